Source: an optimization exercise on an open RTL-to-GDS flow (aim: small area). Production flows keep margins and buffers that such runs may drop.
Only simulation tests tie the RTL to the original design; equivalence was not proved.
Runs are listed by start time; runs that overlapped did not see each other's results, and the first one shown may already differ from the original design.
The series may have gaps, and a smaller design here may also do less where the tests do not look.
In runs 7 to 14 the design's own scripts or RTL, not TritonCTS, make the clock network.
The clock input has no modelled driver; a real chip could not lean on it and would need a root buffer or a full tree.
Power and IR drop assume default switching activity.

**flow/run.sh**
```bash
#!/bin/bash
# synth_recipe.tcl (not shown) runs the flow's synth.tcl, then flattens the netlist and writes it again
# the make line also repeats each setting of config.mk as NAME=value (left out here)
make -C /OpenROAD-flow-scripts/flow DESIGN_CONFIG=/design/flow/config.mk WORK_HOME=/design/flow/orfs CLKGATE_MAP_FILE= SYNTH_SCRIPT=/design/flow/synth_recipe.tcl finish
```
**flow/config.mk**
```make
export PLATFORM = sky130hd
export DESIGN_NAME = cpu
export DESIGN_NICKNAME = cpu
export VERILOG_FILES = /design/flow/design.v
export SDC_FILE = /design/flow/constraint.sdc
export NUM_CORES = 4
export LEC_CHECK = 0
export CAP_MARGIN = 20
export CORE_MARGIN = 2
export CORE_UTILIZATION = 40
export SLEW_MARGIN = 20
```
**flow/constraint.sdc**
```tcl
create_clock -name core_clock -period 10.0 [get_ports {clk}]
set_input_delay 2.0000 -clock core_clock [delete_from_list [all_inputs] [get_ports {clk}]]
set_output_delay 2.0000 -clock core_clock [all_outputs]
set_load 0.01 [all_outputs]
```
**flow/design.v**
```verilog
`timescale 1ns / 1ps
module full_adder (
    input A,
    input B,
    input Cin,
    output Sum,
    output Cout
);
    wire A_xor_B, A_and_B, A_xor_B_and_Cin;
    xor (A_xor_B, A, B);
    xor (Sum, A_xor_B, Cin);
    and (A_and_B, A, B);
    and (A_xor_B_and_Cin, A_xor_B, Cin);
    or  (Cout, A_and_B, A_xor_B_and_Cin);
endmodule
`timescale 1ns / 1ps
module adder_subtractor_4bit (
    input [3:0] A,      
    input [3:0] B,      
    input Cin,          
    output [3:0] Sum,   
    output Cout         
);
    wire [3:0] B_comp;  
    wire [3:0] carry;   
    assign B_comp = B ^ {4{Cin}};
    full_adder fa0 (.A(A[0]), .B(B_comp[0]), .Cin(Cin),       .Sum(Sum[0]), .Cout(carry[0]));
    full_adder fa1 (.A(A[1]), .B(B_comp[1]), .Cin(carry[0]), .Sum(Sum[1]), .Cout(carry[1]));
    full_adder fa2 (.A(A[2]), .B(B_comp[2]), .Cin(carry[1]), .Sum(Sum[2]), .Cout(carry[2]));
    full_adder fa3 (.A(A[3]), .B(B_comp[3]), .Cin(carry[2]), .Sum(Sum[3]), .Cout(carry[3]));
    assign Cout = carry[3];
endmodule
module seven_seg_decoder (
    input [3:0] binary_in,    
    output reg [6:0] seg_out  
);
    always @(*) begin
        case (binary_in)
            4'h0: seg_out = 7'b100_0000;  
            4'h1: seg_out = 7'b111_1001;  
            4'h2: seg_out = 7'b010_0100;  
            4'h3: seg_out = 7'b011_0000;  
            4'h4: seg_out = 7'b001_1001;  
            4'h5: seg_out = 7'b001_0010;  
            4'h6: seg_out = 7'b000_0010;  
            4'h7: seg_out = 7'b111_1000;  
            4'h8: seg_out = 7'b000_0000;  
            4'h9: seg_out = 7'b001_1000;  
            4'hA: seg_out = 7'b000_1000;  
            4'hB: seg_out = 7'b000_0011;  
            4'hC: seg_out = 7'b100_0110;  
            4'hD: seg_out = 7'b010_0001;  
            4'hE: seg_out = 7'b000_0110;  
            4'hF: seg_out = 7'b000_1110;  
            default: seg_out = 7'b111_1111;  
        endcase
    end
 endmodule
`timescale 1ns / 1ps
module clock_divider_1hz (
    input clk_in,       
    input reset,        
    output reg clk_out,  
    output rise         
);
    parameter DIVIDE_BY = 1000;  
    reg [9:0] counter;  
    assign rise = (counter == (DIVIDE_BY - 1)) && !clk_out;
    always @(posedge clk_in or posedge reset) begin
        if (reset) begin
            counter <= 10'd0;
            clk_out <= 1'b0;
        end else begin
            if (counter == (DIVIDE_BY - 1)) begin
                counter <= 10'd0;
                clk_out <= ~clk_out;
            end else begin
                counter <= counter + 10'd1;
            end
        end
    end
endmodule
`timescale 1ns / 1ps
module clock_divider_1khz (
    input clk_in,       
    input reset,        
    output reg clk_out,  
    output rise         
);
    parameter DIVIDE_BY = 50;  
    reg [5:0] counter;  
    assign rise = (counter == (DIVIDE_BY - 1)) && !clk_out;
    always @(posedge clk_in or posedge reset) begin
        if (reset) begin
            counter <= 6'd0;
            clk_out <= 1'b0;
        end else begin
            if (counter == (DIVIDE_BY - 1)) begin
                counter <= 6'd0;
                clk_out <= ~clk_out;  
            end else begin
                counter <= counter + 6'd1;
            end
        end
    end
endmodule
`timescale 1ns / 1ps
module display_controller (
    input clk,               
    input en,                
    input rst,
    input [3:0] A,
    input [3:0] B,
    output reg [6:0] seg,
    output reg [3:0] an
);
    reg digit_select;         
    wire [6:0] seg_A, seg_B;  
    seven_seg_decoder decoder_A (
        .binary_in(A),
        .seg_out(seg_A)
    );
    seven_seg_decoder decoder_B (
        .binary_in(B),
        .seg_out(seg_B)
    );
    always @(posedge clk or posedge rst) begin
        if (rst)
            digit_select <= 1'b0;
        else if (en)
            digit_select <= ~digit_select;
    end
    always @(*) begin
        if (digit_select == 1'b0) begin
            seg = seg_A;
            an  = 4'b1110;  
        end else begin
            seg = seg_B;
            an  = 4'b1101;  
        end
     end
endmodule
`timescale 1ns / 1ps
module cpu (
    input clk,
    input rst,
    input [7:0] instruction,    
    input [3:0] immediate,
    output [6:0] seg,       
    output [3:0] an,         
    output reg Z_flag,          
    output reg C_flag,          
    output reg N_flag           
);
    reg [3:0] alu_in1, alu_in2;
    wire [3:0] alu_result;
    wire alu_carry_out;
    reg alu_sel;                
    reg [3:0] R1,R2;
    reg [3:0] memory [0:15];    
    wire clk_1hz, clk_display;
    wire tick_1hz, tick_display;
    adder_subtractor_4bit alu_unit (
        .A(alu_in1),
        .B(alu_in2),
        .Cin(alu_sel),
        .Sum(alu_result),
        .Cout(alu_carry_out)
    );
    clock_divider_1hz clk_div_1hz (
        .clk_in(clk),
        .reset(rst),
        .clk_out(clk_1hz),
        .rise(tick_1hz)
    );
        clock_divider_1khz clk_div_display (
            .clk_in(clk),
            .reset(rst),
            .clk_out(clk_display),
            .rise(tick_display)
        );
      display_controller display_inst (
            .clk(clk),
            .en(tick_display),
            .rst(rst),
            .A(R1),
            .B(R2),
            .seg(seg),
            .an(an)
        );
    task update_flags;
        input [3:0] result;
        input cout;
        begin
            Z_flag <= (result == 4'b0000);   
            C_flag <= cout;                  
            N_flag <= result[3];             
        end
    endtask
    always @(*) begin
        alu_sel = instruction[5];   
        case (instruction[1:0])
            2'b00: begin alu_in1 = R1; alu_in2 = immediate; end  
            2'b01: begin alu_in1 = R1; alu_in2 = R2;        end  
            2'b10: begin alu_in1 = R2; alu_in2 = R1;        end  
            default: begin alu_in1 = R2; alu_in2 = immediate; end  
        endcase
    end
    always @(posedge clk) begin
        if (tick_1hz) begin   
            case (instruction[7:0])
                8'b0000_1001: memory[R2] <= R1;  
                8'b0000_1010: memory[R1] <= R2;  
                default: ;
            endcase
        end
    end
    always @(posedge clk or posedge rst) begin
        if (rst) begin
            R1 <= 4'b0000;
            R2 <= 4'b0000;
            Z_flag <= 1'b0;
            C_flag <= 1'b0;
            N_flag <= 1'b0;
        end else if (tick_1hz) begin
            case (instruction[7:0])
                8'b0000_0000: begin  
                    R1 <= immediate;
                    update_flags(immediate, 1'b0);
                end
                8'b0000_0001: begin  
                    R1 <= R2;
                    update_flags(R2, 1'b0);
                end
                8'b0000_0010: begin  
                    R2 <= R1;
                    update_flags(R1, 1'b0);
                end
                8'b0000_0011: begin  
                    R2 <= immediate;
                    update_flags(immediate, 1'b0);
                end
                8'b0000_0101: begin  
                    R1 <= memory[R2];
                    update_flags(memory[R2], 1'b0);
                end
                8'b0000_0110: begin  
                    R2 <= memory[R1];
                    update_flags(memory[R1], 1'b0);
                end
                8'b0001_0000, 8'b0001_0001, 8'b0010_0000, 8'b0010_0001: begin
                    R1 <= alu_result;    
                    update_flags(alu_result, alu_carry_out);
                end
                8'b0001_0010, 8'b0001_0011, 8'b0010_0010, 8'b0010_0011: begin
                    R2 <= alu_result;    
                    update_flags(alu_result, alu_carry_out);
                end
                default: ;  
            endcase
        end
    end
endmodule
```
==> run summary, run 1 <==
Comb pwr share=between 6 and 7%; antenna violations before repair=0; GRT Residual Overflow=0; commonest cells after routing, fill and taps aside=edfxtp_1 (64), nor2_1 (53), nand2_1 (36), mux4_2 (32), dfrtp_1 (30); Clock Power Share=about two fifths; leading area contributor after synthesis=edfxtp_1; number of synthesized flops with an enable pin=64; Seq/Total Area, Yosys=roughly 46%; max_slew headroom=43.1%; DRC violations left=0; nets=552; Area contributors post-synth=edfxtp_1 (33%), dfrtp_1 (13%), mux4_2 (12%); die width=about 120 um; period utilisation layout=a little under three fifths; Max Freq=~0.18 GHz; cts repair resizes=0; chip height=around 120 um; post-synth cell types=66; TritonCTS Buffers=9; via total after detailed routing=between 4k and 5k; Die ar.=between 0.015 and 0.02 mm2; number of global-route vias before repair=~4.3k; P per Cell Area=~120 mW/mm2; min Tclk post-route=approximately 5.6 ns; cts hold-fix bufs=0; drt total wl=about 14,000 um; share of layout cells above drive strength 1=approximately 14%; hpwl dp=about 10,000 um; crit path launch type=primary input; setup ws final=around 4.4 ns; Lkg Pwr=2.03 nW; Initial DRC Count=approximately 450; Finished Core Util=~46%; Setup TNS Final=0 ns; ant diodes=0; status=no timing/DRC/antenna violations; largest family of logic cells by synthesized area=multiplexers; standard-cell rows=43; sequential power share=a little over half; Mean Syn Cell Area=roughly 11 um2; VDD IR max=0.111 mV; CTS tree=done; Sink Count=94; Design Area, Final=0.00645 mm2; Gate Count Post-Synth=about 510; Post-Syn Area=0.00579 mm2; clk slew on worst S/H paths=~0.070 ns; area of placed instances=0.00617 mm2; most common cell after layout, fill and taps aside=edfxtp_1; hold_ws=roughly 0.47 ns; DRT antenna net count=0; vias per inst=between 6 and 7; H-tree levels=3; Final Max Tran Viols=0; total of max-cap violations=0; area occupied by multi-input gates=0.00289 mm2; post-synth top area share=between 30% and 40%; IO Port Bufs=25; Internal=between 600 and 700 uW; mux cell area share after synthesis=about 15%; gp weighted congestion=between 0.9 and 1; worst clock skew=around 0.0077 ns; RSZ-0062 raised after global routing=false; FF/Latch Area=~0.0027 mm2; first-pass detailed-route iteration total=5; Post-Synth Simple-Gate Area=around 14%; maximum fanout along the worst path=14; Clock Latency Late Sink=roughly 0.35 ns; IO Count=28; clk buf depth=2; first-pass GRT wire length=around 24,000 um; CTS root buf=clkbuf_16; Worst-Margin Slew=~0.85 ns; CP required=between 10 and 15 ns; FF+latch count, synth=94; Synth warnings=5; Starting Density=around two fifths; pre-CTS setup slack=4.12 ns; final setup vio count=0; CP Capture Type=flip-flop; Synth Area in XOR/XNOR=around 2.4%; Hold Vio Cnt, Final=0; Crit Path Class=in -> reg; post-CTS setup buffers=0; Synth Area in Compound Gates=13.4%; Sw Share=a little under a quarter; total net switching power=~180 uW; Core Region=~0.014 mm2; Synth Flop Type=edfxtp_1; synth-to-layout area growth=11.5%; largest net degree at the start of global routing=32; DR WL/cell=a little over 20 um; Layout fillers=about 1.3k; Synth Area in Adders=4.88%; Post-synth ARST share=between 30% and 40%; Critical Path AT=between 5 and 6 ns; total track usage=19.3%; Hold Crit Class=reg -> reg
[power groups by stage]
| stage | sequential [mW] | combinational [mW] | clock [mW] |
|---|---|---|---|
| finish | 0.414 | 0.0506 | 0.323 |
| detailed placement | 0.422 | 0.0499 | 0 |
| global placement | 0.422 | 0.0495 | 0 |
| CTS | 0.414 | 0.0501 | 0.332 |
| floorplan | 0.421 | 0.0354 | 0 |
| global route | 0.414 | 0.0559 | 0.345 |
[path summary, 6_finish.rpt]
path	startpoint	end	slack, ns	cells past startpoint
worst max-delay path	instruction[1]	R2[3]	4.43	13
worst min-delay path	clk_div_display.clk_out	clk_div_display.clk_out	0.47	1
worst max register to register	R2[0]	R2[3]	6.25	12
worst min register to register	clk_div_display.clk_out	clk_div_display.clk_out	0.47	1
max in group asynchronous	rst	Z_flag	7.53	2
min in group asynchronous	rst	clk_div_display.counter[2]	2.05	2
[registers in the layout, indices dropped and copies added (netlist names)]
signal                     flops
N_flag                         1
display_inst.digit_select      1
R2                             4
clk_div_display.counter        6
clk_div_1hz.clk_out            1
R1                             4
clk_div_1hz.counter           10
memory                        64
Z_flag                         1
C_flag                         1
clk_div_display.clk_out        1
[metrics by stage]
step           cells  power, mW
3_5_place_dp     687      0.472
3_3_place_gp     687      0.472
4_1_cts          703      0.796
5_1_grt          703      0.815
6_report         703      0.788
2_1_floorplan    508      0.456
[synth_stat cells (all sizes together) (2+ instances only)]
library cell and count:
edfxtp 64, nor2 53, nand2 36, mux4 32, dfrtp 30, o21ai 29, clkbuf 24, a21oi 23
ha 17, inv 16, a22oi 15, nand3 15, buf 11, nor3 11, nor2b 10, xor2 9
mux2i 8, a221oi 7, a31oi 7, mux2 7, xnor2 7, and3 6, nand2b 6, nand4 5
a211oi 4, a22o 4, a311oi 4, a32oi 4, and2 4, nor4 4, a32o 3, fa 3
nor3b 3, a21o 2, and4 2, o2111a 2, o2bb2ai 2, or4 2
[area by class of cell]
class / count / share of cell area [%]
multi-input cells: 362 / 44.8
flip-flops and latches: 94 / 41.4
repair buffers: 34 / 4.93
clock buffers: 9 / 3.49
well taps: 180 / 3.49
inverters: 17 / 0.989
clock inverters: 7 / 0.853
[cells by family after synthesis]
family                     Yosys count
xor gates and xnor gates            16
AOI/OAI and AO/OA                  115
muxes                               47
adders and majority gates           21
other                                1
DFF                                 94
buffers and inverters               52
and+or+nand+nor                    161
[critical path, stage by stage]
cell and delay (ns):
clkdlybuf4s50_1 0.52, inv_1 0.07, ha_1 0.35, nor2_1 0.53
mux2i_1 0.32, o21ai_0 0.14, fa_1 0.41, fa_1 0.37
inv_1 0.09, fa_1 0.45, o2bb2ai_1 0.23, a311oi_1 0.08
o32ai_1 0.26
[metal layers]
metal  up-vias  track usage (%)  routed length [um]
met4         0             7.53                 415
met1      2121             25.7                6280
met5         -                0                   0
met3        38             4.21                 695
met2       149             31.0                6990
li1       1953                -                   -
==> run 2, diff against run 1 <==
==> flow/design.v (replaced) <==
`timescale 1ns / 1ps
module cpu (
    input clk,
    input rst,
    input [7:0] instruction,
    input [3:0] immediate,
    output [6:0] seg,
    output [3:0] an,
    output reg Z_flag,
    output reg C_flag,
    output reg N_flag
);
    reg [5:0] c50;
    reg [1:0] g;
    reg [3:0] k;
    wire w50 = (c50 == 6'd49);
    wire exec = w50 & (g == 2'b10) & (k == 4'd4);
    always @(posedge clk or posedge rst) begin
        if (rst) begin
            c50 <= 6'd0;
            g <= 2'b00;
            k <= 4'd0;
        end else begin
            c50 <= w50 ? 6'd0 : c50 + 6'd1;
            if (w50) begin
                g <= {g[0], ~g[1]};
                if (g == 2'b10) k <= (k == 4'd9) ? 4'd0 : k + 4'd1;
            end
        end
    end
    wire ds = g[0];
    reg [3:0] r1, r2;
    reg v1, v2;
    reg pend, pv;
    wire [3:0] hi = instruction[7:4];
    wire [3:0] lo = instruction[3:0];
    wire hz  = (hi == 4'd0);
    wire xo  = lo[1] ^ lo[0];
    wire aop = (hi == 4'd1 || hi == 4'd2) && lo[3:2] == 2'b00;
    wire cpy = hz && lo[3:2] == 2'b00;
    wire fet = hz && lo[3:2] == 2'b01 && xo;
    wire st  = hz && lo[3:2] == 2'b10 && xo;
    wire rw  = aop | cpy | fet;
    wire d   = lo[1];                  
    reg [3:0] F1, F2;                  
    wire [3:0] X  = d ? r2 : r1;
    wire [3:0] Y  = d ? r1 : r2;
    wire [3:0] rd = d ? F1 : F2;       
    wire [3:0] B  = lo[2] ? rd : (xo ? Y : immediate);
    wire [3:0] A  = hz ? 4'd0 : X;
    wire sub = hi[1];
    wire [4:0] s = {1'b0, A} + {1'b0, B ^ {4{sub}}} + {4'd0, sub};
    wire we1 = exec & rw & ~d;
    wire we2 = exec & rw & d;
    always @(posedge clk) begin
        r1 <= we1 ? s[3:0] : (r1 & {4{v1 | pend}});
        r2 <= we2 ? s[3:0] : (r2 & {4{v2 | pend}});
    end
    always @(posedge clk or posedge rst) begin
        if (rst) begin
            v1 <= 1'b0;
            v2 <= 1'b0;
            Z_flag <= 1'b0;
            C_flag <= 1'b0;
            N_flag <= 1'b0;
        end else begin
            if (we1) v1 <= 1'b1;
            if (we2) v2 <= 1'b1;
            if (exec & rw) begin
                Z_flag <= (s[3:0] == 4'd0);
                C_flag <= s[4];
                N_flag <= s[3];
            end
        end
    end
    reg [3:0] P;
    reg [3:0] ring [0:15];
    wire eq1 = (P == r1);
    wire eq2 = (P == r2);
    wire hit = pend & (pv ? eq1 : eq2);
    wire [3:0] nw = hit ? (pv ? r2 : r1) : ring[0];
    integer i;
    always @(posedge clk) begin
        P <= P + 4'd1;
        for (i = 0; i < 15; i = i + 1)
            ring[i] <= ring[i + 1];
        ring[15] <= nw;
        if (eq1) F1 <= nw;
        if (eq2) F2 <= nw;
        if (exec) begin
            pend <= st;
            pv <= d;
        end else if (hit) begin
            pend <= 1'b0;
        end
    end
    wire [3:0] dv = (ds ? r2 : r1) & {4{ds ? v2 : v1}};
    reg [6:0] pat;
    always @(*) begin
        case (dv)
            4'h0: pat = 7'b100_0000;
            4'h1: pat = 7'b111_1001;
            4'h2: pat = 7'b010_0100;
            4'h3: pat = 7'b011_0000;
            4'h4: pat = 7'b001_1001;
            4'h5: pat = 7'b001_0010;
            4'h6: pat = 7'b000_0010;
            4'h7: pat = 7'b111_1000;
            4'h8: pat = 7'b000_0000;
            4'h9: pat = 7'b001_1000;
            4'hA: pat = 7'b000_1000;
            4'hB: pat = 7'b000_0011;
            4'hC: pat = 7'b100_0110;
            4'hD: pat = 7'b010_0001;
            4'hE: pat = 7'b000_0110;
            default: pat = 7'b000_1110;
        endcase
    end
    assign seg = pat;
    assign an = {2'b11, ~ds, ds};
endmodule
==> run 2 against run 1 <==
Effect of this change: still clean on timing, DRC and antenna; fmax rose by 6.6%; register-to-register slack better by 1.1 ns; non-clock buffer count fell by 9; sequential power about the same; flip-flop and latch count up 9; via count down 47%; synthesized cell count fell by 39%; global-route usage fell by 5.5 points; sequential share of layout area increased by 11 points; hold slack got worse by 0.15 ns; clock power is 19% lower; critical path type is now reg -> out; largest cell class is now flip-flops and latches; largest power group unchanged.
==> run summary, run 2 <==
first-pass GRT wire length=10,700 um; Post-Synth Simple-Gate Area=a little under 10%; Setup TNS Final=0 ns; clk slew on worst S/H paths=0.11 ns; hpwl dp=4580 um; total track usage=roughly 14%; H-tree levels=3; TritonCTS Buffers=9; Die ar.=about 0.010 mm2; antenna violations before repair=0; synth-to-layout area growth=14.5%; Worst-Margin Slew=slightly above 1 ns; slowest CP cell=dfrtp_1; Post-synth ARST share=16.5%; FF+latch count, synth=103; Synth Area in Compound Gates=under 10%; crit path launch type=flip-flop; DRC violations left=0; clk buf depth=2; Lkg Pwr=1.78 nW; largest net degree at the start of global routing=22; Synth Flop Type=dfxtp_1; Largest Register=ring; DRT antenna net count=0; r2r setup slk=7.37 ns; P per Cell Area=around 160 mW/mm2; Sink Count=a little over 100; r2r startpoint=r2[1]; Area contributors post-synth=dfxtp_1 (41%), dfrtp_1 (11%), edfxtp_1 (8.0%); max FFs per register=between 60 and 70; gp weighted congestion=around 0.74; period utilisation layout=roughly 52%; min Tclk post-route=5.23 ns; number of global-route vias before repair=roughly 2.2k; chip height=between 100 and 150 um; ant diodes=0; Seq/Total Area, Yosys=60.2%; largest family of logic cells by synthesized area=multiplexers; nets=about 360; most frequent cells after synthesis=dfxtp_1 (76), nor2_1 (20), dfrtp_1 (17); CP required=approximately 8 ns; hold path start=ring[1][0]; Final Max Tran Viols=0; CP Capture Type=output port; Core Region=a little over 0.009 mm2; maximum fanout along the worst path=13; Crit Path Class=reg -> out; Synth Area in Adders=around 4.2%; Final Power=705 uW; Hold Crit Depth=0; total of max-cap violations=0; cell family with the largest share of critical-path delay=buffers and inverters; Hold Crit Class=reg -> reg; Synth warnings=2; IO Count=28; crit-path max cell delay=approximately 0.67 ns; post-synth top area share=around 41%; cts hold-fix bufs=0; most common cell after layout, fill and taps aside=dfxtp_1; post-synth cell types=47; Synth Area in XOR/XNOR=around 5.4%; Starting Density=between 40% and 50%; Max Freq=approximately 0.19 GHz; VDD IR max=0.158 mV; cts repair resizes=0; Initial DRC Count=54; biggest regs=ring x64, c50 x6; leading area contributor after synthesis=dfxtp_1; via total after detailed routing=~2.3k; die width=101 um; Critical Path AT=approximately 3.2 ns; commonest cells after routing, fill and taps aside=dfxtp_1 (76), clkdlybuf4s50_1 (25), nor2_1 (20), dfrtp_1 (17); most frequent cell after synthesis=dfxtp_1; Clock Latency Late Sink=approximately 0.37 ns; cells on worst reg2reg path=5; post-CTS setup buffers=0; Hold Vio Cnt, Final=0; worst hold endpoint=ring[0][0]; DR WL/cell=between 10 and 15 um; Mean Syn Cell Area=around 12 um2; first-pass detailed-route iteration total=4; drt total wl=6440 um; vias per inst=approximately 5.0; IO Port Bufs=25; mux cell area share after synthesis=10.7%; Layout fillers=837; status=no timing/DRC/antenna violations; Bufs and invs on worst path=2; RSZ-0062 raised after global routing=false; standard-cell rows=35; Finished Core Util=a little under half; CTS root buf=clkbuf_8; share of layout cells above drive strength 1=11.1%; final setup vio count=0; CTS tree=done; worst clock skew=0.0124 ns; Gate Count Post-Synth=approximately 310; Post-Syn Area=0.00373 mm2; critical path cell sequence=mux2i_1 -> nor2_1 -> inv_1 -> ha_1 -> o21ai_0 -> o221ai_1 -> a21oi_1 -> clkdlybuf4s50_1; number of synthesized flops with an enable pin=10; Crit Reg-Reg Endpoint=F1[1]; GRT Residual Overflow=0; max_slew headroom=between 30 and 40%
## run 2: worst max path at each step
stage                        start      to  slack (ns)  cells past startpoint
floorplan           instruction[0]  Z_flag        5.78                      9
global placement    instruction[0]  Z_flag        5.07                      9
detailed placement  instruction[0]  Z_flag        5.02                      9
CTS                           g[0]  seg[3]        4.76                      8
global route                  g[0]  seg[3]        4.40                      9
finish                        g[0]  seg[3]        4.77                      8
## run 2: logic make-up after synthesis
| family | after synthesis |
|---|---|
| mux | 33 |
| buf+inv | 24 |
| fa+ha+maj | 12 |
| compound gates | 44 |
| xor+xnor | 22 |
| other cells | 1 |
| simple gates | 72 |
| flops | 103 |
## run 2: power by group
part           internal, mW  switching [mW]  total [mW]
logic                0.0135          0.0125      0.0260
registers             0.417        0.000273       0.417
clock network         0.101           0.161       0.262
## run 2: per-layer routing
metal  track usage, %  vias up  wire (um)
met4             5.58        0        170
met2             22.2       40       3050
met3             4.44       16        221
li1                 -     1120          -
met1             17.3     1077       3000
met5                0        -          0
## run 2: cell type report
type                            instances  area, um2  area share (%)
Sequential cell                       103       2250            52.5
Multi-Input combinational cell        185       1390            32.4
Timing Repair Buffer                   25        250            5.85
Tap cell                              111        139            3.25
Clock buffer                            9        124            2.90
Clock inverter                          7       81.3            1.90
Inverter                               13       48.8            1.14
## run 2: worst register-to-register path, cell delays in order, from the launching register on
cell and delay, ns:
dfxtp_1 0.50, xor2_1 0.11, nor4_1 0.89, mux2i_1 0.13
nand2b_1 0.33, o21ai_0 0.44
## run 2: stage by stage
step / area, um2 / worst slack, ns / std cells / hold WS (ns)
2_1_floorplan: 3740 / 5.78 / 312 / 0.310
3_3_place_gp: 4070 / 5.07 / 437 / 0.311
3_5_place_dp: 4070 / 5.02 / 437 / 0.312
4_1_cts: 4270 / 4.76 / 453 / 0.330
5_1_grt: 4280 / 4.40 / 453 / 0.336
6_report: 4280 / 4.77 / 453 / 0.323
==> run 3, diff against run 2 <==
--- a/flow/design.v
+++ b/flow/design.v
@@ -10,21 +10,23 @@
     output reg C_flag,
     output reg N_flag
 );
-    reg [5:0] c50;
+    reg [5:0] c;
     reg [1:0] g;
     reg [3:0] k;
-    wire w50 = (c50 == 6'd49);
-    wire exec = w50 & (g == 2'b10) & (k == 4'd4);
+    wire w = c[4] & ~c[3] & ~c[2] & ~c[1] & c[0];
+    wire cfb = ~(c[5] ^ c[4]) ^ w;
+    wire k9 = k[3] & k[0];
+    wire exec = w & g[1] & ~g[0] & k9;
     always @(posedge clk or posedge rst) begin
         if (rst) begin
-            c50 <= 6'd0;
+            c <= 6'b100010;
             g <= 2'b00;
-            k <= 4'd0;
+            k <= 4'd5;
         end else begin
-            c50 <= w50 ? 6'd0 : c50 + 6'd1;
-            if (w50) begin
+            c <= {c[4:0], cfb};
+            if (w) begin
                 g <= {g[0], ~g[1]};
-                if (g == 2'b10) k <= (k == 4'd9) ? 4'd0 : k + 4'd1;
+                if (g == 2'b10) k <= k9 ? 4'd0 : k + 4'd1;
             end
         end
     end
--- a/flow/config.mk
+++ b/flow/config.mk
@@ -7,5 +7,8 @@
 export LEC_CHECK = 0
 export CAP_MARGIN = 20
 export CORE_MARGIN = 2
-export CORE_UTILIZATION = 40
+export CORE_UTILIZATION = 70
+export CTS_BUF_LIST = sky130_fd_sc_hd__clkbuf_16
+export CTS_CLUSTER_DIAMETER = 500
+export CTS_CLUSTER_SIZE = 100
 export SLEW_MARGIN = 20
==> run 3 against run 2 <==
Effect of this change: still clean on timing, DRC and antenna; cell count is 12% lower; clock skew down 0.0043 ns; setup slack better by 0.066 ns; utilization grew 37 points; power increased by 15%; global-route usage up 15 points; first-iteration DRC count grew to 3.8 times the previous value; synthesized area shrank 0.90%; routed wire length grew 24%; flip-flop and latch count unchanged; clock power is about 40% higher; via count up 3.8%; critical endpoint unchanged; largest cell class unchanged.
==> run summary, run 3 <==
synth-to-layout area growth=15.7%; status=no timing/DRC/antenna violations; Clock Latency Late Sink=0.35 ns; Bufs and invs on worst path=1; Die ar.=around 0.006 mm2; biggest regs=ring x64, c x6; clk buf depth=2; vias per inst=5.88; Post-synth ARST share=between 15 and 20%; first-pass GRT wire length=between 10,000 and 15,000 um; number of synthesized flops with an enable pin=10; H-tree levels=3; Max Freq=0.194 GHz; Hold Vio Cnt, Final=0; DRT antenna net count=0; standard-cell rows=26; Core Region=between 0.005 and 0.006 mm2; DR WL/cell=between 20 and 25 um; share of layout cells above drive strength 1=11.6%; gp weighted congestion=roughly 0.83; clk slew on worst S/H paths=around 0.070 ns; Starting Density=between 70 and 80%; Finished Core Util=a little over four fifths; Post-Syn Area=approximately 0.0037 mm2; FF+latch count, synth=103; Synth Flop Type=dfxtp_1; antenna violations before repair=0; IO Port Bufs=25; max_slew headroom=25.7%; Setup TNS Final=0 ns; crit-path max cell delay=0.63 ns; RSZ-0062 raised after global routing=false; post-synth cell types=48; slowest CP cell=dfrtp_1; crit path launch type=flip-flop; most frequent cell after synthesis=dfxtp_1; Crit Path Class=reg -> out; Final Max Tran Viols=0; die width=~77 um; cell family with the largest share of critical-path delay=flip-flops; Area contributors post-synth=dfxtp_1 (41%), dfrtp_1 (8.8%), edfxtp_1 (8.1%); hpwl dp=~4500 um; ant diodes=0; GRT Residual Overflow=0; cts repair resizes=0; CP Capture Type=output port; Mean Syn Cell Area=~12 um2; min Tclk post-route=5.16 ns; most frequent cells after synthesis=dfxtp_1 (76), o21ai_0 (24), mux2i_1 (23), nand2_1 (22); CTS tree=done; post-synth top area share=41.1%; number of global-route vias before repair=between 2k and 2.5k; Layout fillers=about 270; final setup vio count=0; Critical Path AT=around 3.2 ns; Worst-Margin Slew=around 1.1 ns; maximum fanout along the worst path=11; Gate Count Post-Synth=between 200 and 300; nets=between 300 and 400; Initial DRC Count=between 200 and 250; Lkg Pwr=roughly 1.8 nW; Synth warnings=2; DRC violations left=0; period utilisation layout=approximately 52%; total of max-cap violations=0; worst clock skew=0.00808 ns; total track usage=slightly below 30%; VDD IR max=between 0.2 and 0.25 mV; chip height=76.7 um; first-pass detailed-route iteration total=4; IO Count=28; post-CTS setup buffers=0; Largest Register=ring; max FFs per register=64; drt total wl=7990 um; Seq/Total Area, Yosys=60.9%; largest net degree at the start of global routing=20; via total after detailed routing=about 2.3k; CP required=8.00 ns; Sink Count=roughly 100; TritonCTS Buffers=9; most common cell after layout, fill and taps aside=dfxtp_1; commonest cells after routing, fill and taps aside=dfxtp_1 (76), clkdlybuf4s50_1 (25), o21ai_0 (24), mux2i_1 (23), nand2_1 (22); CTS root buf=clkbuf_16; critical path cell sequence=mux2i_1 -> or2_2 -> ha_1 -> o21ai_0 -> o221ai_1 -> a21oi_1 -> clkdlybuf4s50_1; cts hold-fix bufs=0; leading area contributor after synthesis=dfxtp_1; r2r setup slk=~7.0 ns; pre-CTS setup slack=between 5 and 6 ns; Hold Crit Class=reg -> reg; setup ws final=around 4.8 ns; P per Cell Area=about 190 mW/mm2
[run 3: cell count changes after synthesis, moves of 3 or more]
cell,previous run,this run
nand3_1,15,4
nor2_1,20,9
o21ai_0,13,24
nand2_1,13,22
mux2i_1,16,23
a21oi_1,16,11
dfrtp_1,17,13
dfstp_2,0,4
nand2b_1,4,1
xor2_1,16,13
[run 3: power breakdown]
group,internal (mW),leakage (nW),total (mW),switching (mW)
logic,0.0143,0.727,0.0289,0.0145
clock network,0.200,0.156,0.367,0.167
registers,0.417,0.943,0.418,0.000594
total,0.632,1.83,0.814,0.182
[run 3: area by class of cell]
class / instances / area (um2) / share of cell area [%]
Inverter: 11 / 41.3 / 0.964
Tap cell: 70 / 87.6 / 2.05
Clock buffer: 9 / 225 / 5.26
Multi-Input combinational cell: 173 / 1340 / 31.3
Sequential cell: 103 / 2250 / 52.6
Clock inverter: 7 / 86.3 / 2.02
Timing Repair Buffer: 25 / 250 / 5.84
[run 3: worst paths after layout]
kind                                  from    endpoint  cells past startpoint
worst min register to register  ring[2][3]  ring[1][3]                      0
worst max register to register       r2[1]       F1[0]                      5
max in group asynchronous              rst        k[3]                      2
worst min-delay path            ring[2][3]  ring[1][3]                      0
min in group asynchronous              rst      Z_flag                      2
worst max-delay path                  g[0]      seg[3]                      7
[run 3: routing by layer]
layer	vias up	GRT usage, %	wire length [um]
met5	-	0	0
met4	0	10.2	125
met3	12	9.41	526
met2	94	46.8	4010
met1	1147	36.7	3330
li1	1086	-	-
[run 3: logic make-up after synthesis]
kind of cell	Yosys count	synth area share, %
adder cells (fa/ha/maj)	11	3.92
flip-flops	103	60.9
other	1	0.101
buffers and inverters	23	3.04
XOR/XNOR	18	4.26
AO/OA/AOI/OAI	48	7.61
AND/OR/NAND/NOR	54	7.27
multiplexers	40	12.9
[run 3: stage by stage]
stage / instance area [um2] / hold slack, ns / std cells / total power, mW
after floorplan: 3700 / 0.310 / 299 / 0.445
after global placement: 3970 / 0.311 / 382 / 0.454
after global routing: 4280 / 0.332 / 398 / 0.831
after CTS: 4280 / 0.325 / 398 / 0.815
after detailed placement: 3970 / 0.312 / 382 / 0.455
final: 4280 / 0.325 / 398 / 0.814
==> run 4, diff against run 3 <==
--- a/flow/config.mk
+++ b/flow/config.mk
@@ -7,8 +7,7 @@
 export LEC_CHECK = 0
 export CAP_MARGIN = 20
 export CORE_MARGIN = 2
-export CORE_UTILIZATION = 70
-export CTS_BUF_LIST = sky130_fd_sc_hd__clkbuf_16
+export CORE_UTILIZATION = 40
 export CTS_CLUSTER_DIAMETER = 500
 export CTS_CLUSTER_SIZE = 100
 export SLEW_MARGIN = 20
==> run 4 against run 3 <==
Effect of this change: still clean on timing, DRC and antenna; non-clock buffer count unchanged; critical path depth unchanged; flip-flop and latch count unchanged; clock-buffer cell count unchanged; register-to-register slack improved by 0.12 ns; clock power decreased by 25%; critical endpoint unchanged.
==> run summary, run 4 <==
Final Power=around 700 uW; total track usage=13.6%; area of placed instances=just over 0.004 mm2; Final Max Tran Viols=0; maximum fanout along the worst path=11; share of layout cells above drive strength 1=11.6%; DR WL/cell=between 10 and 15 um; Max Freq=0.193 GHz; Mean Syn Cell Area=12.4 um2; pre-CTS setup slack=5.08 ns; number of synthesized flops with an enable pin=10; Setup TNS Final=0 ns; post-CTS setup buffers=0; period utilisation layout=between 50 and 60%; Hold Crit Class=reg -> reg; status=no timing/DRC/antenna violations; largest net degree at the start of global routing=21; Largest Register=ring; DRC violations left=0; clk buf depth=2; CTS tree=done; max_slew headroom=between 30% and 40%; Worst-Margin Slew=~1.0 ns; min Tclk post-route=around 5.2 ns; Area contributors post-synth=dfxtp_1 (41%), dfrtp_1 (8.8%), edfxtp_1 (8.1%); first-pass GRT wire length=roughly 10,000 um; Layout Cells excl Fill=about 440; Die ar.=0.0100 mm2; Post-synth ARST share=between 15 and 20%; post-synth cell types=48; Gate Count Post-Synth=around 300; largest family of logic cells by synthesized area=multiplexers; max FFs per register=64; standard-cell rows=35; antenna violations before repair=0; drt total wl=just over 6000 um; Synth warnings=2; Sink Count=103; highest routed layer=met4; gp weighted congestion=~0.8; clk slew on worst S/H paths=0.10 ns; first-pass detailed-route iteration total=4; nets=approximately 350; IO Count=28; Lkg Pwr=~1.8 nW; CP Capture Type=output port; met3 wire len=about 240 um; setup ws final=about 4.8 ns; Seq/Total Area, Yosys=between 60% and 70%; ant diodes=0; Crit Path Class=reg -> out; cts repair resizes=0; FF+latch count, synth=103; commonest cells after routing, fill and taps aside=dfxtp_1 (76), clkdlybuf4s50_1 (25), o21ai_0 (24), mux2i_1 (23), nand2_1 (22); Clock Latency Late Sink=between 0.3 and 0.4 ns; post-synth top area share=41.1%; Initial DRC Count=75; Synth Area in Compound Gates=under 10%; most common cell after layout, fill and taps aside=dfxtp_1; Synth Flop Type=dfxtp_1; RSZ-0062 raised after global routing=false; synth-to-layout area growth=14.7%; DRT antenna net count=0; Routed met1 length=2920 um; die width=100 um; GRT Residual Overflow=0; total of max-cap violations=0; Critical Path AT=approximately 3.2 ns; worst clock skew=between 0.008 and 0.009 ns; chip height=roughly 100 um; number of global-route vias before repair=approximately 2.1k; most frequent cells after synthesis=dfxtp_1 (76), o21ai_0 (24), mux2i_1 (23), nand2_1 (22); CTS root buf=clkbuf_8; final setup vio count=0; leading area contributor after synthesis=dfxtp_1; crit path launch type=flip-flop; mux cell area share after synthesis=roughly 13%; P per Cell Area=approximately 170 mW/mm2; WL met2=just under 3000 um; hpwl dp=between 4000 and 5000 um; Starting Density=40.6%; via total after detailed routing=between 2k and 2.5k; biggest regs=ring x64, c x6; Design Area, Final=~0.0042 mm2; placed cells=roughly 420; Post-Synth Simple-Gate Area=7.27%; H-tree levels=3; Synth Area in XOR/XNOR=under 10%; Hold Vio Cnt, Final=0; CP required=~8.0 ns; vias per inst=about 4.9; Finished Core Util=46.6%; VDD IR max=0.132 mV; most frequent cell after synthesis=dfxtp_1; Post-Syn Area=approximately 0.0037 mm2; hold_ws=~0.33 ns; Core Region=0.00911 mm2; Synth Area in Adders=3.92%; cts hold-fix bufs=0; TritonCTS Buffers=9; IO Port Bufs=25
==> run 4: cell types whose count changed in the layout (fill, tap and decap cells not counted), moves of 2 or more <==
cell / previous run / this run
clkbuf_16: 9 / 0
clkbuf_8: 0 / 9
inv_6: 1 / 4
inv_8: 3 / 0
clkinv_8: 0 / 2
==> run 4: routing by layer <==
metal	vias up	track usage [%]
met5	-	0
met4	0	6.01
met3	10	5.43
met2	33	20.4
met1	1047	17.2
li1	1081	-
==> run 4: worst max-delay path, stage by stage, from the launching register on <==
cell             delay, ns
dfrtp_1               0.64
mux2i_1               0.58
or2_2                 0.26
ha_1                  0.29
o21ai_0               0.20
o221ai_1              0.14
a21oi_1               0.17
clkdlybuf4s50_1       0.55
==> run 4: worst paths after layout <==
kind / startpoint / end / slack, ns / cells past startpoint
setup / recovery: g[0] / seg[3] / 4.82 / 7
hold / removal: ring[7][0] / ring[6][0] / 0.33 / 0
setup reg to reg: c[3] / r1[2] / 7.14 / 5
hold reg to reg: ring[7][0] / ring[6][0] / 0.33 / 0
max in group asynchronous: rst / v1 / 7.59 / 2
min in group asynchronous: rst / k[1] / 2.00 / 2
==> run 4: kinds of logic after synthesis <==
| kind of cell | after synthesis |
|---|---|
| mux | 40 |
| buf+inv | 23 |
| compound gates | 48 |
| other cells | 1 |
| fa+ha+maj | 11 |
| flops | 103 |
| xor+xnor | 18 |
| simple gates | 54 |
==> run 4: layout make-up <==
type                            count  area, um2
Multi-Input combinational cell    173       1340
Sequential cell                   103       2250
Fill cell                         821       4870
Tap cell                          111        139
Clock inverter                      7       97.6
Clock buffer                        9        124
Inverter                           11       41.3
Timing Repair Buffer               25        250
==> run 4: report_power, final <==
part	switching (mW)	internal [mW]
registers	0.000475	0.417
clock network	0.151	0.123
logic	0.0134	0.0143
==> run 5, diff against run 4 <==
==> flow/flow/run.sh (new file) <==
#!/bin/bash
# Own layout flow: the standard flow (standard.sh), with three changes:
#  1. after the standard synthesis, its combinational cells are re-mapped for
#     area with Yosys/ABC (flow/remap.ys, flow/area.abc); every flip-flop keeps
#     its cell and name;
#  2. the port buffers are sky130_fd_sc_hd__buf_1;
#  3. clock tree synthesis without dummy loads.
# Each tool's output goes to a log file of its own in the work folder.
set -euo pipefail
W=$(pwd)
R=$W/orfs/results/$FLOW_PLATFORM/cpu/base
LIB=$FLOW_HOME/platforms/$FLOW_PLATFORM/lib/sky130_fd_sc_hd__tt_025C_1v80.lib
YOSYS=$FLOW_HOME/../tools/install/yosys/bin/yosys
[[ -x $YOSYS ]] || YOSYS=yosys

# 1. standard synthesis
bash standard.sh "$R/1_2_yosys.v" > "$W/log_1_synth.log" 2>&1
cp "$R/1_2_yosys.v" "$W/std_1_2_yosys.v"

# 2. area re-map of the combinational logic
DU=$(sed -n '/DONT_USE_CELLS += /,/^$/p' "$FLOW_HOME/platforms/$FLOW_PLATFORM/config.mk" \
     | grep -oE "sky130_fd_sc_hd__[a-z0-9_]+" | sed 's/^/-dont_use /' | tr '\n' ' ')
sed -e "s#@LIB@#$LIB#g" -e "s#@IN@#$W/std_1_2_yosys.v#" -e "s#@TOP@#$FLOW_TOP#" \
    -e "s#@DONTUSE@#$DU#" -e "s#@ABC@#$W/flow/area.abc#" -e "s#@OUT@#$W/remap_1_2_yosys.v#" \
    -e "s#@STAT0@#$W/remap_stat_before.txt#" -e "s#@STAT1@#$W/remap_stat_after.txt#" \
    "$W/flow/remap.ys" > "$W/remap.ys"
"$YOSYS" -s "$W/remap.ys" > "$W/log_2_remap.log" 2>&1
cp "$W/remap_1_2_yosys.v" "$R/1_2_yosys.v"

# 3. the rest of the standard flow
bash standard.sh finish \
    "BUFFER_PORTS_ARGS=-buffer_cell sky130_fd_sc_hd__buf_1" \
    "CTS_ARGS=-sink_clustering_enable -repair_clock_nets -dont_use_dummy_load" \
    > "$W/log_3_layout.log" 2>&1
==> flow/flow/area.abc (new file) <==
strash
&get -n
&st
&if -K 4
&mfs
&st
&syn2
&if -K 6
&mfs
&st
&dch
&nf -R 1000 -a
&put
topo
==> flow/flow/remap.ys (new file) <==
# Re-map the combinational cells of the standard synthesis for area.
# The flip-flop cells are kept as they are (blackboxes), with their names.
read_liberty -ignore_miss_func @LIB@
blackbox sky130_fd_sc_hd__df* sky130_fd_sc_hd__edf* sky130_fd_sc_hd__sdf* sky130_fd_sc_hd__sedf* sky130_fd_sc_hd__dl*
read_verilog @IN@
hierarchy -top @TOP@
flatten
rename -hide w:*.*
opt_clean -purge
tee -o @STAT0@ stat -liberty @LIB@
abc -liberty @LIB@ @DONTUSE@ -script @ABC@
read_liberty -lib -ignore_redef @LIB@
hierarchy -top @TOP@
opt_clean -purge
hilomap -singleton -hicell sky130_fd_sc_hd__conb_1 HI -locell sky130_fd_sc_hd__conb_1 LO
insbuf -buf sky130_fd_sc_hd__buf_1 A X
splitnets
opt_clean -purge
check -assert -mapped
tee -o @STAT1@ stat -liberty @LIB@
write_verilog -noattr -noexpr -nohex -nodec @OUT@
==> flow/standard.sh (new file) <==
#!/bin/bash
# synth_recipe.tcl (not shown) runs the flow's synth.tcl, then flattens the netlist and writes it again
# the make line also repeats each setting of config.mk as NAME=value (left out here)
make -C /OpenROAD-flow-scripts/flow DESIGN_CONFIG=/design/flow/config.mk WORK_HOME=/design/flow/orfs CLKGATE_MAP_FILE= SYNTH_SCRIPT=/design/flow/synth_recipe.tcl "${@:-finish}"
--- a/flow/config.mk
+++ b/flow/config.mk
@@ -8,6 +8,4 @@
 export CAP_MARGIN = 20
 export CORE_MARGIN = 2
 export CORE_UTILIZATION = 40
-export CTS_CLUSTER_DIAMETER = 500
-export CTS_CLUSTER_SIZE = 100
 export SLEW_MARGIN = 20
removed: flow/run.sh
==> run 5 against run 4 <==
Effect of this change: synthesized cell count down 0.67%; synthesized area down 7.2%; design area down 11%; register-to-register slack worse by 0.03 ns; power down 11%; largest power group unchanged.
==> run summary, run 5 <==
Initial DRC Count=79; Final Max Tran Viols=0; final setup vio count=0; GRT Residual Overflow=0; post-CTS setup buffers=0; setup ws final=~5.5 ns; ant diodes=0; antenna violations before repair=0; TritonCTS Buffers=9; P per Cell Area=roughly 170 mW/mm2; CP Capture Point=seg[0]; Sink Count=~100; CTS root buf=clkbuf_8; Layout fillers=between 700 and 800; DRC violations left=0; H-tree levels=3; area of placed instances=approximately 0.0036 mm2; area occupied by multi-input gates=between 0.001 and 0.0015 mm2; cells on worst reg2reg path=11; Mean Syn Cell Area=11.6 um2; CP required=8.00 ns; chip height=96.6 um; Hold Vio Cnt, Final=0; period utilisation layout=between 40% and 50%; total track usage=between 10% and 20%; nets=between 300 and 400; Die ar.=0.00934 mm2; IO Count=28; Lkg Pwr=about 1.5 nW; FF/Latch Area=approximately 0.0023 mm2; biggest regs=ring x64, c x6; drt total wl=5900 um; vias per inst=slightly below 5; Setup TNS Final=0 ns; pre-CTS setup slack=approximately 5.2 ns; share of layout cells above drive strength 1=4.57%; max FFs per register=64; maximum fanout along the worst path=11; Worst-Margin Slew=approximately 0.83 ns; die width=96.6 um; Crit Reg-Reg Endpoint=r2[0]; Clock Latency Late Sink=0.36 ns; status=no timing/DRC/antenna violations; cts hold-fix bufs=0; r2r setup slk=about 7.1 ns; r2r startpoint=c[2]; synth-to-layout area growth=10.3%; IO Port Bufs=25; cts repair resizes=0; RSZ-0062 raised after global routing=false; VDD IR max=0.105 mV; CP Capture Type=output port; Hold Crit Class=reg -> reg; standard-cell rows=33; DRT antenna net count=0; total of max-cap violations=0; Crit Path Class=reg -> out; Core Region=a little over 0.008 mm2; Critical Path AT=around 2.5 ns; commonest cells after routing, fill and taps aside=dfxtp_1 (76), nor2_1 (29), buf_1 (25), o21ai_0 (23), nand2_1 (20); first-pass GRT wire length=10,000 um; crit path from=g[0]; Post-Syn Area=around 0.0034 mm2; Gate Count Post-Synth=approximately 300; via total after detailed routing=2,092; Largest Register=ring; DR WL/cell=approximately 14 um; largest net degree at the start of global routing=20; clk buf depth=2; clk slew on worst S/H paths=between 0.1 and 0.15 ns; crit path launch type=flip-flop; worst clock skew=between 0.03 and 0.04 ns; Design Area, Final=~0.0038 mm2; CTS tree=done; most common cell after layout, fill and taps aside=dfxtp_1; Starting Density=41.6%; number of global-route vias before repair=about 2.1k; first-pass detailed-route iteration total=4; gp weighted congestion=0.794; Synth warnings=2; hpwl dp=between 4000 and 5000 um; max_slew headroom=about 44%; Max Freq=approximately 0.22 GHz; min Tclk post-route=4.47 ns
==> run 5: metrics by stage <==
stage / utilization, % / hold slack [ns] / power [mW] / instances
2_1_floorplan: - / 0.310 / 0.443 / 297
3_3_place_gp: 44.2 / 0.310 / 0.450 / 424
3_5_place_dp: 44.2 / 0.312 / 0.451 / 424
4_1_cts: 45.7 / 0.303 / 0.648 / 433
5_1_grt: 45.8 / 0.309 / 0.664 / 433
6_report: 45.8 / 0.302 / 0.637 / 433
==> run 5: routing by layer <==
metal | track usage (%) | wire [um]
met1 | 18.6 | 3020
met2 | 20.1 | 2540
met3 | 3.97 | 247
met4 | 5.63 | 90
met5 | 0 | 0
==> run 5: worst max-delay path, cell delays in order, from the launching register on <==
cell	delay (ns)
dfrtp_1	0.64
mux2i_1	0.51
or2_0	0.39
o21ai_0	0.19
a211oi_1	0.24
buf_1	0.17
==> run 5: layout make-up <==
class | count | share of cell area (%)
flip-flops and latches | 103 | 59.5
multi-input cells | 183 | 30.5
well taps | 105 | 3.47
clock buffers | 9 | 3.27
repair buffers | 25 | 2.48
inverters | 8 | 0.793
==> run 5: worst min-delay path by stage <==
stage / cells past startpoint / start / slack, ns / to
3_3_place_gp: 0 / ring[3][0] / 0.31 / ring[2][0]
4_1_cts: 0 / ring[10][1] / 0.30 / ring[9][1]
5_1_grt: 0 / ring[15][3] / 0.31 / ring[14][3]
2_1_floorplan: 0 / ring[1][0] / 0.31 / ring[0][0]
6_report: 0 / ring[10][1] / 0.30 / ring[9][1]
3_5_place_dp: 0 / ring[11][2] / 0.31 / ring[10][2]
==> run 5: where the power goes <==
part / total, mW / internal [mW] / switching, mW
combinational: 0.0243 / 0.00903 / 0.0152
sequential: 0.417 / 0.417 / 0.000173
clock: 0.196 / 0.0809 / 0.115
total: 0.637 / 0.507 / 0.131
==> run 6, diff against run 5 <==
--- a/flow/design.v
+++ b/flow/design.v
@@ -46,10 +46,8 @@
     wire d   = lo[1];                  
     reg [3:0] F1, F2;                  
     wire [3:0] X  = d ? r2 : r1;
-    wire [3:0] Y  = d ? r1 : r2;
-    wire [3:0] rd = d ? F1 : F2;       
-    wire [3:0] B  = lo[2] ? rd : (xo ? Y : immediate);
-    wire [3:0] A  = hz ? 4'd0 : X;
+    wire [3:0] B  = xo ? (d ? (lo[2] ? F1 : r1) : (lo[2] ? F2 : r2)) : immediate;
+    wire [3:0] A  = (hi[1] | hi[0]) ? X : 4'd0;    
     wire sub = hi[1];
     wire [4:0] s = {1'b0, A} + {1'b0, B ^ {4{sub}}} + {4'd0, sub};
     wire we1 = exec & rw & ~d;
@@ -79,11 +77,13 @@
     reg [3:0] ring [0:15];
     wire eq1 = (P == r1);
     wire eq2 = (P == r2);
-    wire hit = pend & (pv ? eq1 : eq2);
-    wire [3:0] nw = hit ? (pv ? r2 : r1) : ring[0];
+    wire hit1 = pend & pv & eq1;       
+    wire hit2 = pend & ~pv & eq2;      
+    wire hit = hit1 | hit2;
+    wire [3:0] nw = hit1 ? r2 : (hit2 ? r1 : ring[0]);
     integer i;
     always @(posedge clk) begin
-        P <= P + 4'd1;
+        P <= {P[2:0], P[3] ^ P[2] ^ ~(P[2] | P[1] | P[0])};    
         for (i = 0; i < 15; i = i + 1)
             ring[i] <= ring[i + 1];
         ring[15] <= nw;
@@ -96,7 +96,7 @@
             pend <= 1'b0;
         end
     end
-    wire [3:0] dv = (ds ? r2 : r1) & {4{ds ? v2 : v1}};
+    wire [3:0] dv = ds ? (r2 & {4{v2}}) : (r1 & {4{v1}});
     reg [6:0] pat;
     always @(*) begin
         case (dv)
==> run 6 against run 5 <==
Effect of this change: hold slack better by 0.018 ns; combinational power down 12%; sequential power about the same; clock power about the same; synthesized area down 2.6%; register-to-register slack better by 0.08 ns; design area down 2.5%; clock skew down 0.0075 ns; first-iteration DRC count up 27%; routed wire length up 1.1%; synthesized cell count up 0.68%.
==> run summary, run 6 <==
status=no timing/DRC/antenna violations; Die ar.=a little over 0.009 mm2; DRC violations left=0; maximum fanout along the worst path=9; CP required=roughly 10 ns; Starting Density=between 40% and 50%; Max Freq=between 0.2 and 0.25 GHz; VDD IR max=around 0.11 mV; cts repair resizes=0; clk buf depth=2; biggest regs=ring x64, c x6; DRT antenna net count=0; Post-Syn Area=0.00334 mm2; nets=346; Lkg Pwr=about 1.5 nW; gp weighted congestion=between 0.8 and 0.9; cts hold-fix bufs=0; Mean Syn Cell Area=approximately 11 um2; Final Max Tran Viols=0; chip height=around 95 um; ant diodes=0; GRT Residual Overflow=0; Critical Path AT=4.76 ns; RSZ-0062 raised after global routing=false; CTS root buf=clkbuf_8; area occupied by multi-input gates=~0.0011 mm2; Core Region=0.00818 mm2; via total after detailed routing=2,192; IO Port Bufs=25; worst clock skew=~0.03 ns; share of layout cells above drive strength 1=about 4.2%; placed cells=roughly 430; clk slew on worst S/H paths=about 0.090 ns; largest net degree at the start of global routing=20; FF/Latch Area=about 0.0023 mm2; max FFs per register=64; period utilisation layout=around 45%; standard-cell rows=33; Setup TNS Final=0 ns; Crit Path Class=in -> reg; first-pass GRT wire length=between 10,000 and 15,000 um; min Tclk post-route=between 4 and 5 ns; H-tree levels=3; Initial DRC Count=100; max_slew headroom=between 20 and 30%; Synth warnings=2; post-CTS setup buffers=0; die width=between 90 and 100 um; Largest Register=ring; synth-to-layout area growth=10.4%; DR WL/cell=about 14 um; r2r setup slk=between 7 and 8 ns; hpwl dp=4110 um; Hold Crit Class=reg -> reg; Layout Cells excl Fill=between 400 and 500; Hold Vio Cnt, Final=0; total of max-cap violations=0; antenna violations before repair=0; final setup vio count=0; most common cell after layout, fill and taps aside=dfxtp_1; Worst-Margin Slew=approximately 1.1 ns; Layout fillers=between 700 and 800; Sink Count=around 100; TritonCTS Buffers=9; P per Cell Area=roughly 170 mW/mm2; CP Capture Type=flip-flop; CTS tree=done; crit path launch type=primary input; first-pass detailed-route iteration total=4; Gate Count Post-Synth=between 200 and 300; vias per inst=between 5 and 6; Clock Latency Late Sink=roughly 0.36 ns; number of global-route vias before repair=between 2k and 2.5k; drt total wl=about 6000 um; Finished Core Util=between 40% and 50%; total track usage=between 10% and 20%; IO Count=28; commonest cells after routing, fill and taps aside=dfxtp_1 (76), nand2_1 (35), nor2_1 (32), o21ai_0 (27), buf_1 (25)
## run 6: cell types whose count changed in the layout (fill, tap and decap cells not counted), moves of 4 or more
| cell | delta |
|---|---|
| mux2i_1 | -12 |
| a22oi_1 | +5 |
| o21a_1 | +5 |
| o21ai_0 | +4 |
| nand2_1 | +15 |
| o211ai_1 | +9 |
| o22ai_1 | -6 |
## run 6: per-layer routing
| layer | global-route usage (%) | up-vias | part of all wire [%] |
|---|---|---|---|
| met5 | 0 | - | 0 |
| met4 | 5.48 | 0 | 0.84 |
| met3 | 5.61 | 4 | 4.9 |
| met2 | 22.3 | 43 | 47 |
| met1 | 19.7 | 1058 | 47 |
| li1 | - | 1087 | - |
## run 6: stage by stage
stage / hold WS, ns / setup WS (ns) / cell area (um2) / total power, mW
after detailed placement: 0.312 / 5.22 / 3560 / 0.447
after CTS: 0.318 / 5.57 / 3680 / 0.640
after global placement: 0.310 / 5.37 / 3560 / 0.447
final: 0.320 / 5.50 / 3690 / 0.632
after global routing: 0.318 / 5.24 / 3690 / 0.662
after floorplan: 0.310 / 5.98 / 3350 / 0.440
## run 6: area by class of cell
type	instances	area share (%)
clock buffer	9	3.36
inverter	6	0.610
multi-input combinational	187	28.9
sequential	103	61.0
tap	105	3.56
timing repair buffer	25	2.54
## run 6: worst paths after layout
path	startpoint	endpoint	cells after the start
worst max-delay path	instruction[1]	Z_flag	12
worst min-delay path	ring[4][2]	ring[3][2]	0
worst max register to register	c[2]	r1[0]	9
worst min register to register	ring[4][2]	ring[3][2]	0
max in group asynchronous	rst	c[5]	2
min in group asynchronous	rst	k[3]	2
## run 6: worst max-delay path: stages
cell	delay, ns
buf_1	0.40
nor2b_1	0.43
or2_0	0.27
o21ai_0	0.10
a21oi_1	0.24
mux2_1	0.25
nor2_1	0.08
or3_1	0.38
and3_1	0.19
nor2_1	0.16
nand2_1	0.09
o21ai_0	0.16
## run 6: where the power goes
group	internal, mW	switching, mW
Combinational	0.00753	0.0140
Clock	0.0809	0.113
Sequential	0.417	0
Total	0.505	0.127
==> run 7, diff against run 6 <==
==> flow/flow/run.sh (replaced) <==
#!/bin/bash
# Own layout flow: the standard flow (standard.sh), with three changes:
#  1. after the standard synthesis, its combinational cells are re-mapped for
#     area with Yosys/ABC (flow/remap.ys, flow/area.abc); every flip-flop keeps
#     its cell and name;
#  2. the port buffers are sky130_fd_sc_hd__buf_1;
#  3. a two-level clock tree built by flow/cts.tcl in place of the standard
#     CTS step (one root buffer fed by the clock port, six leaf buffers).
# Each tool's output goes to a log file of its own in the work folder.
set -euo pipefail
W=$(pwd)
R=$W/orfs/results/$FLOW_PLATFORM/cpu/base
LIB=$FLOW_HOME/platforms/$FLOW_PLATFORM/lib/sky130_fd_sc_hd__tt_025C_1v80.lib
YOSYS=$FLOW_HOME/../tools/install/yosys/bin/yosys
[[ -x $YOSYS ]] || YOSYS=yosys

# 1. standard synthesis
bash standard.sh "$R/1_2_yosys.v" > "$W/log_1_synth.log" 2>&1
cp "$R/1_2_yosys.v" "$W/std_1_2_yosys.v"

# 2. area re-map of the combinational logic: each ABC script in turn, the
#    smallest result is kept
DU=$(sed -n '/DONT_USE_CELLS += /,/^$/p' "$FLOW_HOME/platforms/$FLOW_PLATFORM/config.mk" \
     | grep -oE "sky130_fd_sc_hd__[a-z0-9_]+" | sed 's/^/-dont_use /' | tr '\n' ' ')
best=""; bestarea=""
for s in area area2; do
  sed -e "s#@LIB@#$LIB#g" -e "s#@IN@#$W/std_1_2_yosys.v#" -e "s#@TOP@#$FLOW_TOP#" \
      -e "s#@DONTUSE@#$DU#" -e "s#@ABC@#$W/flow/$s.abc#" -e "s#@OUT@#$W/remap_$s.v#" \
      -e "s#@STAT0@#$W/remap_stat_before.txt#" -e "s#@STAT1@#$W/remap_stat_$s.txt#" \
      "$W/flow/remap.ys" > "$W/remap_$s.ys"
  "$YOSYS" -s "$W/remap_$s.ys" > "$W/log_2_remap_$s.log" 2>&1 || continue
  a=$(awk '/Chip area for module/ {print $NF}' "$W/remap_stat_$s.txt")
  echo "remap $s: $a"
  if [[ -z $best ]] || python3 -c "import sys; sys.exit(0 if float('$a') < float('$bestarea') else 1)"; then
    best=$s; bestarea=$a
  fi
done
[[ -n $best ]]
echo "remap kept: $best ($bestarea)"
cp "$W/remap_$best.v" "$R/1_2_yosys.v"

# 3. placement with the standard flow, small port buffers
KNOBS=("BUFFER_PORTS_ARGS=-buffer_cell sky130_fd_sc_hd__buf_1")
bash standard.sh place "${KNOBS[@]}" > "$W/log_3_place.log" 2>&1

# 4. clock tree
RESULTS=$R LIB=$LIB FLOWDIR=$W/flow CTS_ROOT=sky130_fd_sc_hd__clkbuf_2 \
  CTS_LEAF=sky130_fd_sc_hd__clkbuf_8 CTS_NX=3 CTS_NY=2 \
  openroad -no_init -exit "$W/flow/cts.tcl" > "$W/log_4_cts.log" 2>&1

# 5. the rest of the standard flow
bash standard.sh finish "${KNOBS[@]}" > "$W/log_5_route.log" 2>&1
==> flow/flow/area2.abc (new file) <==
strash
&get -n
&st
&if -K 3
&mfs
&st
&syn2
&if -K 4
&mfs
&st
&syn2
&if -K 6
&mfs
&st
&dch
&nf -R 1000 -a -p
&put
topo
==> flow/flow/cts.tcl (new file) <==
# Clock tree: the sinks are split into NX x NY groups of equal size by
# position; each group gets a leaf buffer at its centre, and one root buffer,
# driven by the clock port, drives the leaves.  Then hold repair as the
# standard CTS step does, and the results it writes.
set R $::env(RESULTS)
read_liberty $::env(LIB)
read_db $R/3_place.odb
read_sdc $R/3_place.sdc
source $::env(FLOW_HOME)/platforms/$::env(FLOW_PLATFORM)/setRC.tcl
source $::env(FLOWDIR)/tree.tcl
build_clock_tree clk $::env(CTS_LEAF) $::env(CTS_NX) $::env(CTS_NY) $::env(CTS_ROOT)
detailed_placement
set_propagated_clock [all_clocks]
estimate_parasitics -placement
report_clock_skew
repair_timing -setup -hold -setup_margin 0 -hold_margin 0 -verbose
detailed_placement
check_placement -verbose
estimate_parasitics -placement
report_worst_slack -min
report_worst_slack -max
set worst 0
foreach pin [get_pins -hierarchical */CLK] {
  set s [get_property $pin slew_max]
  if {$s > $worst} { set worst $s }
}
puts "worst flip-flop clock pin slew (placement estimate): $worst"
write_db $R/4_1_cts.odb
write_sdc -no_timestamp $R/4_cts.sdc
==> flow/flow/tree.tcl (new file) <==
# build_clock_tree NET MASTER NX NY: split the clock sinks into NX columns by x
# (equal counts), each into NY groups by y, and drive each group from its own
# buffer placed at the group's centre; the clock port drives the buffers.
proc build_clock_tree {netname mastername nx ny {rootname ""}} {
  set block [ord::get_db_block]
  set clknet [$block findNet $netname]
  set master [[ord::get_db] findMaster $mastername]
  set srcnet $clknet
  set pts {}
  foreach it [$clknet getITerms] {
    set bb [[$it getInst] getBBox]
    lappend pts [list [expr {([$bb xMin]+[$bb xMax])/2}] [expr {([$bb yMin]+[$bb yMax])/2}] $it]
  }
  set pts [lsort -integer -index 0 $pts]
  set n [llength $pts]
  if {$rootname ne ""} {
    # a root buffer at the centre of all sinks drives the group buffers
    set sx 0; set sy 0
    foreach p $pts { set sx [expr {$sx + [lindex $p 0]}]; set sy [expr {$sy + [lindex $p 1]}] }
    set root [odb::dbInst_create $block [[ord::get_db] findMaster $rootname] clkbuf_root]
    set srcnet [odb::dbNet_create $block clknet_root]
    $srcnet setSigType CLOCK
    $root setLocation [expr {$sx/$n}] [expr {$sy/$n}]
    $root setPlacementStatus PLACED
    [$root findITerm A] connect $clknet
    [$root findITerm X] connect $srcnet
  }
  set k 0
  for {set i 0} {$i < $nx} {incr i} {
    set col [lrange $pts [expr {$i*$n/$nx}] [expr {($i+1)*$n/$nx - 1}]]
    set col [lsort -integer -index 1 $col]
    set m [llength $col]
    for {set j 0} {$j < $ny} {incr j} {
      set grp [lrange $col [expr {$j*$m/$ny}] [expr {($j+1)*$m/$ny - 1}]]
      set buf [odb::dbInst_create $block $master clkbuf_leaf_$k]
      set net [odb::dbNet_create $block clknet_leaf_$k]
      $net setSigType CLOCK
      set sx 0; set sy 0
      foreach p $grp {
        set sx [expr {$sx + [lindex $p 0]}]; set sy [expr {$sy + [lindex $p 1]}]
        set it [lindex $p 2]
        $it disconnect
        $it connect $net
      }
      set g [llength $grp]
      $buf setLocation [expr {$sx/$g}] [expr {$sy/$g}]
      $buf setPlacementStatus PLACED
      [$buf findITerm A] connect $srcnet
      [$buf findITerm X] connect $net
      incr k
    }
  }
}
==> run 7 against run 6 <==
Effect of this change: still clean on timing, DRC and antenna; sequential share of layout area rose by 0.61 points; flip-flop and latch count unchanged; via count is 0.68% lower; utilization is 0.44 points lower; clock skew is 0.016 ns lower; first-iteration DRC count is 2.0% lower; synthesized cell count stayed put; critical path depth decreased by 6; cell count shrank 0.46%; power down 4.6%.
==> run summary, run 7 <==
Synth warnings=2; total track usage=between 10% and 20%; Design Area, Final=0.00365 mm2; Post-Syn Area=0.00334 mm2; Mean Syn Cell Area=~11 um2; P per Cell Area=165 mW/mm2; share of layout cells above drive strength 1=3.66%; met1 Resource Use GR=19.9%; status=no timing/DRC/antenna violations; Hold Vio Cnt, Final=0; min Tclk post-route=between 4 and 5 ns; die width=roughly 95 um; Starting Density=roughly 41%; GRT Residual Overflow=0; IO Port Bufs=25; CP required=approximately 8 ns; drt total wl=5900 um; Hold Crit Class=reg -> reg; Lkg Pwr=between 1 and 1.5 nW; area of placed instances=0.00356 mm2; standard-cell rows=33; IO Count=28; DRT antenna net count=0; Largest Register=ring; total of max-cap violations=0; via total after detailed routing=between 2k and 2.5k; Initial DRC Count=98; Max Freq=roughly 0.23 GHz; maximum fanout along the worst path=6; clk slew on worst S/H paths=approximately 0.11 ns; DR WL/cell=13.6 um; Worst-Margin Slew=about 1.0 ns; first-pass GRT wire length=~9900 um; largest net degree at the start of global routing=19; met3 usage=about 1.7%; max FFs per register=64; vias per inst=about 5; Final Max Tran Viols=0; ant diodes=0; Core Region=0.00818 mm2; commonest cells after routing, fill and taps aside=dfxtp_1 (76), nand2_1 (35), nor2_1 (32), o21ai_0 (27), buf_1 (25); crit path launch type=flip-flop; Final Power=roughly 600 uW; period utilisation layout=a little over two fifths; Setup TNS Final=0 ns; final setup vio count=0; CP Capture Type=output port; Die ar.=0.00910 mm2; Clock Latency Late Sink=0.51 ns; nets=around 340; Gate Count Post-Synth=298; grt met2 use=21.4%; gp weighted congestion=0.831; antenna violations before repair=0; chip height=approximately 95 um; VDD IR max=0.128 mV; max_slew headroom=slightly below 30%; hpwl dp=approximately 4100 um; synth-to-layout area growth=9.32%; gr busiest metal=met2; number of global-route vias before repair=~2k; biggest regs=ring x64, c x6; Critical Path AT=2.35 ns; Crit Path Class=reg -> out; most common cell after layout, fill and taps aside=dfxtp_1; DRC violations left=0; RSZ-0062 raised after global routing=false; worst clock skew=approximately 0.013 ns; first-pass detailed-route iteration total=4
## run 7: worst max-delay path, stage by stage, from the launching register on
cell,delay [ns]
dfxtp_1,0.54
nand2_1,0.11
o21ai_0,0.50
nand2_1,0.14
a211o_1,0.31
o21ai_0,0.07
buf_1,0.18
## run 7: final timing paths
check / from / endpoint / slack (ns) / depth (start not counted)
max reg2reg: c[2] / r1[3] / 7.25 / 9
min: ring[8][0] / ring[7][0] / 0.32 / 0
max: r1[3] / seg[3] / 5.65 / 6
min in group asynchronous: rst / c[4] / 1.44 / 2
max in group asynchronous: rst / c[5] / 8.22 / 2
min reg2reg: ring[8][0] / ring[7][0] / 0.32 / 0
## run 7: metal layers
| metal | wire length, um | vias to the layer above |
|---|---|---|
| met1 | 2820 | 1034 |
| met2 | 2620 | 44 |
| li1 | - | 1088 |
| met5 | 0 | - |
| met4 | 127 | 0 |
| met3 | 322 | 11 |
## run 7: cell type report
| class | count | area (um2) |
|---|---|---|
| fillers | 774 | 4520 |
| flip-flops and latches | 103 | 2250 |
| multi-input cells | 187 | 1070 |
| well taps | 105 | 131 |
| repair buffers | 25 | 93.8 |
| plain buffers | 7 | 87.6 |
| inverters | 6 | 22.5 |
## run 7: metrics by stage
stage	worst slack [ns]	hold WS [ns]	utilization, %	instances
6_report	5.65	0.319	44.7	433
3_3_place_gp	5.37	0.310	43.6	426
2_1_floorplan	5.98	0.310	-	299
3_5_place_dp	5.22	0.312	43.6	426
5_1_grt	5.43	0.330	44.7	433
## run 7: report_power, final
group / internal, mW / switching (mW)
logic: 0.00753 / 0.0139
registers: 0.417 / 0
clock network: 0.0557 / 0.110
total: 0.480 / 0.124
==> run 8, diff against run 7 <==
--- a/flow/design.v
+++ b/flow/design.v
@@ -32,7 +32,7 @@
     end
     wire ds = g[0];
     reg [3:0] r1, r2;
-    reg v1, v2;
+    reg v;                             
     reg pend, pv;
     wire [3:0] hi = instruction[7:4];
     wire [3:0] lo = instruction[3:0];
@@ -53,19 +53,17 @@
     wire we1 = exec & rw & ~d;
     wire we2 = exec & rw & d;
     always @(posedge clk) begin
-        r1 <= we1 ? s[3:0] : (r1 & {4{v1 | pend}});
-        r2 <= we2 ? s[3:0] : (r2 & {4{v2 | pend}});
+        r1 <= we1 ? s[3:0] : (r1 & {4{v | pend}});
+        r2 <= we2 ? s[3:0] : (r2 & {4{v | pend}});
     end
     always @(posedge clk or posedge rst) begin
         if (rst) begin
-            v1 <= 1'b0;
-            v2 <= 1'b0;
+            v <= 1'b0;
             Z_flag <= 1'b0;
             C_flag <= 1'b0;
             N_flag <= 1'b0;
         end else begin
-            if (we1) v1 <= 1'b1;
-            if (we2) v2 <= 1'b1;
+            if (exec & rw) v <= 1'b1;
             if (exec & rw) begin
                 Z_flag <= (s[3:0] == 4'd0);
                 C_flag <= s[4];
@@ -96,7 +94,7 @@
             pend <= 1'b0;
         end
     end
-    wire [3:0] dv = ds ? (r2 & {4{v2}}) : (r1 & {4{v1}});
+    wire [3:0] dv = (ds ? r2 : r1) & {4{v}};
     reg [6:0] pat;
     always @(*) begin
         case (dv)
--- a/flow/flow/run.sh
+++ b/flow/flow/run.sh
@@ -23,7 +23,7 @@
 DU=$(sed -n '/DONT_USE_CELLS += /,/^$/p' "$FLOW_HOME/platforms/$FLOW_PLATFORM/config.mk" \
      | grep -oE "sky130_fd_sc_hd__[a-z0-9_]+" | sed 's/^/-dont_use /' | tr '\n' ' ')
 best=""; bestarea=""
-for s in area area2; do
+for s in area area2 area3; do
   sed -e "s#@LIB@#$LIB#g" -e "s#@IN@#$W/std_1_2_yosys.v#" -e "s#@TOP@#$FLOW_TOP#" \
       -e "s#@DONTUSE@#$DU#" -e "s#@ABC@#$W/flow/$s.abc#" -e "s#@OUT@#$W/remap_$s.v#" \
       -e "s#@STAT0@#$W/remap_stat_before.txt#" -e "s#@STAT1@#$W/remap_stat_$s.txt#" \
==> flow/flow/area3.abc (new file) <==
strash
&get -n
&st
&deepsyn -T 60
&if -K 3
&mfs
&st
&syn2
&if -K 4
&mfs
&st
&syn2
&if -K 6
&mfs
&st
&dch
&nf -R 1000 -a -p
&put
topo
--- a/flow/flow/remap.ys
+++ b/flow/flow/remap.ys
@@ -12,7 +12,8 @@
 read_liberty -lib -ignore_redef @LIB@
 hierarchy -top @TOP@
 opt_clean -purge
-hilomap -singleton -hicell sky130_fd_sc_hd__conb_1 HI -locell sky130_fd_sc_hd__conb_1 LO
+hilomap -hicell sky130_fd_sc_hd__conb_1 HI -locell sky130_fd_sc_hd__conb_1 LO
+opt_clean -purge
 insbuf -buf sky130_fd_sc_hd__buf_1 A X
 splitnets
 opt_clean -purge
==> run 8 against run 7 <==
Effect of this change: flip-flop and latch count is 1 lower; sequential power fell by 1%; clock power about the same; critical path type unchanged; highest routed layer unchanged.
==> run summary, run 8 <==
status=no timing/DRC/antenna violations; gp weighted congestion=0.852; Sw Share=21.0%; vias per inst=slightly below 5; number of global-route vias before repair=between 1.5k and 2k; hpwl dp=~4000 um; GRT Residual Overflow=0; sequential power share=around two thirds; worst clock skew=0.0149 ns; synth-to-layout area growth=9.96%; clk slew on worst S/H paths=roughly 0.11 ns; Worst-Margin Slew=0.937 ns; Setup TNS Final=0 ns; P per Cell Area=166 mW/mm2; Critical Path AT=2.72 ns; min Tclk post-route=roughly 4.7 ns; Hold Crit Depth=0; max FFs per register=between 60 and 70; first-pass detailed-route iteration total=4; DRC violations left=0; Mean Syn Cell Area=11.3 um2; CP required=8.00 ns; VDD IR max=0.123 mV; Initial DRC Count=93; area occupied by multi-input gates=0.00104 mm2; Internal=479 uW; max_slew headroom=between 30% and 40%; CP Capture Type=output port; die width=approximately 95 um; most common cell after layout, fill and taps aside=dfxtp_1; total track usage=between 10% and 20%; first-pass GRT wire length=roughly 9500 um; Gate Count Post-Synth=just under 300; Comb pwr share=under 10%; final setup vio count=0; largest net degree at the start of global routing=23; chip height=~95 um; IO Count=28; Hold Vio Cnt, Final=0; nets=between 300 and 400; Layout fillers=between 700 and 800; Lkg Pwr=about 1.5 nW; via total after detailed routing=2,115; IO Port Bufs=25; Max Freq=approximately 0.21 GHz; biggest regs=ring x64, c x6; Clock Latency Late Sink=roughly 0.51 ns; standard-cell rows=33; Finished Core Util=between 40 and 50%; RSZ-0062 raised after global routing=false; total net switching power=127 uW; Die ar.=around 0.0090 mm2; Core Region=0.00813 mm2; DR WL/cell=between 10 and 15 um; Final Max Tran Viols=0; Synth warnings=2; period utilisation layout=about 47%; Post-Syn Area=around 0.0033 mm2; drt total wl=~5700 um; ant diodes=0; antenna violations before repair=0; share of layout cells above drive strength 1=4.59%; crit path launch type=flip-flop; Largest Register=ring; Crit Path Class=reg -> out; Hold Crit Class=reg -> reg; Starting Density=between 40% and 50%; FF/Latch Area=roughly 0.0022 mm2; total of max-cap violations=0; cells on worst reg2reg path=9; commonest cells after routing, fill and taps aside=dfxtp_1 (76), nand2_1 (27), buf_1 (25), nor2_1 (22); maximum fanout along the worst path=11; DRT antenna net count=0; Clock Power Share=a little over a quarter
run 8: cell type report:
type	count	area share, %
multi-input combinational	178	28.6
sequential	102	61.1
timing repair buffer	27	2.98
tap	105	3.60
buffer	7	2.40
inverter	13	1.34
run 8: final timing paths:
kind	from	end	slack, ns
max reg2reg	c[2]	r2[1]	6.87
max in group asynchronous	rst	k[2]	8.22
min	ring[6][1]	ring[5][1]	0.33
min in group asynchronous	rst	k[3]	1.44
max	g[0]	seg[3]	5.28
min reg2reg	ring[6][1]	ring[5][1]	0.33
run 8: per-stage QoR:
stage | cells | hold slack, ns | setup WS, ns | instance area [um2] | total power, mW
2_1_floorplan | 294 | 0.310 | 6.04 | 3320 | 0.441
3_3_place_gp | 425 | 0.311 | 5.11 | 3550 | 0.449
3_5_place_dp | 425 | 0.312 | 5.04 | 3550 | 0.450
5_1_grt | 432 | 0.339 | 4.96 | 3650 | 0.631
6_report | 432 | 0.331 | 5.28 | 3650 | 0.606
run 8: routing by layer:
metal,track usage (%),share of wire (%),up-vias
met3,1.82,4.4,7
met1,17.9,48,995
li1,-,-,1076
met2,21.8,45,37
met4,2.66,2.0,0
met5,0,0,-
run 8: power by group through the flow:
stage	sequential [mW]	combinational (mW)	clock (mW)
global placement	0.423	0.0268	0
finish	0.413	0.0269	0.166
floorplan	0.423	0.0178	0
global route	0.414	0.0304	0.187
detailed placement	0.423	0.0270	0
run 8: worst max-delay path, stage by stage (launching register included):
cell and delay, ns:
dfrtp_1 0.57, clkinv_1 0.23, o21ai_0 0.56, nor2b_1 0.36
nand2_1 0.08, nand2_1 0.06, nand2_1 0.04, o21ai_0 0.12
buf_1 0.18
==> run 9, diff against run 8 <==
--- a/flow/flow/run.sh
+++ b/flow/flow/run.sh
@@ -23,7 +23,7 @@
 DU=$(sed -n '/DONT_USE_CELLS += /,/^$/p' "$FLOW_HOME/platforms/$FLOW_PLATFORM/config.mk" \
      | grep -oE "sky130_fd_sc_hd__[a-z0-9_]+" | sed 's/^/-dont_use /' | tr '\n' ' ')
 best=""; bestarea=""
-for s in area area2 area3; do
+for s in area area2 area3 b1 b2 b4 b5 b6 b7; do
   sed -e "s#@LIB@#$LIB#g" -e "s#@IN@#$W/std_1_2_yosys.v#" -e "s#@TOP@#$FLOW_TOP#" \
       -e "s#@DONTUSE@#$DU#" -e "s#@ABC@#$W/flow/$s.abc#" -e "s#@OUT@#$W/remap_$s.v#" \
       -e "s#@STAT0@#$W/remap_stat_before.txt#" -e "s#@STAT1@#$W/remap_stat_$s.txt#" \
==> flow/flow/b1.abc (new file) <==
strash
&get -n
&st
&dch
&nf -R 1000 -a
&put
topo
==> flow/flow/b2.abc (new file) <==
strash
&get -n
&st
&syn2
&dch
&nf -R 1000 -a -p
&put
topo
==> flow/flow/b4.abc (new file) <==
strash
dc2
&get -n
&st
&if -K 6 -a
&mfs
&st
&syn2
&dch
&nf -R 1000 -a
&put
topo
==> flow/flow/b5.abc (new file) <==
strash
&get -n
&st
&synch2
&if -K 4
&mfs
&st
&dch -f
&nf -R 1000 -a -p
&put
topo
==> flow/flow/b6.abc (new file) <==
strash
&get -n
&st
&if -K 5
&mfs
&st
&syn2
&if -K 3
&mfs
&st
&dch
&nf -R 1000 -a -p
&put
topo
==> flow/flow/b7.abc (new file) <==
strash
dch -f
map -a
strash
&get -n
&st
&if -K 4
&mfs
&st
&dch
&nf -R 1000 -a -p
&put
topo
==> run 9 against run 8 <==
Effect of this change: still clean on timing, DRC and antenna; global-route usage shrank 0.084 points; hold slack lost 0.0097 ns; die area shrank 0.76%; sequential share of layout area grew 0.55 points; sequential power is essentially flat; synthesized cell count shrank 3.7%; clock skew grew 0.0014 ns; cell count shrank 2.5%; largest power group unchanged.
==> run summary, run 9 <==
Post-Syn Area=0.00329 mm2; Bufs and invs on worst path=2; DRT antenna net count=0; biggest regs=ring x64, c x6; IO Count=28; Clock Latency Late Sink=roughly 0.50 ns; setup ws final=5.24 ns; chip height=~95 um; RSZ-0062 raised after global routing=false; cell family with the largest share of critical-path delay=compound AO/OA/AOI/OAI gates; IO Port Bufs=25; Clock Power Share=between 20 and 30%; pre-CTS setup slack=5.09 ns; hold_ws=roughly 0.32 ns; Core Region=a little over 0.008 mm2; DRC violations left=0; hpwl dp=about 4000 um; Internal=478 uW; Mean Syn Cell Area=about 12 um2; Hold Crit Class=reg -> reg; slowest CP cell=o21ai_0; Finished Core Util=around 45%; first-pass GRT wire length=roughly 9400 um; sequential power share=around two thirds; Final Power=between 600 and 700 uW; crit-path max cell delay=approximately 0.6 ns; critical path cell sequence=clkinv_1 -> o21ai_0 -> nand2b_1 -> nand2_1 -> o31ai_1 -> buf_1; period utilisation layout=between 40 and 50%; maximum fanout along the worst path=12; status=no timing/DRC/antenna violations; met1 Resource Use GR=20.8%; share of layout cells above drive strength 1=between 4 and 5%; met3 usage=around 1.6%; Starting Density=40.7%; most common cell after layout, fill and taps aside=dfxtp_1; vias per inst=5.01; Synth warnings=2; standard-cell rows=33; Sw Share=roughly a fifth; max_slew headroom=32.5%; die width=around 95 um; Layout Cells excl Fill=~420; Critical Path AT=around 2.8 ns; Largest Register=ring; Lkg Pwr=roughly 1.5 nW; crit path launch type=flip-flop; final setup vio count=0; total net switching power=around 130 uW; min Tclk post-route=about 4.8 ns; Gate Count Post-Synth=about 280; area of placed instances=around 0.0035 mm2; gr busiest metal=met1; CP Capture Type=output port; number of global-route vias before repair=between 1.5k and 2k; VDD IR max=0.118 mV; gp weighted congestion=around 0.79; drt total wl=5840 um; nets=approximately 330; DR WL/cell=~14 um; CP required=8.00 ns; antenna violations before repair=0; clk slew on worst S/H paths=0.11 ns; commonest cells after routing, fill and taps aside=dfxtp_1 (76), buf_1 (25), nand2_1 (23), nor2_1 (20), o21ai_0 (20); grt met2 use=18.9%; Initial DRC Count=~150; GRT Residual Overflow=0; Hold Vio Cnt, Final=0; placed cells=a little over 400; max FFs per register=64; largest net degree at the start of global routing=25; P per Cell Area=about 170 mW/mm2; total of max-cap violations=0; via total after detailed routing=around 2.1k; first-pass detailed-route iteration total=5; worst clock skew=approximately 0.016 ns; synth-to-layout area growth=9.85%; Comb pwr share=roughly 4.2%; Final Max Tran Viols=0; ant diodes=0; Die ar.=approximately 0.009 mm2; total track usage=between 10 and 15%; Worst-Margin Slew=1.01 ns; Crit Path Class=reg -> out; Setup TNS Final=0 ns; Design Area, Final=approximately 0.0036 mm2; Max Freq=between 0.2 and 0.25 GHz
-- run 9: metal layers --
layer	share of wire [%]	vias up
met1	53	1010
met2	42	46
met5	0	-
li1	-	1047
met3	4.2	7
met4	1.3	0
-- run 9: power groups by stage --
| stage | Combinational (mW) | Clock, mW | Sequential, mW |
|---|---|---|---|
| 2_1_floorplan | 0.0168 | 0 | 0.422 |
| 3_3_place_gp | 0.0250 | 0 | 0.422 |
| 3_5_place_dp | 0.0252 | 0 | 0.422 |
| 5_1_grt | 0.0286 | 0.188 | 0.413 |
| 6_report | 0.0256 | 0.166 | 0.413 |
-- run 9: path summary, 6_finish.rpt --
check                           slack [ns]  startpoint    endpoint  cells past startpoint
worst max-delay path                  5.24        g[0]      seg[6]                      6
worst min-delay path                  0.32  ring[1][3]  ring[0][3]                      0
worst max register to register        7.53       r1[0]      N_flag                     10
worst min register to register        0.32  ring[1][3]  ring[0][3]                      0
max in group asynchronous             8.22         rst        k[2]                      2
min in group asynchronous             1.45         rst        c[4]                      2
-- run 9: layout make-up --
type,count,area [um2]
Sequential cell,102,2230
Multi-Input combinational cell,171,1030
Buffer,7,87.6
Fill cell,786,4480
Timing Repair Buffer,27,109
Tap cell,105,131
Inverter,9,33.8
==> run 10, diff against run 9 <==
--- a/flow/flow/run.sh
+++ b/flow/flow/run.sh
@@ -1,11 +1,15 @@
 #!/bin/bash
-# Own layout flow: the standard flow (standard.sh), with three changes:
+# Own layout flow: the standard flow (standard.sh), with these changes:
 #  1. after the standard synthesis, its combinational cells are re-mapped for
-#     area with Yosys/ABC (flow/remap.ys, flow/area.abc); every flip-flop keeps
-#     its cell and name;
+#     area with Yosys/ABC (flow/remap.ys), once with each ABC script in the
+#     list below (flow/*.abc), and the smallest netlist is kept; every
+#     flip-flop keeps its cell and name;
 #  2. the port buffers are sky130_fd_sc_hd__buf_1;
-#  3. a two-level clock tree built by flow/cts.tcl in place of the standard
-#     CTS step (one root buffer fed by the clock port, six leaf buffers).
+#  3. a two-level clock tree built by flow/cts.tcl (with flow/tree.tcl) in
+#     place of the standard CTS step: one root buffer fed by the clock port,
+#     six leaf buffers, each driving the flip-flops of one region;
+#  4. everything else (floorplan, power grid, placement, routing) is the
+#     standard flow's.
 # Each tool's output goes to a log file of its own in the work folder.
 set -euo pipefail
 W=$(pwd)
@@ -23,7 +27,7 @@
 DU=$(sed -n '/DONT_USE_CELLS += /,/^$/p' "$FLOW_HOME/platforms/$FLOW_PLATFORM/config.mk" \
      | grep -oE "sky130_fd_sc_hd__[a-z0-9_]+" | sed 's/^/-dont_use /' | tr '\n' ' ')
 best=""; bestarea=""
-for s in area area2 area3 b1 b2 b4 b5 b6 b7; do
+for s in area area2 b1 b2 b4 b5 b6 b7 c2 c3 c4; do
   sed -e "s#@LIB@#$LIB#g" -e "s#@IN@#$W/std_1_2_yosys.v#" -e "s#@TOP@#$FLOW_TOP#" \
       -e "s#@DONTUSE@#$DU#" -e "s#@ABC@#$W/flow/$s.abc#" -e "s#@OUT@#$W/remap_$s.v#" \
       -e "s#@STAT0@#$W/remap_stat_before.txt#" -e "s#@STAT1@#$W/remap_stat_$s.txt#" \
==> flow/flow/c2.abc (new file) <==
strash
&get -n
&st
&syn2
&syn2
&dch
&nf -R 1000 -a -p
&put
topo
==> flow/flow/c3.abc (new file) <==
strash
&get -n
&st
&syn3
&dch
&nf -R 1000 -a -p
&put
topo
==> flow/flow/c4.abc (new file) <==
strash
&get -n
&st
&syn2
&dch
&nf -R 1000 -a -p -F 8 -A 8 -C 32
&put
topo
removed: flow/flow/area3.abc
==> run 10 against run 9 <==
Effect of this change: critical path type unchanged; largest cell class unchanged; flip-flop and latch count is the same; critical path depth stayed put; first-iteration DRC count rose by 5.4%; highest routed layer unchanged; die area decreased by 0.33%; still clean on timing, DRC and antenna; sequential power about the same.
==> run summary, run 10 <==
Die ar.=0.00894 mm2; IO Count=28; grt met2 use=approximately 21%; Post-Syn Area=0.00328 mm2; Hold Vio Cnt, Final=0; total of max-cap violations=0; biggest regs=ring x64, c x6; met3 usage=under 10%; critical path cell sequence=clkinv_1 -> o21ai_0 -> or2_0 -> nand2_1 -> o32ai_1 -> buf_1; gp weighted congestion=a little under 0.8; crit path from=g[0]; total track usage=a little over an eighth; nets=about 330; most common cell after layout, fill and taps aside=dfxtp_1; first-pass detailed-route iteration total=4; area of placed instances=0.00351 mm2; min Tclk post-route=about 4.7 ns; max_slew headroom=between 30% and 40%; Worst-Margin Slew=1.01 ns; IO Port Bufs=25; Clock Latency Late Sink=~0.5 ns; CP Capture Type=output port; period utilisation layout=47.0%; r2r startpoint=r2[3]; crit path launch type=flip-flop; placed cells=roughly 420; Crit Path Class=reg -> out; Largest Register=ring; commonest cells after routing, fill and taps aside=dfxtp_1 (76), nand2_1 (26), buf_1 (25), o21ai_0 (24), nor2_1 (18); DRT antenna net count=0; via total after detailed routing=approximately 2.1k; status=no timing/DRC/antenna violations; RSZ-0062 raised after global routing=false; Initial DRC Count=156; die width=about 95 um; CP required=around 8.0 ns; Gate Count Post-Synth=~290; chip height=94.5 um; Starting Density=just over 40%; maximum fanout along the worst path=11; largest net degree at the start of global routing=26; first-pass GRT wire length=~9600 um; Critical Path AT=between 2 and 3 ns; VDD IR max=between 0.08 and 0.09 mV; Design Area, Final=between 0.003 and 0.004 mm2; max FFs per register=64; Setup TNS Final=0 ns; Lkg Pwr=roughly 1.4 nW; clk slew on worst S/H paths=about 0.11 ns; hold path start=ring[1][0]; Synth warnings=2; vias per inst=~4.9; P per Cell Area=roughly 170 mW/mm2; number of global-route vias before repair=1,925; final setup vio count=0; antenna violations before repair=0; ant diodes=0; gr busiest metal=met1; GRT Residual Overflow=0; Max Freq=approximately 0.21 GHz; Final Max Tran Viols=0; hpwl dp=between 4000 and 5000 um; met1 Resource Use GR=between 20 and 25%; Core Region=~0.0081 mm2; worst clock skew=between 0.015 and 0.02 ns; DR WL/cell=13.8 um; Hold Crit Class=reg -> reg; synth-to-layout area growth=9.65%; Mean Syn Cell Area=about 11 um2; slowest CP cell=dfrtp_1; Layout Cells excl Fill=~420; share of layout cells above drive strength 1=just over 4%; standard-cell rows=33; drt total wl=5820 um; crit-path max cell delay=0.55 ns; DRC violations left=0
-- run 10: area by class of cell --
cell class                 count  area (um2)
fill                         778        4500
buffer                         7        87.6
tap                          105         131
multi-input combinational    170        1000
sequential                   102        2230
inverter                      13        48.8
timing repair buffer          26         101
-- run 10: final timing paths --
check                                  end  slack (ns)  cells past startpoint
worst max-delay path                seg[6]        5.30                      6
worst min-delay path            ring[0][0]        0.32                      0
worst max register to register       F1[3]        7.53                      7
worst min register to register  ring[0][0]        0.32                      0
max in group asynchronous             c[5]        8.22                      2
min in group asynchronous                v        1.44                      2
-- run 10: where the power goes --
group | switching [mW] | internal, mW | total [mW] | leakage (nW)
clock | 0.108 | 0.0558 | 0.164 | 0.0473
combinational | 0.0172 | 0.0104 | 0.0277 | 0.434
sequential | 0 | 0.412 | 0.412 | 0.929
total | 0.125 | 0.479 | 0.604 | 1.41
-- run 10: critical path, delay by kind of cell (launching register included) --
kind | cells | cell delay (ns)
compound gates | 2 | 0.81
buf+inv | 2 | 0.40
simple gates | 2 | 0.45
flops | 1 | 0.55
-- run 10: metal layers --
metal  vias to the layer above  wire length, um
li1                       1048                -
met1                       983             2880
met2                        51             2570
met3                         6              304
met4                         0               56
met5                         -                0
-- run 10: metrics by stage --
stage,hold slack [ns],total power [mW],utilization [%],setup slack [ns]
after global routing,0.321,0.633,44.4,4.95
final,0.320,0.604,44.4,5.30
after detailed placement,0.312,0.449,43.4,5.52
after floorplan,0.310,0.440,-,6.20
after global placement,0.311,0.449,43.4,5.59
==> run 11, diff against run 10 <==
--- a/flow/design.v
+++ b/flow/design.v
@@ -87,12 +87,8 @@
         ring[15] <= nw;
         if (eq1) F1 <= nw;
         if (eq2) F2 <= nw;
-        if (exec) begin
-            pend <= st;
-            pv <= d;
-        end else if (hit) begin
-            pend <= 1'b0;
-        end
+        pend <= (exec & st) | (pend & ~hit);    
+        if (!pend) pv <= d;                     
     end
     wire [3:0] dv = (ds ? r2 : r1) & {4{v}};
     reg [6:0] pat;
==> run 11 against run 10 <==
Effect of this change: highest routed layer unchanged; setup slack gained 0.20 ns; critical path depth shrank 1; cell count fell by 1.2%; clock power hardly changed; synthesized cell count down 1.0%; via count shrank 1.0%; first-iteration DRC count shrank 38%; global-route usage down 0.23 points.
==> run summary, run 11 <==
slowest CP cell=o21ai_1; crit-path max cell delay=about 0.58 ns; Final Max Tran Viols=0; GRT Residual Overflow=0; status=no timing/DRC/antenna violations; number of global-route vias before repair=~1.9k; IO Port Bufs=25; Die ar.=approximately 0.0089 mm2; Clock Latency Late Sink=just over 0.5 ns; most common cell after layout, fill and taps aside=dfxtp_1; period utilisation layout=45.0%; Setup TNS Final=0 ns; Core Region=between 0.007 and 0.008 mm2; critical path cell sequence=clkinv_1 -> o21ai_1 -> a22oi_1 -> nor3_1 -> buf_1; hpwl dp=around 4100 um; gp weighted congestion=between 0.8 and 0.9; VDD IR max=0.145 mV; IO Count=28; Hold Vio Cnt, Final=0; biggest regs=ring x64, c x6; Synth warnings=2; clk slew on worst S/H paths=approximately 0.1 ns; worst clock skew=between 0.01 and 0.015 ns; CP Capture Type=output port; Gate Count Post-Synth=about 280; ant diodes=0; DRT antenna net count=0; r2r startpoint=c[2]; Initial DRC Count=97; Max Freq=~0.22 GHz; share of layout cells above drive strength 1=4.11%; chip height=roughly 94 um; hold path start=ring[15][2]; total track usage=a little over an eighth; Critical Path AT=between 2 and 3 ns; Lkg Pwr=1.37 nW; Largest Register=ring; standard-cell rows=32; Finished Core Util=a little under half; DRC violations left=0; synth-to-layout area growth=9.87%; drt total wl=~5600 um; CP required=8.00 ns; Hold Crit Depth=0; first-pass GRT wire length=9400 um; Post-Syn Area=0.00325 mm2; Starting Density=41.6%; max FFs per register=64; max_slew headroom=54.8%; P per Cell Area=170 mW/mm2; min Tclk post-route=approximately 4.5 ns; cell family with the largest share of critical-path delay=compound AO/OA/AOI/OAI gates; cells on worst reg2reg path=9; Mean Syn Cell Area=11.5 um2; Levels on crit path=5; maximum fanout along the worst path=13; Bufs and invs on worst path=2; vias per inst=roughly 4.9; commonest cells after routing, fill and taps aside=dfxtp_1 (77), o21ai_0 (30), buf_1 (25), nand2_1 (20), a21oi_1 (17); Worst-Margin Slew=between 0.6 and 0.7 ns; Hold Crit Class=reg -> reg; antenna violations before repair=0; via total after detailed routing=between 2k and 2.5k; DR WL/cell=between 10 and 15 um; die width=between 90 and 100 um; Crit Path Class=reg -> out; first-pass detailed-route iteration total=4; total of max-cap violations=0; crit path launch type=flip-flop; RSZ-0062 raised after global routing=false; largest net degree at the start of global routing=18; crit path from=g[0]; nets=approximately 330; final setup vio count=0
run 11: cell type report:
class                   count  area (um2)
plain buffers               7        87.6
fillers                   751        4240
inverters                  13        48.8
multi-input cells         167         976
flip-flops and latches    102        2220
well taps                 102         128
repair buffers             27         109
run 11: worst paths after layout:
path                                    end  slack (ns)
max in group asynchronous              c[5]        8.26
min in group asynchronous              k[1]        1.42
worst max-delay path                 seg[6]        5.50
worst min register to register  ring[14][2]        0.32
worst min-delay path            ring[14][2]        0.32
worst max register to register        r1[3]        7.20
run 11: report_power, final:
group          switching [mW]  total (mW)  leakage (nW)  internal (mW)
logic                  0.0182      0.0284         0.388         0.0103
clock network           0.108       0.164        0.0473         0.0556
registers             0.00108       0.415         0.932          0.414
run 11: per-layer routing:
layer / up-vias / GRT usage (%) / share of wire [%] / routed length (um)
met3: 7 / 1.36 / 6.6 / 371
li1: 1050 / - / - / -
met5: - / 0 / 0 / 0
met4: 0 / 2.42 / 1.9 / 108
met2: 49 / 19.9 / 43 / 2410
met1: 961 / 20.4 / 49 / 2730
run 11: stage by stage:
step / power [mW] / setup slack, ns / instances / instance area, um2 / hold WS, ns
global placement: 0.452 / 5.42 / 411 / 3480 / 0.309
finish: 0.607 / 5.50 / 418 / 3570 / 0.322
floorplan: 0.443 / 5.99 / 283 / 3250 / 0.310
global route: 0.634 / 5.18 / 418 / 3570 / 0.337
detailed placement: 0.452 / 5.32 / 411 / 3480 / 0.312
==> run 12, diff against run 11 <==
--- a/flow/design.v
+++ b/flow/design.v
@@ -16,7 +16,7 @@
     wire w = c[4] & ~c[3] & ~c[2] & ~c[1] & c[0];
     wire cfb = ~(c[5] ^ c[4]) ^ w;
     wire k9 = k[3] & k[0];
-    wire exec = w & g[1] & ~g[0] & k9;
+    wire exec = w & g[1] & g[0] & k9;
     always @(posedge clk or posedge rst) begin
         if (rst) begin
             c <= 6'b100010;
@@ -25,12 +25,12 @@
         end else begin
             c <= {c[4:0], cfb};
             if (w) begin
-                g <= {g[0], ~g[1]};
-                if (g == 2'b10) k <= k9 ? 4'd0 : k + 4'd1;
+                g <= g + 2'd1;
+                if (g == 2'b11) k <= k9 ? 4'd0 : k + 4'd1;
             end
         end
     end
-    wire ds = g[0];
+    wire ds = g[1] ^ g[0];
     reg [3:0] r1, r2;
     reg v;                             
     reg pend, pv;
==> run 12 against run 11 <==
Effect of this change: design area is 0.35% lower; die area is 0.29% lower; combinational power is 5% higher; power is 0.54% higher; hold slack worse by 0.0015 ns; flip-flop and latch count stayed put; clock power hardly changed; first-iteration DRC count is 23% lower; critical path depth is 2 higher; clock skew is 0.0038 ns higher; fmax is 4.7% lower; critical endpoint is now seg[3].
==> run summary, run 12 <==
Die ar.=0.00882 mm2; hold_ws=roughly 0.32 ns; most common cell after layout, fill and taps aside=dfxtp_1; chip height=93.9 um; Starting Density=41.7%; Clock Latency Late Sink=~0.50 ns; setup ws final=approximately 5.3 ns; Synth warnings=2; Hold Vio Cnt, Final=0; Critical Path AT=roughly 2.7 ns; largest net degree at the start of global routing=18; highest routed layer=met4; r2r startpoint=c[2]; biggest regs=ring x64, c x6; DR WL/cell=14.0 um; gp weighted congestion=between 0.8 and 0.9; worst clock skew=~0.015 ns; via total after detailed routing=approximately 2.0k; antenna violations before repair=0; number of global-route vias before repair=about 1.9k; crit path from=g[1]; Setup TNS Final=0 ns; status=no timing/DRC/antenna violations; total of max-cap violations=0; Post-Syn Area=about 0.0032 mm2; hold path start=ring[2][3]; Lkg Pwr=approximately 1.4 nW; Largest Register=ring; Mean Syn Cell Area=approximately 11 um2; VDD IR max=0.113 mV; Core Region=a little under 0.008 mm2; total track usage=approximately an eighth; synth-to-layout area growth=9.82%; Crit Path Class=reg -> out; share of layout cells above drive strength 1=between 4 and 5%; period utilisation layout=a little under half; crit path launch type=flip-flop; Routed met1 length=2800 um; WL met2=2610 um; clk slew on worst S/H paths=about 0.10 ns; IO Port Bufs=25; Worst-Margin Slew=0.875 ns; first-pass detailed-route iteration total=4; area of placed instances=0.00345 mm2; standard-cell rows=32; first-pass GRT wire length=around 9600 um; GRT Residual Overflow=0; IO Count=28; vias per inst=4.91; Gate Count Post-Synth=between 200 and 300; Max Freq=between 0.2 and 0.25 GHz; Initial DRC Count=75; final setup vio count=0; DRC violations left=0; drt total wl=just under 6000 um; hpwl dp=slightly above 4000 um; met3 wire len=roughly 290 um; max FFs per register=64; maximum fanout along the worst path=12; Hold Crit Class=reg -> reg; nets=around 330; RSZ-0062 raised after global routing=false; CP required=around 8.0 ns; DRT antenna net count=0; Design Area, Final=approximately 0.0036 mm2; CP Capture Type=output port; Final Max Tran Viols=0; Layout fillers=763; die width=~94 um; Final Power=610 uW; pre-CTS setup slack=about 5.4 ns; min Tclk post-route=around 4.7 ns; ant diodes=0; P per Cell Area=between 150 and 200 mW/mm2; max_slew headroom=~41%; commonest cells after routing, fill and taps aside=dfxtp_1 (77), o21ai_0 (31), buf_1 (25), nand2_1 (23), a21oi_1 (20)
## run 12: per-layer routing
metal,global-route usage [%],up-vias
li1,-,1032
met3,1.93,8
met2,21.5,35
met1,19.2,964
met4,2.17,0
met5,0,-
## run 12: path summary, 6_finish.rpt
| path | depth (start not counted) | endpoint | slack [ns] |
|---|---|---|---|
| min | 0 | ring[1][3] | 0.32 |
| max | 7 | seg[3] | 5.28 |
| max reg2reg | 8 | r2[3] | 7.10 |
| min reg2reg | 0 | ring[1][3] | 0.32 |
| min in group asynchronous | 2 | Z_flag | 1.43 |
| max in group asynchronous | 2 | k[2] | 8.23 |
## run 12: cell type report
type,count,area [um2],share of cell area [%]
Inverter,13,48.8,1.37
Multi-Input combinational cell,166,978,27.5
Tap cell,102,128,3.59
Buffer,7,87.6,2.46
Sequential cell,102,2220,62.4
Timing Repair Buffer,25,93.8,2.64
## run 12: metrics by stage
| step | cells | utilization (%) |
|---|---|---|
| final | 415 | 45.7 |
| after global routing | 415 | 45.7 |
| after detailed placement | 408 | 44.5 |
| after global placement | 408 | 44.5 |
| after floorplan | 282 | - |
## run 12: report_power, final
group	switching [mW]	internal, mW	total, mW
registers	0.00119	0.414	0.415
logic	0.0192	0.0107	0.0299
clock network	0.109	0.0558	0.165
total	0.130	0.480	0.610
## run 12: critical path, stage by stage (launching register included)
cell      delay, ns
dfrtp_1        0.44
xnor2_1        0.23
clkinv_1       0.31
o211ai_1       0.65
nand2_1        0.14
a21boi_0       0.16
xor2_1         0.15
buf_1          0.16
==> run 13, diff against run 12 <==
--- a/flow/flow/run.sh
+++ b/flow/flow/run.sh
@@ -27,7 +27,7 @@
 DU=$(sed -n '/DONT_USE_CELLS += /,/^$/p' "$FLOW_HOME/platforms/$FLOW_PLATFORM/config.mk" \
      | grep -oE "sky130_fd_sc_hd__[a-z0-9_]+" | sed 's/^/-dont_use /' | tr '\n' ' ')
 best=""; bestarea=""
-for s in area area2 b1 b2 b4 b5 b6 b7 c2 c3 c4; do
+for s in area area2 b1 b2 b4 b5 b6 b7 c2 c3 c4 e1 e3 e8; do
   sed -e "s#@LIB@#$LIB#g" -e "s#@IN@#$W/std_1_2_yosys.v#" -e "s#@TOP@#$FLOW_TOP#" \
       -e "s#@DONTUSE@#$DU#" -e "s#@ABC@#$W/flow/$s.abc#" -e "s#@OUT@#$W/remap_$s.v#" \
       -e "s#@STAT0@#$W/remap_stat_before.txt#" -e "s#@STAT1@#$W/remap_stat_$s.txt#" \
==> flow/flow/e1.abc (new file) <==
strash
dch -f
map -a
strash
&get -n
&st
&if -K 4
&mfs
&st
&dch
&nf -R 1000 -a -p
&put
strash
&get -n
&st
&if -K 4
&mfs
&st
&dch
&nf -R 1000 -a -p
&put
topo
==> flow/flow/e3.abc (new file) <==
strash
dch -f
map -a
strash
&get -n
&st
&if -K 3
&mfs
&st
&dch
&nf -R 1000 -a -p
&put
topo
==> flow/flow/e8.abc (new file) <==
strash
dch -f
amap
strash
&get -n
&st
&if -K 4
&mfs
&st
&dch
&nf -R 1000 -a -p
&put
topo
==> run 13 against run 12 <==
Effect of this change: still clean; critical path depth stayed put; register-to-register slack better by 0.34 ns; routed wire length is 1.8% higher; sequential share of layout area is 0.15 points higher; synthesized area is 0.27% lower; clock power hardly changed; via count is 1.3% higher; combinational power is 8.4% lower; utilization is 0.11 points lower; largest power group unchanged.
==> run summary, run 13 <==
Crit Path Class=reg -> out; Hold Crit Class=reg -> reg; hpwl dp=4230 um; IO Count=28; Critical Path AT=2.98 ns; maximum fanout along the worst path=8; Gate Count Post-Synth=between 200 and 300; number of global-route vias before repair=about 2k; min Tclk post-route=approximately 5 ns; met1 Resource Use GR=between 20 and 25%; Lkg Pwr=around 1.4 nW; slowest CP cell=xnor2_1; Mean Syn Cell Area=~12 um2; die width=roughly 94 um; first-pass detailed-route iteration total=4; crit-path max cell delay=0.57 ns; critical path cell sequence=xnor2_1 -> o21ai_0 -> a21oi_1 -> nand2b_1 -> a221o_1 -> a21oi_1 -> buf_1; RSZ-0062 raised after global routing=false; cell family with the largest share of critical-path delay=compound AO/OA/AOI/OAI gates; final setup vio count=0; largest net degree at the start of global routing=18; area of placed instances=around 0.0034 mm2; DR WL/cell=14.3 um; Levels on crit path=7; Post-Syn Area=between 0.003 and 0.004 mm2; Initial DRC Count=between 100 and 150; period utilisation layout=49.8%; crit-path most repeated cell=a21oi_1; r2r startpoint=r1[1]; total of max-cap violations=0; Setup TNS Final=0 ns; Clock Latency Late Sink=0.48 ns; Final Power=607 uW; Worst-Margin Slew=roughly 0.72 ns; P per Cell Area=around 170 mW/mm2; nets=around 330; Die ar.=approximately 0.0088 mm2; first-pass GRT wire length=a little under 10,000 um; gp weighted congestion=around 0.86; Bufs and invs on worst path=1; chip height=about 94 um; antenna violations before repair=0; worst clock skew=roughly 0.016 ns; crit path from=g[0]; crit path launch type=flip-flop; IO Port Bufs=25; via total after detailed routing=2,065; grt met2 use=between 20% and 30%; Largest Register=ring; cells on worst reg2reg path=6; commonest cells after routing, fill and taps aside=dfxtp_1 (77), buf_1 (25), nand2_1 (24), o21ai_0 (22), a21oi_1 (22); Design Area, Final=between 0.003 and 0.004 mm2; synth-to-layout area growth=9.85%; clk slew on worst S/H paths=about 0.1 ns; vias per inst=5.01; CP Capture Type=output port; share of layout cells above drive strength 1=between 4 and 5%; GRT Residual Overflow=0; Starting Density=41.5%; Hold Vio Cnt, Final=0; most common cell after layout, fill and taps aside=dfxtp_1; CP Capture Point=seg[6]; Crit Reg-Reg Endpoint=F2[0]; CP required=8.00 ns; DRT antenna net count=0; DRC violations left=0; ant diodes=0; total track usage=between 10% and 20%; r2r setup slk=between 7 and 8 ns; Final Max Tran Viols=0; max_slew headroom=between 50% and 60%; drt total wl=5910 um; Max Freq=roughly 0.2 GHz; gr busiest metal=met2; VDD IR max=approximately 0.14 mV; Finished Core Util=a little under half; Core Region=0.00777 mm2; standard-cell rows=32; max FFs per register=64; status=no timing/DRC/antenna violations; Synth warnings=2; met3 usage=between 1.5 and 2%; biggest regs=ring x64, c x6
-- run 13: cell types whose count changed in the layout (fill, tap and decap cells not counted), moves of 2 or more --
cell / before / now
xnor2_1: 9 / 5
nor3_1: 2 / 4
a21oi_1: 20 / 22
nor2b_1: 2 / 4
mux2i_1: 1 / 3
nand2b_1: 4 / 6
a21o_1: 4 / 0
o211ai_1: 1 / 4
o21ai_0: 31 / 22
-- run 13: cell type report --
| type | count | area, um2 |
|---|---|---|
| Inverter | 12 | 45.0 |
| Multi-Input combinational cell | 164 | 973 |
| Sequential cell | 102 | 2220 |
| Fill cell | 726 | 4220 |
| Tap cell | 102 | 128 |
| Buffer | 7 | 87.6 |
| Timing Repair Buffer | 25 | 93.8 |
-- run 13: routing by layer --
metal  vias to the layer above  wire length [um]
met5                         -                 0
met4                         0                76
met3                         6               255
met2                        45              2650
met1                       979              2930
li1                       1035                 -
-- run 13: how the worst min path moves through the flow --
stage / startpoint / end / slack, ns / cells past startpoint
2_1_floorplan: ring[1][0] / ring[0][0] / 0.31 / 0
3_3_place_gp: ring[3][0] / ring[2][0] / 0.31 / 0
3_5_place_dp: ring[14][2] / ring[13][2] / 0.31 / 0
5_1_grt: ring[6][0] / ring[5][0] / 0.33 / 0
6_report: ring[6][0] / ring[5][0] / 0.32 / 0
-- run 13: power breakdown --
| group | total, mW | switching (mW) | internal, mW |
|---|---|---|---|
| registers | 0.414 | 0.000556 | 0.414 |
| clock network | 0.165 | 0.109 | 0.0559 |
| logic | 0.0274 | 0.0180 | 0.00941 |
-- run 13: per-stage QoR --
step	setup slack (ns)	cells	hold WS, ns
final	5.02	412	0.321
after global routing	4.68	412	0.334
after detailed placement	5.47	405	0.312
after global placement	5.59	405	0.310
after floorplan	5.77	279	0.310
==> run 14, diff against run 13 <==
--- a/flow/flow/run.sh
+++ b/flow/flow/run.sh
@@ -7,7 +7,8 @@
 #  2. the port buffers are sky130_fd_sc_hd__buf_1;
 #  3. a two-level clock tree built by flow/cts.tcl (with flow/tree.tcl) in
 #     place of the standard CTS step: one root buffer fed by the clock port,
-#     six leaf buffers, each driving the flip-flops of one region;
+#     six leaf buffers, each driving the flip-flops of one region (buf_6
+#     leaves when their slew estimate allows, else clkbuf_8);
 #  4. everything else (floorplan, power grid, placement, routing) is the
 #     standard flow's.
 # Each tool's output goes to a log file of its own in the work folder.
@@ -47,10 +48,15 @@
 KNOBS=("BUFFER_PORTS_ARGS=-buffer_cell sky130_fd_sc_hd__buf_1")
 bash standard.sh place "${KNOBS[@]}" > "$W/log_3_place.log" 2>&1
 
-# 4. clock tree
-RESULTS=$R LIB=$LIB FLOWDIR=$W/flow CTS_ROOT=sky130_fd_sc_hd__clkbuf_2 \
-  CTS_LEAF=sky130_fd_sc_hd__clkbuf_8 CTS_NX=3 CTS_NY=2 \
-  openroad -no_init -exit "$W/flow/cts.tcl" > "$W/log_4_cts.log" 2>&1
+# 4. clock tree: six leaves of sky130_fd_sc_hd__buf_6 if their estimated
+#    clock-pin slew is at most 117 ps, else six sky130_fd_sc_hd__clkbuf_8
+if ! RESULTS=$R LIB=$LIB FLOWDIR=$W/flow CTS_ROOT=sky130_fd_sc_hd__clkbuf_2 \
+  CTS_LEAF=sky130_fd_sc_hd__buf_6 CTS_NX=3 CTS_NY=2 CTS_MAX_SLEW=0.117 \
+  openroad -no_init -exit "$W/flow/cts.tcl" > "$W/log_4_cts_buf6.log" 2>&1; then
+  RESULTS=$R LIB=$LIB FLOWDIR=$W/flow CTS_ROOT=sky130_fd_sc_hd__clkbuf_2 \
+    CTS_LEAF=sky130_fd_sc_hd__clkbuf_8 CTS_NX=3 CTS_NY=2 CTS_MAX_SLEW=1.0 \
+    openroad -no_init -exit "$W/flow/cts.tcl" > "$W/log_4_cts_clkbuf8.log" 2>&1
+fi
 
 # 5. the rest of the standard flow
 bash standard.sh finish "${KNOBS[@]}" > "$W/log_5_route.log" 2>&1
--- a/flow/flow/cts.tcl
+++ b/flow/flow/cts.tcl
@@ -1,7 +1,9 @@
 # Clock tree: the sinks are split into NX x NY groups of equal size by
 # position; each group gets a leaf buffer at its centre, and one root buffer,
 # driven by the clock port, drives the leaves.  Then hold repair as the
-# standard CTS step does, and the results it writes.
+# standard CTS step does, and the results it writes, unless the estimated
+# clock-pin slew is above CTS_MAX_SLEW (then it exits with an error and
+# writes nothing).
 set R $::env(RESULTS)
 read_liberty $::env(LIB)
 read_db $R/3_place.odb
@@ -25,5 +27,9 @@
   if {$s > $worst} { set worst $s }
 }
 puts "worst flip-flop clock pin slew (placement estimate): $worst"
+if {$worst > $::env(CTS_MAX_SLEW)} {
+  puts "above $::env(CTS_MAX_SLEW) ns: this tree is not kept"
+  exit 1
+}
 write_db $R/4_1_cts.odb
 write_sdc -no_timestamp $R/4_cts.sdc
--- a/flow/config.mk
+++ b/flow/config.mk
@@ -7,5 +7,5 @@
 export LEC_CHECK = 0
 export CAP_MARGIN = 20
 export CORE_MARGIN = 2
-export CORE_UTILIZATION = 40
+export CORE_UTILIZATION = 60
 export SLEW_MARGIN = 20
==> run 14 against run 13 <==
Effect of this change: still clean on timing, DRC and antenna; routed wire length decreased by 6.4%; fmax is 3.4% higher; cell count down 7.8%.
==> run summary, run 14 <==
Final Max Tran Viols=0; Crit Path Class=reg -> out; Largest Register=ring; Lkg Pwr=1.38 nW; Finished Core Util=~68%; DRT antenna net count=0; RSZ-0062 raised after global routing=false; share of layout cells above drive strength 1=under 10%; Crit Reg-Reg Endpoint=F1[2]; P per Cell Area=171 mW/mm2; Core Region=~0.0051 mm2; status=no timing/DRC/antenna violations; Setup TNS Final=0 ns; clk slew on worst S/H paths=0.11 ns; first-pass detailed-route iteration total=4; drt total wl=~5500 um; nets=between 300 and 400; via total after detailed routing=around 2.1k; Critical Path AT=around 2.8 ns; period utilisation layout=48.2%; total track usage=approximately a fifth; standard-cell rows=26; Max Freq=between 0.2 and 0.25 GHz; CP Capture Type=output port; r2r setup slk=just over 7 ns; Hold Crit Class=reg -> reg; die width=just under 80 um; max FFs per register=between 60 and 70; max_slew headroom=32.1%; GRT Residual Overflow=0; DRC violations left=0; antenna violations before repair=0; Synth warnings=2; first-pass GRT wire length=between 9000 and 10,000 um; final setup vio count=0; crit path from=g[0]; ant diodes=0; VDD IR max=between 0.15 and 0.2 mV; DR WL/cell=14.6 um; commonest cells after routing, fill and taps aside=dfxtp_1 (77), buf_1 (25), nand2_1 (24), o21ai_0 (22), a21oi_1 (22); Gate Count Post-Synth=between 200 and 300; r2r startpoint=r1[1]; Hold Vio Cnt, Final=0; hpwl dp=4030 um; min Tclk post-route=about 4.8 ns; crit path launch type=flip-flop; vias per inst=5.47; worst clock skew=about 0.016 ns; cells on worst reg2reg path=6; maximum fanout along the worst path=8; Initial DRC Count=approximately 130; chip height=slightly below 80 um; IO Count=28; Starting Density=a little over three fifths; gp weighted congestion=0.826; Clock Latency Late Sink=roughly 0.42 ns; CP required=8.00 ns; Die ar.=between 0.005 and 0.006 mm2; Post-Syn Area=~0.0032 mm2; CP Capture Point=seg[6]; number of global-route vias before repair=approximately 1.9k; total of max-cap violations=0; IO Port Bufs=25; Mean Syn Cell Area=11.6 um2; biggest regs=ring x64, c x6; most common cell after layout, fill and taps aside=dfxtp_1; synth-to-layout area growth=7.75%; largest net degree at the start of global routing=18; Worst-Margin Slew=a little over 1 ns
## run 14: worst min path at each step
stage / from / end / slack [ns] / depth (start not counted)
floorplan: ring[1][0] / ring[0][0] / 0.31 / 0
global placement: ring[9][1] / ring[8][1] / 0.31 / 0
detailed placement: ring[3][1] / ring[2][1] / 0.31 / 0
global route: ring[9][0] / ring[8][0] / 0.33 / 0
finish: ring[2][0] / ring[1][0] / 0.32 / 0
## run 14: stage by stage
stage | total power [mW] | hold WS, ns | setup slack, ns | instance area [um2] | std cells
floorplan | 0.442 | 0.310 | 5.77 | 3230 | 279
global placement | 0.451 | 0.311 | 5.59 | 3400 | 373
detailed placement | 0.451 | 0.312 | 5.51 | 3400 | 373
global route | 0.621 | 0.333 | 4.87 | 3480 | 380
finish | 0.595 | 0.322 | 5.18 | 3480 | 380
## run 14: cell type report
class                      instances  area, um2
tap                               70       87.6
timing repair buffer              25       93.8
fill                             427       1660
multi-input combinational        164        961
sequential                       102       2220
buffer                             7       72.6
inverter                          12       45.0
## run 14: where the power goes
| group | internal (mW) | total (mW) | switching, mW |
|---|---|---|---|
| Combinational | 0.00942 | 0.0283 | 0.0188 |
| Sequential | 0.414 | 0.414 | 0.000651 |
| Clock | 0.0487 | 0.152 | 0.104 |
| Total | 0.472 | 0.595 | 0.123 |
## run 14: layer usage
metal | up-vias | track usage (%) | share of wire, %
met5 | - | 0 | 0
met4 | 0 | 4.46 | 1.3
met3 | 8 | 2.09 | 6.5
met2 | 71 | 29.0 | 44
met1 | 955 | 28.7 | 48
li1 | 1045 | - | -
## run 14: critical path, stage by stage (launching register included)
cell and delay [ns]:
dfrtp_1 0.44, xnor2_1 0.50, o21ai_0 0.15, a21oi_1 0.47, nand2b_1 0.20, a221o_1 0.36
a21oi_1 0.12, buf_1 0.16

-- afterwards: timing with drivers on the ports --
The results above use ideal ports. As a check the final layouts listed here were re-extracted and re-timed, cells and wires unchanged. Step 1, drivers: a clkbuf_16 drives clk and a buf_2 each remaining input, both assumed. Step 2 also shifts input and output timing later by t, the mid clock arrival at the registers, as if the neighbouring blocks saw the same clock. Three values: ideal, step 1, step 2; two values: the first two.
run	shift t [ns]	setup WS [ns]	worst setup path after step 2	pins driven straight from the clock port
run 1	0.382	4.426 / 4.438 / 4.056	input to register	1
run 2	0.394	4.772 / 4.743 / 5.036	input to register	1
run 3	0.384	4.838 / 4.803 / 4.983	input to register	1
run 4	0.393	4.817 / 4.788 / 5.058	input to register	1
run 5	0.376	5.531 / 5.502 / 5.199	input to register	1
run 6	0.372	5.502 / 5.509 / 5.137	input to register	1
run 7	0.526	5.650 / 5.624 / 5.182	input to register	1
run 8	0.526	5.276 / 5.251 / 5.034	input to register	1
run 9	0.520	5.237 / 5.209 / 5.116	input to register	1
run 10	0.512	5.296 / 5.271 / 5.509	input to register	1
run 11	0.537	5.496 / 5.468 / 5.283	input to register	1
run 12	0.516	5.276 / 5.253 / 5.414	input to register	1
run 13	0.497	5.019 / 4.995 / 5.469	input to register	1
run 14	0.439	5.181 / 5.157 / 5.456	input to register	1
After both steps setup and hold are still met in every run listed. For run 7, which loses most, drivers alone change the setup slack by -0.026 ns; drivers and shift together by -0.468 ns.
